Context: an optimization exercise on an open-source flow, tuned for small area. The choices shown serve that exercise and are no tape-out recipe.
Only simulation tests tie the RTL to the original design; equivalence was not proved.
The runs stand in the order in which they began. Some may have run side by side, so a run need not build on the results above it, and the first need not be the original design.
Some runs may be left out. An edit can pass the tests and still lose a function that they never use.
Power figures rest on the tool's default switching activity, not on a simulated workload.

==> design.v <==
module fullAdder(Sum,Cout,Cin,In1,In2);
   input wire In1,In2,Cin;
   output wire Sum,Cout;
   assign Cout = (In1&In2)|(In1&Cin)|(In2&Cin);
   assign Sum = In1^In2^Cin;
endmodule
module j_mac #(
  parameter WEIGHT_RESET_VAL = 8'b00100011,
  parameter SHARED_W         = 0
) (
  input             clk               ,
  input             reset             ,
  input             accumulation      ,
  input             plus_one          ,
  input             clear_accu_control,
  input             dataflow_in       ,  
  input             control1          ,  
  input             update_w          ,
  input             mac_en            ,
  input       [7:0] shared_W          ,
  output reg        result            ,
  output wire       input_accu_adder
);
    wire       dd2        ;
    wire       dd1,dd3,dd4;
    wire [7:0] Sum        ;
    wire [7:0] B          ;
    wire [7:0] transferC  ;
    wire       Cout,cc_in;
    reg  [7:0] W          ;
    reg        p0         ;
    reg        p1         ;
    reg        p2         ;
    reg        p3         ;
    reg        p4         ;
    reg        p5         ;
    reg        p6         ;
    reg        p7         ;
    reg        f_in       ;
    reg        q2         ;
    reg        Sum0_reg   ;
    reg        result_d   ;
    reg        Cin_adder  ;
    reg        Cin_adder_d;
    wire       z0,z1,z2,z3,z4,z5,z6,z7;
    wire       Sum0_dummy ;
    generate if(SHARED_W == 0) begin: g_W
        always @(posedge clk) begin : proc_W
          if(reset) begin
            W <= WEIGHT_RESET_VAL;
          end else if(update_w) begin
            W <= {dataflow_in, W[7:1]};
          end
        end
      end
      else begin
        always @(*) begin : proc_W
          W = shared_W;
        end
      end 
    endgenerate
    assign cc_in      = f_in;
    assign Sum0_dummy = Sum0_reg;
    assign dd1        = ~dd2;
    assign dd2        = Sum[0];
    assign dd3        = dd2;
    wire Cin_adder_d_mask = Cin_adder_d & ~clear_accu_control;
    assign dd4 = mac_en ? (dd1 ^ plus_one ^ Cin_adder_d_mask) : 1'b0;
    assign z0 = W[0] & dataflow_in  ;
    assign z1 = W[1] & dataflow_in  ;
    assign z2 = W[2] & dataflow_in  ;
    assign z3 = W[3] & dataflow_in  ;
    assign z4 = W[4] & dataflow_in  ;
    assign z5 = W[5] & dataflow_in  ;
    assign z6 = W[6] & dataflow_in  ;
    assign z7 = W[7] & dataflow_in  ;
    assign B[0] = p0 & ~clear_accu_control;
    assign B[1] = p1 & ~clear_accu_control;
    assign B[2] = p2 & ~clear_accu_control;
    assign B[3] = p3 & ~clear_accu_control;
    assign B[4] = p4 & ~clear_accu_control;
    assign B[5] = p5 & ~clear_accu_control;
    assign B[6] = p6 & ~clear_accu_control;
    assign B[7] = p7 & ~clear_accu_control;
    assign input_accu_adder = (~control1&dd4)|(control1&dd3);
    fullAdder FA1 (
      .In1 (z0          ),
      .In2 (B[0]        ),
      .Cin (1'b0        ),
      .Sum (Sum[0]      ),
      .Cout(transferC[0])
    );
    fullAdder FA2 (
      .In1 (z1          ),
      .In2 (B[1]        ),
      .Cin (transferC[0]),
      .Sum (Sum[1]      ),
      .Cout(transferC[1])
    );
    fullAdder FA3 (
      .In1 (z2          ),
      .In2 (B[2]        ),
      .Cin (transferC[1]),
      .Sum (Sum[2]      ),
      .Cout(transferC[2])
    );
    fullAdder FA4 (
      .In1 (z3          ),
      .In2 (B[3]        ),
      .Cin (transferC[2]),
      .Sum (Sum[3]      ),
      .Cout(transferC[3])
    );
    fullAdder FA5 (
      .In1 (z4          ),
      .In2 (B[4]        ),
      .Cin (transferC[3]),
      .Sum (Sum[4]      ),
      .Cout(transferC[4])
    );
    fullAdder FA6 (
      .In1 (z5          ),
      .In2 (B[5]        ),
      .Cin (transferC[4]),
      .Sum (Sum[5]      ),
      .Cout(transferC[5])
    );
    fullAdder FA7 (
      .In1 (z6          ),
      .In2 (B[6]        ),
      .Cin (transferC[5]),
      .Sum (Sum[6]      ),
      .Cout(transferC[6])
    );
    fullAdder FA8 (
      .In1 (z7          ),
      .In2 (B[7]        ),
      .Cin (transferC[6]),
      .Sum (Sum[7]      ),
      .Cout(Cout        )
    );
    always@(posedge clk)
      if(reset) begin
        p0   <= 0;
        p1   <= 0;
        p2   <= 0;
        p3   <= 0;
        p4   <= 0;
        p5   <= 0;
        p6   <= 0;
        p7   <= 0;
        f_in <= 0;
      end
      else if(mac_en) begin
        p0   <= Sum[1];
        p1   <= Sum[2];
        p2   <= Sum[3];
        p3   <= Sum[4];
        p4   <= Sum[5];
        p5   <= Sum[6];
        p6   <= Sum[7];
        p7   <= Cout;
        f_in <= dataflow_in;
      end
    always@(posedge clk) begin
      if(reset) begin
        q2       <= 0;
        Sum0_reg <= 0;
      end
      else if(mac_en) begin
        q2       <= dd2;
        Sum0_reg <= Sum[0];
      end
    end
    wire Cin_adder_mask = Cin_adder & ~clear_accu_control;
    wire result_nxt     = input_accu_adder ^ accumulation ^ (Cin_adder_mask);   
    wire Cin_adder_nxt  = (input_accu_adder & Cin_adder_mask) | (accumulation & Cin_adder_mask) | (input_accu_adder & accumulation);
    always@(posedge clk)
      if(reset) begin
        Cin_adder <= 0;
      end
      else if(mac_en) begin
        Cin_adder <= Cin_adder_nxt;   
      end
    always@(posedge clk)
      if(reset) begin
        result    <= 0;
      end
      else if(mac_en) begin
        result    <= result_nxt;
      end
    wire Cin_adder_d_nxt = (dd1 & Cin_adder_d_mask) | (plus_one & Cin_adder_d_mask) | (dd1 & plus_one);
    always@(posedge clk)
      if(reset) begin
        result_d    <= 0;
        Cin_adder_d <= 0;
      end
      else if (mac_en) begin
        result_d    <=  dd1 ^ plus_one ^ Cin_adder_d_mask;   
        Cin_adder_d <= Cin_adder_d_nxt;   
      end
      reg  [5:0] timer;
      wire [5:0] timer_nxt;
      assign     timer_nxt = mac_en             ? timer + 1 :
                             0;
      always @(posedge clk) begin : proc_timer
        if(reset) begin
          timer <= 0;
        end else begin
          timer <= timer_nxt;
        end
      end
  endmodule
module j_MX_cell #(
  parameter DEFAULT_SHARED_WEIGHT = 8'h01            ,
  parameter DATA_WIDTH            = 2                ,
  parameter DATA_MUL_W            = clog2(DATA_WIDTH)
) (
  input                        clk               ,  
  input       [DATA_WIDTH-1:0] dataflow_in       ,  
  input       [DATA_MUL_W-1:0] dataflow_select   ,  
  input                        reset             ,
  input  wire                  control1          ,
  input  wire [           3:0] clr_and_plus_one_i,
  input  wire [           3:0] serial_end_i      ,
  input  wire                  update_w_i        ,
  input  wire [           3:0] mac_en_i          ,
  output wire [           3:0] result            ,  
  output wire [DATA_WIDTH-1:0] dataflow_out      ,  
  output reg  [           3:0] clr_and_plus_one_o,
  output wire [           3:0] serial_end_o      ,
  output reg                   update_w_o        ,
  output reg  [           3:0] mac_en_o          ,
  input  wire [           3:0] accumulation_in      
);
function [31:0] clog2 (input [31:0] x);
    reg [31:0] x_tmp;
    begin
            x_tmp = x-1;
            for(clog2=0; x_tmp>0; clog2=clog2+1) begin
                x_tmp = x_tmp >> 1;
            end
    end
endfunction
wire data_mux_in = dataflow_in[dataflow_select];
wire [3:0] data_in;
reg reg1, reg2;
always @(posedge clk) begin : proc_mac_en_o
  if(reset) begin
    mac_en_o <= 0;
  end else begin
    mac_en_o <= mac_en_i;
  end
end
assign data_in[0] = ((({reg2, reg1} == 2'b00) & ~clr_and_plus_one_i[1] & ~clr_and_plus_one_i[2] & ~clr_and_plus_one_i[3]) | clr_and_plus_one_i[0]) & data_mux_in;
assign data_in[1] = ((({reg2, reg1} == 2'b01) & ~clr_and_plus_one_i[2] & ~clr_and_plus_one_i[3] & ~clr_and_plus_one_i[0]) | clr_and_plus_one_i[1]) & data_mux_in;
assign data_in[2] = ((({reg2, reg1} == 2'b10) & ~clr_and_plus_one_i[3] & ~clr_and_plus_one_i[0] & ~clr_and_plus_one_i[1]) | clr_and_plus_one_i[2]) & data_mux_in;
assign data_in[3] = ((({reg2, reg1} == 2'b11) & ~clr_and_plus_one_i[0] & ~clr_and_plus_one_i[1] & ~clr_and_plus_one_i[2]) | clr_and_plus_one_i[3]) & data_mux_in;
wire [1:0] reg_cnt_nxt = {reg2, reg1} + 2'b01;
wire       reg_cnt_en  = (|clr_and_plus_one_i);
always @(posedge clk) begin : proc_reg
  if(reset) begin
    {reg2, reg1} <= 2'b11;
  end else if(reg_cnt_en) begin
    {reg2, reg1} <= reg_cnt_nxt;
  end
end
reg [7:0] shared_W;
generate
  if(DATA_WIDTH == 1) begin: g_shift_weight
    always @(posedge clk)
      if(reset) begin
        shared_W <= DEFAULT_SHARED_WEIGHT;
      end else if(update_w_i) begin
        shared_W <= {dataflow_in[0], shared_W[7:1]};
      end
  end 
  else if(DATA_WIDTH == 2) begin
    always @(posedge clk)
      if(reset) begin
        shared_W <= DEFAULT_SHARED_WEIGHT;
      end else if(update_w_i) begin
        shared_W <= {dataflow_in[1:0], shared_W[7:2]};
      end
  end
  else if(DATA_WIDTH == 4) begin
    always @(posedge clk)
      if(reset) begin
        shared_W <= DEFAULT_SHARED_WEIGHT;
      end else if(update_w_i) begin
        shared_W <= {dataflow_in[3:0], shared_W[7:4]};
      end
  end
  else if(DATA_WIDTH == 8) begin
    always @(posedge clk)
      if(reset) begin
        shared_W <= DEFAULT_SHARED_WEIGHT;
      end else if(update_w_i) begin
        shared_W <= {dataflow_in[7:0]};
      end
  end
endgenerate
j_mac #(.WEIGHT_RESET_VAL(DEFAULT_SHARED_WEIGHT), .SHARED_W(1)) mac1(.clk(clk), .shared_W(shared_W), .update_w(1'b0), .mac_en(mac_en_i[0]), .control1(control1),.reset(reset),.plus_one(clr_and_plus_one_i[0]),.clear_accu_control(clr_and_plus_one_i[0]),.accumulation(accumulation_in[0]),.dataflow_in(data_in[0]),.result(result[0]));
j_mac #(.WEIGHT_RESET_VAL(DEFAULT_SHARED_WEIGHT), .SHARED_W(1)) mac2(.clk(clk), .shared_W(shared_W), .update_w(1'b0), .mac_en(mac_en_i[1]), .control1(control1),.reset(reset),.plus_one(clr_and_plus_one_i[1]),.clear_accu_control(clr_and_plus_one_i[1]),.accumulation(accumulation_in[1]),.dataflow_in(data_in[1]),.result(result[1]));
j_mac #(.WEIGHT_RESET_VAL(DEFAULT_SHARED_WEIGHT), .SHARED_W(1)) mac3(.clk(clk), .shared_W(shared_W), .update_w(1'b0), .mac_en(mac_en_i[2]), .control1(control1),.reset(reset),.plus_one(clr_and_plus_one_i[2]),.clear_accu_control(clr_and_plus_one_i[2]),.accumulation(accumulation_in[2]),.dataflow_in(data_in[2]),.result(result[2]));
j_mac #(.WEIGHT_RESET_VAL(DEFAULT_SHARED_WEIGHT), .SHARED_W(1)) mac4(.clk(clk), .shared_W(shared_W), .update_w(1'b0), .mac_en(mac_en_i[3]), .control1(control1),.reset(reset),.plus_one(clr_and_plus_one_i[3]),.clear_accu_control(clr_and_plus_one_i[3]),.accumulation(accumulation_in[3]),.dataflow_in(data_in[3]),.result(result[3]));
reg  [DATA_WIDTH-1:0] dataflow_out_tmp;
always@(posedge clk) begin
  if(reset) begin
    dataflow_out_tmp       <= {(DATA_WIDTH){1'b0}};
    clr_and_plus_one_o     <= 4'b0;
    update_w_o             <= 1'b0;
  end else begin
    dataflow_out_tmp       <= dataflow_in;  
    clr_and_plus_one_o     <= clr_and_plus_one_i;
    update_w_o             <= update_w_i;
  end
end
assign serial_end_o = 4'b0;
assign dataflow_out = update_w_o ? shared_W : dataflow_out_tmp;
endmodule
module j_systolic_array #(
    parameter SUBARRAY_WIDTH      = 8                          ,  
    parameter SUBARRAY_HEIGHT     = 4                          ,  
    parameter NUM_DATAFLOW_PER_MX = 8                          ,
    parameter W_DATA_MUX          = clog2(NUM_DATAFLOW_PER_MX)
) (
    input                                                  clk             ,
    input                                                  reset           ,
    input  [                        4*SUBARRAY_HEIGHT-1:0] accumulation_in ,
    input  [                        4*SUBARRAY_HEIGHT-1:0] clr_and_plus_one,
    input  [                        4*SUBARRAY_HEIGHT-1:0] mac_en          ,
    input  [       NUM_DATAFLOW_PER_MX*SUBARRAY_WIDTH-1:0] dataflow_in     ,
    input  [SUBARRAY_WIDTH*SUBARRAY_HEIGHT*W_DATA_MUX-1:0] dataflow_select ,
    input  [                           SUBARRAY_WIDTH-1:0] update_w        ,
    input  [           SUBARRAY_WIDTH*SUBARRAY_HEIGHT-1:0] control1        ,
    output [                        4*SUBARRAY_HEIGHT-1:0] result          ,
    output [                        4*SUBARRAY_HEIGHT-1:0] result_en       ,
    output [                        4*SUBARRAY_HEIGHT-1:0] result_start
); 
function [31:0] clog2 (input [31:0] x);
    reg [31:0] x_tmp;
    begin
            x_tmp = x-1;
            for(clog2=0; x_tmp>0; clog2=clog2+1) begin
                x_tmp = x_tmp >> 1;
            end
    end
endfunction
wire [NUM_DATAFLOW_PER_MX-1:0] arr_dataflow_in       [SUBARRAY_WIDTH-1:0][SUBARRAY_HEIGHT-1:0];
wire [NUM_DATAFLOW_PER_MX-1:0] arr_dataflow_out      [SUBARRAY_WIDTH-1:0][SUBARRAY_HEIGHT-1:0];
wire [                    3:0] arr_clr_and_plus_one_i[SUBARRAY_WIDTH-1:0][SUBARRAY_HEIGHT-1:0];
wire [                    3:0] arr_clr_and_plus_one_o[SUBARRAY_WIDTH-1:0][SUBARRAY_HEIGHT-1:0];
wire [                    3:0] arr_serial_ende_i     [SUBARRAY_WIDTH-1:0][SUBARRAY_HEIGHT-1:0];
wire [                    3:0] arr_serial_ende_o     [SUBARRAY_WIDTH-1:0][SUBARRAY_HEIGHT-1:0];
wire                           arr_update_w_i        [SUBARRAY_WIDTH-1:0][SUBARRAY_HEIGHT-1:0];
wire                           arr_update_w_o        [SUBARRAY_WIDTH-1:0][SUBARRAY_HEIGHT-1:0];
wire [                    3:0] arr_mac_en_i          [SUBARRAY_WIDTH-1:0][SUBARRAY_HEIGHT-1:0];
wire [                    3:0] arr_mac_en_o          [SUBARRAY_WIDTH-1:0][SUBARRAY_HEIGHT-1:0];
wire [                    3:0] arr_accumulation_in   [SUBARRAY_WIDTH-1:0][SUBARRAY_HEIGHT-1:0];
wire [                    3:0] arr_result            [SUBARRAY_WIDTH-1:0][SUBARRAY_HEIGHT-1:0];
genvar i,j;
generate
    for (j=0; j<SUBARRAY_HEIGHT; j=j+1) begin: g_H
        for (i=0; i<SUBARRAY_WIDTH; i=i+1) begin: g_W
            assign arr_update_w_i[i][j] = update_w[i];
        if(j==0) begin: g_j_eq_0
            assign arr_dataflow_in       [i][0] = dataflow_in      [i*NUM_DATAFLOW_PER_MX +: NUM_DATAFLOW_PER_MX];
        end else begin: g_j_others
            assign arr_dataflow_in       [i][j] = arr_dataflow_out       [i][j-1];
        end
        if(i==0) begin: g_i_eq_0
            assign arr_accumulation_in   [0][j] = accumulation_in  [4*j +: 4];
            assign arr_mac_en_i          [0][j] = mac_en           [4*j +: 4];
            assign arr_clr_and_plus_one_i[0][j] = clr_and_plus_one [4*j +: 4];
        end else begin: g_i_others
            assign arr_accumulation_in   [i][j] = arr_result             [i-1][j];
            assign arr_mac_en_i          [i][j] = arr_mac_en_o           [i-1][j];
            assign arr_clr_and_plus_one_i[i][j] = arr_clr_and_plus_one_o [i-1][j];
        end
        if(i==(SUBARRAY_WIDTH-1)) begin: g_i_eq_W
            assign result                [4*j +: 4] = arr_result             [SUBARRAY_WIDTH-1][j];
            assign result_en             [4*j +: 4] = arr_mac_en_o           [SUBARRAY_WIDTH-1][j];
            assign result_start          [4*j +: 4] = arr_clr_and_plus_one_o [SUBARRAY_WIDTH-1][j];
        end
        j_MX_cell #(.DATA_WIDTH(NUM_DATAFLOW_PER_MX)) i_j_MX_cell (
            .clk               (clk                                                             ),
            .reset             (reset                                                           ),
            .dataflow_select   (dataflow_select[((SUBARRAY_WIDTH*j)+i)*W_DATA_MUX +: W_DATA_MUX]),
            .control1          (control1       [((SUBARRAY_WIDTH*j)+i)]                         ),
            .dataflow_in       (arr_dataflow_in       [i][j]                                    ),
            .dataflow_out      (arr_dataflow_out      [i][j]                                    ),
            .clr_and_plus_one_i(arr_clr_and_plus_one_i[i][j]                                    ),
            .clr_and_plus_one_o(arr_clr_and_plus_one_o[i][j]                                    ),
            .update_w_i        (arr_update_w_i        [i][j]                                    ),
            .update_w_o        (arr_update_w_o        [i][j]                                    ),
            .mac_en_i          (arr_mac_en_i          [i][j]                                    ),
            .mac_en_o          (arr_mac_en_o          [i][j]                                    ),
            .accumulation_in   (arr_accumulation_in   [i][j]                                    ),
            .result            (arr_result            [i][j]                                    )
        );
        end
    end
endgenerate
endmodule
==> run.sh <==
#!/bin/bash
# synth_recipe.tcl (not shown) runs the flow's synth.tcl, then flattens the netlist and writes it again
# the make line also repeats each setting of config.mk as NAME=value (left out here)
make -C /OpenROAD-flow-scripts/flow DESIGN_CONFIG=/design/flow/config.mk WORK_HOME=/design/flow/orfs CLKGATE_MAP_FILE= SYNTH_SCRIPT=/design/flow/synth_recipe.tcl finish
==> config.mk <==
export PLATFORM = sky130hd
export DESIGN_NAME = j_systolic_array
export DESIGN_NICKNAME = j_systolic_array
export VERILOG_FILES = /design/flow/design.v
export SDC_FILE = /design/flow/constraint.sdc
export NUM_CORES = 4
export LEC_CHECK = 0
export CAP_MARGIN = 20
export CORE_MARGIN = 2
export CORE_UTILIZATION = 35
export PLACE_DENSITY = 0.55
export SLEW_MARGIN = 20
==> constraint.sdc <==
create_clock -name core_clock -period 6.0 [get_ports {clk}]
set_input_delay 1.2000 -clock core_clock [delete_from_list [all_inputs] [get_ports {clk}]]
set_output_delay 1.2000 -clock core_clock [all_outputs]
set_load 0.01 [all_outputs]
==> results.toml, run 1 <==
[status]
status = "complete, no violations"

[finish]
drive_gt1_share_pct = 7.53
final_cell_mix = "2184 x dfxtp_1, 1984 x nor2_1, 1307 x nor2b_1, 1152 x fa_1, 1064 x a211oi_1"
area_growth_pct = 13.7
final_common_cell = "dfxtp_1"
utilization_pct = 39.9
fin_nets = 14300
finalInstanceArea_um2 = 139000

[setup_path]
crit_path_end_kind = "register"
path_class = "register to register"
crit_required_ps = 6800
cp_common_cell = "fa_1"
cp_data_arrival_time_ps = 6160
path_max_fanout = 16
r2r-start = "g_H[2].g_W[7].i_j_MX_cell.update_w_o"
worst_path_max_delay_cell = "dfxtp_1"
rrSetupSlack_ps = 640
critPathMaxStageDelay_ps = 660
crit_start = "g_H[2].g_W[7].i_j_MX_cell.update_w_o"
crit_chain = "buf_4 -> mux2i_1 -> a222oi_1 -> a32oi_2 -> nor2b_1 -> ha_1 -> inv_1 -> fa_1 -> fa_1 -> inv_1 -> fa_1 -> fa_1 -> fa_1 -> fa_1 -> inv_1 -> fa_1 -> a211oi_1"
cp-start-kind = "register"

[global_route]
grt_overflow = 0
track_usage_pct = 17.6
grt_max_degree = 203
grt_pass1_vias = 84300
grt_pass1_wl_um = 498000
antenna_found_initial = 45

[clocking]
cts-root-buf = "clkbuf_16"
cts_sinks = 2184
cts_buffers = 269
cts_setup_buffers = 0
cts_max_path_buffers = 4
htreeDepth = 5
cts-resized-gates = 0
cts_tree = "yes"
clkTransAtPathRegs_ps = 60
worstSkewPairLatency_ps = 900
hold_buffers = 0

[placed_design]
port_buffers = 297
gp_congestion = 0.803
dpl.hpwl_um = 226000
placedInstanceArea_um2 = 130000

[logic_synthesis]
ys_types = 39
synth_edf_count = 0
netlist_instances = 12500
synth_area_um2 = 122000
yosysSeqAreaShare_pct = 35.7
yosys_most_used_dff = "dfxtp_1"
yosysWarnings = 3
async_flop_share_pct = 0
yosysTopAreaCell = "dfxtp_1"
avgSynthCellArea_um2 = 9.82
ys_ff_latch = 2184
yosysTopAreaCellShare_pct = 35.7
synthTopCellsByArea = "dfxtp_1 36%, fa_1 19%, nor2b_1 6.7%"

[sta]
tightest_slew_ps = 1100
fmax_ghz = 0.187
drv_slew = 0
setup_tns_ps = 0
slew_headroom_pct = 26.4
period_share_pct = 89.3
rsz0062_at_grt = "no"
hold_violations = 0
fin_crit_ps = 5360
setup_viol = 0
fin_worst_skew_ps = 51.6

[route]
drtAntennaViolNets = 0
firstDrtPassIters = 12
drc_errors = 0
drtIter0Drc = 4902
via_per_inst = 4.84
routed_wl_um = 312000
wl_per_cell_um = 17.9
vias = 84300

[die]
design.core.area_um2 = 349000
die-area_um2 = 355000
die_w_um = 596
die_h_um = 596
io_pins = 298
start_util_pct = 35.1
row_count = 217

[pwr]
pwr_density_cell_nw_per_um2 = 256
leakage_uw = 0.0515
ir_drop_v = 0.000233

[min_path]
min_path_type = "register to register"
min_from = "g_H[0].g_W[7].i_j_MX_cell.mac1.p6"

[flow_run]
cap_violations = 0
stage by stage:
| step | instances | hold WS (ps) | power [µW] | setup slack [ps] |
|---|---|---|---|---|
| 5_1_grt | 17400 | 484 | 37100 | 320 |
| 2_1_floorplan | 12500 | 452 | 18000 | 939 |
| 3_5_place_dp | 16900 | 464 | 19300 | 37.2 |
| 6_report | 17400 | 470 | 35600 | 643 |
| 3_3_place_gp | 16900 | 460 | 19200 | 120 |
| 4_1_cts | 17400 | 471 | 36100 | 652 |
layout make-up:
| class | count | area (µm²) |
|---|---|---|
| diodes | 9 | 22.5 |
| well taps | 4599 | 5750 |
| clock inverters | 91 | 1150 |
| flip-flops and latches | 2184 | 43700 |
| inverters | 728 | 2730 |
| clock buffers | 386 | 7850 |
| repair buffers | 594 | 5320 |
| fillers | 34600 | 210000 |
| multi-input cells | 8816 | 72600 |
routing by layer:
metal	routed length (µm)	global-route usage, %
met1	143000	23.6
met2	148000	29.6
met3	13100	2.49
met4	8740	4.74
met5	195	0
worst paths after layout:
| check | to | cells after the start |
|---|---|---|
| min | g_H[0].g_W[7].i_j_MX_cell.mac1.p6 | 2 |
| max reg2reg | g_H[3].g_W[7].i_j_MX_cell.mac1.p6 | 17 |
| max | g_H[3].g_W[7].i_j_MX_cell.mac1.p6 | 17 |
| min reg2reg | g_H[0].g_W[7].i_j_MX_cell.mac1.p6 | 2 |
state kept, by name, indices dropped and copies added (netlist names), 128 cells and up:
signal,cells
g_H.g_W.i_j_MX_cell.clr_and_plus_one_o,128
g_H.g_W.i_j_MX_cell.mac_en_o,128
g_H.g_W.i_j_MX_cell.shared_W,256
g_H.g_W.i_j_MX_cell.dataflow_out_tmp,192
worst max-delay path: cells and delay by family, from the launching register on:
family | cells | cell delay (ps)
adders and majority gates | 8 | 2470
AOI/OAI and AO/OA | 3 | 880
DFF | 1 | 660
buffers and inverters | 4 | 590
muxes | 1 | 540
and+or+nand+nor | 1 | 100
where the power goes:
| group | total, µW | switching (µW) | internal (µW) |
|---|---|---|---|
| sequential | 15600 | 575 | 15000 |
| clock | 16700 | 6750 | 9940 |
| combinational | 3370 | 1960 | 1410 |
| total | 35600 | 9280 | 26300 |
cells by family after synthesis:
logic type / Yosys count / synth area share (%)
xor+xnor: 32 / 0.229
buf+inv: 1475 / 4.99
flops: 2184 / 35.7
simple gates: 5040 / 20.5
mux: 784 / 6.57
fa+ha+maj: 1408 / 21.4
compound gates: 1552 / 10.5
cell usage after synthesis, types with 39 or more instances:
cell type and n:
and2b_1 50, clkbuf_2 47, nand2b_1 352, nor3b_1 128, a222oi_1 96, ha_1 256, inv_1 600, nor2b_1 1307
and2_1 184, clkbuf_1 570, buf_4 44, buf_6 39, a211oi_1 1064, a32oi_2 95, mux2i_1 768, fa_1 1152
clkinv_1 128, nor2_1 1984, dfxtp_1 2184, or4b_1 72, nand2_1 864, a21oi_1 152
==> run 2, diff against run 1 <==
==> design.v (replaced) <==
module fullAdder(Sum,Cout,Cin,In1,In2);
   input wire In1,In2,Cin;
   output wire Sum,Cout;
   assign Cout = (In1&In2)|(In1&Cin)|(In2&Cin);
   assign Sum = In1^In2^Cin;
endmodule
module j_mac (
  input            clk     ,
  input            mac_en  ,
  input            take    ,  
  input            clr     ,  
  input            control1,
  input            acc_in  ,
  input      [8:0] t       ,  
  output reg [7:0] p       ,  
  output reg       result
);
wire s_hold  = ~mac_en;
wire s_shift = mac_en & ~take;
wire s_take  = mac_en & take;
wire [7:0] p_n = ({8{s_hold}}  & p)
               | ({8{s_shift}} & {1'b0, p[7:1]})
               | ({8{s_take}}  & t[8:1]);
wire d   = take ? t[0] : p[0];
reg  c;
wire dd  = d ^ ~control1;
wire ci  = clr ? ~control1 : c;
always @(posedge clk) begin
  p <= p_n;
  if (mac_en) c <= (acc_in & dd) | (acc_in & ci) | (dd & ci);
  result <= acc_in ^ dd ^ ci;
end
endmodule
module j_MX_cell (
  input            clk               ,
  input            reset             ,
  input      [7:0] dataflow_in       ,
  input      [2:0] dataflow_select   ,
  input            control1          ,
  input            update_w_i        ,
  input            w_default         ,
  input            ctl_valid         ,
  input      [3:0] clr_and_plus_one_i,
  input      [3:0] mac_en_i          ,
  input      [3:0] accumulation_in   ,
  output reg [7:0] dataflow_out      ,
  output reg [3:0] clr_and_plus_one_o,
  output reg [3:0] mac_en_o          ,
  output     [3:0] result
);
reg [7:0] shared_W;
reg [1:0] cnt;
always @(posedge clk) begin
  if (update_w_i) shared_W <= dataflow_in;
  clr_and_plus_one_o <= clr_and_plus_one_i;
  mac_en_o           <= mac_en_i;
end
always @(posedge clk) begin
  if (reset) begin
    cnt          <= 2'b11;
    dataflow_out <= 8'h00;
  end else begin
    if (ctl_valid & |clr_and_plus_one_i) cnt <= cnt + 2'b01;
    dataflow_out <= dataflow_in;
  end
end
wire       x    = dataflow_in[dataflow_select];
wire       nc   = ~|clr_and_plus_one_i;
wire [3:0] take = clr_and_plus_one_i | ({4{nc}} & (4'b0001 << cnt));
wire       xw = x & ~w_default;
wire [7:0] wx = {shared_W[7:1] & {7{xw}}, (shared_W[0] | w_default) & x};
wire [7:0] p0, p1, p2, p3;
reg  [7:0] pc;
always @(*) begin
  case (cnt)
    2'd0: pc = p0;
    2'd1: pc = p1;
    2'd2: pc = p2;
    default: pc = p3;
  endcase
end
wire [7:0] b = nc ? pc : 8'h00;
wire [8:0] t;
wire [7:0] cy;
assign t[0]  = wx[0] ^ b[0];
assign cy[0] = wx[0] & b[0];
genvar k;
generate
  for (k = 1; k < 8; k = k + 1) begin: g_fa
    fullAdder fa (.Sum(t[k]), .Cout(cy[k]), .Cin(cy[k-1]), .In1(wx[k]), .In2(b[k]));
  end
endgenerate
assign t[8] = cy[7];
j_mac mac0 (.clk(clk), .mac_en(mac_en_i[0]), .take(take[0]), .clr(clr_and_plus_one_i[0]), .control1(control1), .acc_in(accumulation_in[0]), .t(t), .p(p0), .result(result[0]));
j_mac mac1 (.clk(clk), .mac_en(mac_en_i[1]), .take(take[1]), .clr(clr_and_plus_one_i[1]), .control1(control1), .acc_in(accumulation_in[1]), .t(t), .p(p1), .result(result[1]));
j_mac mac2 (.clk(clk), .mac_en(mac_en_i[2]), .take(take[2]), .clr(clr_and_plus_one_i[2]), .control1(control1), .acc_in(accumulation_in[2]), .t(t), .p(p2), .result(result[2]));
j_mac mac3 (.clk(clk), .mac_en(mac_en_i[3]), .take(take[3]), .clr(clr_and_plus_one_i[3]), .control1(control1), .acc_in(accumulation_in[3]), .t(t), .p(p3), .result(result[3]));
endmodule
module j_systolic_array (
    input         clk             ,
    input         reset           ,
    input  [15:0] accumulation_in ,
    input  [15:0] clr_and_plus_one,
    input  [15:0] mac_en          ,
    input  [63:0] dataflow_in     ,
    input  [95:0] dataflow_select ,
    input  [ 7:0] update_w        ,
    input  [31:0] control1        ,
    output [15:0] result          ,
    output [15:0] result_en       ,
    output [15:0] result_start
);
localparam W = 8, H = 4;
reg [8:1] ctl_valid_q;
wire [8:0] ctl_valid = {ctl_valid_q, 1'b1};
always @(posedge clk) begin
  if (reset) ctl_valid_q <= 8'h00;
  else       ctl_valid_q <= ctl_valid[7:0];
end
reg [W-1:0] w_default;
always @(posedge clk) begin
  if (reset) w_default <= {W{1'b1}};
  else       w_default <= w_default & ~update_w;
end
wire [7:0] df_in  [W-1:0][H-1:0];
wire [7:0] df_out [W-1:0][H-1:0];
wire [3:0] clr_i  [W-1:0][H-1:0];
wire [3:0] clr_o  [W-1:0][H-1:0];
wire [3:0] en_i   [W-1:0][H-1:0];
wire [3:0] en_o   [W-1:0][H-1:0];
wire [3:0] acc_i  [W-1:0][H-1:0];
wire [3:0] res    [W-1:0][H-1:0];
genvar i, j;
generate
  for (j = 0; j < H; j = j + 1) begin: g_H
    for (i = 0; i < W; i = i + 1) begin: g_W
      if (j == 0) begin: g_j_eq_0
        assign df_in[i][0] = dataflow_in[8*i +: 8];
      end else begin: g_j_others
        assign df_in[i][j] = df_out[i][j-1];
      end
      if (i == 0) begin: g_i_eq_0
        assign acc_i[0][j] = accumulation_in [4*j +: 4];
        assign en_i [0][j] = mac_en          [4*j +: 4];
        assign clr_i[0][j] = clr_and_plus_one[4*j +: 4];
      end else begin: g_i_others
        assign acc_i[i][j] = res  [i-1][j];
        assign en_i [i][j] = en_o [i-1][j];
        assign clr_i[i][j] = clr_o[i-1][j];
      end
      if (i == W-1) begin: g_i_eq_W
        assign result      [4*j +: 4] = res  [i][j];
        assign result_en   [4*j +: 4] = en_o [i][j] & {4{ctl_valid[W]}};
        assign result_start[4*j +: 4] = clr_o[i][j] & {4{ctl_valid[W]}};
      end
      j_MX_cell i_j_MX_cell (
        .clk               (clk                                 ),
        .reset             (reset                               ),
        .dataflow_in       (df_in[i][j]                         ),
        .dataflow_select   (dataflow_select[3*(W*j+i) +: 3]     ),
        .control1          (control1[W*j+i]                     ),
        .update_w_i        (update_w[i]                         ),
        .w_default         (w_default[i]                        ),
        .ctl_valid         (ctl_valid[i]                        ),
        .clr_and_plus_one_i(clr_i[i][j]                         ),
        .mac_en_i          (en_i[i][j]                          ),
        .accumulation_in   (acc_i[i][j]                         ),
        .dataflow_out      (df_out[i][j]                        ),
        .clr_and_plus_one_o(clr_o[i][j]                         ),
        .mac_en_o          (en_o[i][j]                          ),
        .result            (res[i][j]                           )
      );
    end
  end
endgenerate
endmodule
--- a/config.mk
+++ b/config.mk
@@ -10,3 +10,4 @@
 export CORE_UTILIZATION = 35
 export PLACE_DENSITY = 0.55
 export SLEW_MARGIN = 20
+export SYNTH_HIERARCHICAL = 1
==> run 2 against run 1 <==
Effect of this change:
- still clean
- fmax decreased by 5.8%
- total power increased by 3.3%
- sequential share of layout area increased by 9.3 points
- sequential cell count decreased by 120
- combinational power increased by 42%
- critical path type is now input port to register
==> results.toml, run 2 <==
[clocking]
cts-root-buf = "clkbuf_16"
htreeDepth = 4
hold_buffers = 0
cts_setup_buffers = 0
worstSkewPairLatency_ps = 890
cts_sinks = 2064
cts_max_path_buffers = 4
cts_tree = "yes"
cts_buffers = 227
clkTransAtPathRegs_ps = 60
cts-resized-gates = 0

[route]
drtAntennaViolNets = 0
routed_wl_um = 250000
drtIter0Drc = 5566
firstDrtPassIters = 12
via_per_inst = 5.05
wl_per_cell_um = 18.6
drc_errors = 0
vias = 67900

[setup_path]
crit_path_end_kind = "register"
path_max_fanout = 4
cp-start-kind = "input port"
cp_data_arrival_time_ps = 6410
cp_common_cell = "fa_1"
crit_chain = "clkdlybuf4s50_1 -> mux2_2 -> o22ai_1 -> nor3_1 -> ha_1 -> fa_1 -> fa_1 -> fa_1 -> fa_1 -> fa_1 -> fa_1 -> fa_1 -> mux2i_1 -> a21oi_1"
critPathMaxStageDelay_ps = 560
crit_required_ps = 6720
path_class = "input port to register"
worst_path_max_delay_cell = "fa_1"
crit_buf_inv = 1
cpLargestDelayFamily = "adder cells"

[pwr]
power.share.switching_pct = 26.5
p_sw_uw = 9740
ir_drop_v = 0.000236
p_int_uw = 27000
p_total_uw = 36800
comb_power_share_pct = 13.0
clkPwrFrac_pct = 39.5
pwr-share-seq_pct = 47.5
pwr_density_cell_nw_per_um2 = 331
leakage_uw = 0.0474

[die]
die-area_um2 = 283000
design.core.area_um2 = 277000
die_h_um = 532
io_pins = 298
die_w_um = 532
row_count = 193
start_util_pct = 35.3

[sta]
rsz0062_at_grt = "no"
slew_headroom_pct = 28.4
fmax_ghz = 0.176
layout_setup_ws_ps = 313
tightest_slew_ps = 1070
setup_viol = 0
drv_slew = 0
whs_ps = 429
fin_worst_skew_ps = 40.5
hold_violations = 0
fin_crit_ps = 5690
period_share_pct = 94.8

[finish]
finalInstanceArea_um2 = 111000
final_cell_mix = "1676 x dfxtp_1, 1216 x nor2_1, 1216 x mux2i_1, 960 x a21oi_1, 553 x inv_1"
area_growth_pct = 13.7
drive_gt1_share_pct = 8.33
final_common_cell = "dfxtp_1"
stdcell_count = 13400
fin_nets = 10400

[placed_design]
port_buffers = 297
gp_congestion = 0.863
dp_slack_ps = -545
dp_cells = 13000
dpl.hpwl_um = 182000
placedInstanceArea_um2 = 103000

[min_path]
min_path_type = "register to register"

[flow_run]
cap_violations = 0

[logic_synthesis]
avgSynthCellArea_um2 = 10.5
yosysWarnings = 9
synth_area_um2 = 97700
netlist_instances = 9324

[global_route]
grt_pass1_wl_um = 390000
antenna_found_initial = 46
grt_max_degree = 133
track_usage_pct = 17.1
grt_overflow = 0
grt_pass1_vias = 67800

[status]
status = "complete, no violations"
[run 2: cell type report]
| type | count | area [µm²] |
|---|---|---|
| clock buffers | 330 | 6690 |
| clock inverters | 87 | 1100 |
| well taps | 3705 | 4640 |
| multi-input cells | 6143 | 46500 |
| inverters | 553 | 2080 |
| flip-flops and latches | 2064 | 45200 |
| fillers | 26700 | 166000 |
| diodes | 9 | 22.5 |
| repair buffers | 551 | 4880 |
[run 2: worst paths after layout]
path,startpoint,to,slack [ps],depth (start not counted)
max,dataflow_select[3],g_H[0].g_W[1].i_j_MX_cell.mac3.p[6],310,14
min,g_H[2].g_W[2].i_j_MX_cell.dataflow_out[5],g_H[3].g_W[2].i_j_MX_cell.shared_W[5],430,0
max reg2reg,g_H[1].g_W[1].i_j_MX_cell.cnt[0],g_H[1].g_W[1].i_j_MX_cell.mac0.p[6],350,15
min reg2reg,g_H[2].g_W[2].i_j_MX_cell.dataflow_out[5],g_H[3].g_W[2].i_j_MX_cell.shared_W[5],430,0
[run 2: through the flow]
| step | util (%) | TNS (ps) |
|---|---|---|
| CTS | 40.1 | 0 |
| detailed placement | 37.3 | -94450 |
| floorplan | - | 0 |
| global route | 40.1 | 0 |
| finish | 40.1 | 0 |
| global placement | 37.3 | -76220 |
[run 2: metal layers]
metal  wire length [µm]  global-route usage, %  vias up
li1                   -                      -    33100
met1             110000                   22.4    32600
met2             118000                   28.6     1642
met3              13500                   2.97      455
met4               7660                   5.39       44
met5                296                      0        -
[run 2: power groups by stage]
stage | combinational, µW | clock [µW] | sequential [µW]
after detailed placement | 4820 | 0 | 17800
final | 4790 | 14500 | 17500
after global routing | 5400 | 15500 | 17700
after CTS | 4840 | 15000 | 17500
after floorplan | 3360 | 0 | 17100
after global placement | 4670 | 0 | 17700
==> run 3, diff against run 2 <==
--- a/design.v
+++ b/design.v
@@ -3,6 +3,28 @@
    output wire Sum,Cout;
    assign Cout = (In1&In2)|(In1&Cin)|(In2&Cin);
    assign Sum = In1^In2^Cin;
+endmodule
+module j_pbit (
+  input      clk    ,
+  input      s_hold ,
+  input      s_shift,
+  input      s_take ,
+  input      shift_v,
+  input      take_v ,
+  output reg q
+);
+always @(posedge clk)
+  q <= (s_hold & q) | (s_shift & shift_v) | (s_take & take_v);
+endmodule
+module j_pbit_top (
+  input      clk    ,
+  input      s_hold ,
+  input      s_take ,
+  input      take_v ,
+  output reg q
+);
+always @(posedge clk)
+  q <= (s_hold & q) | (s_take & take_v);
 endmodule
 module j_mac (
   input            clk     ,
@@ -12,24 +34,54 @@
   input            control1,
   input            acc_in  ,
   input      [8:0] t       ,  
-  output reg [7:0] p       ,  
+  output     [7:0] p       ,  
   output reg       result
 );
 wire s_hold  = ~mac_en;
 wire s_shift = mac_en & ~take;
 wire s_take  = mac_en & take;
-wire [7:0] p_n = ({8{s_hold}}  & p)
-               | ({8{s_shift}} & {1'b0, p[7:1]})
-               | ({8{s_take}}  & t[8:1]);
+genvar b;
+generate
+  for (b = 0; b < 7; b = b + 1) begin: g_p
+    j_pbit pb (.clk(clk), .s_hold(s_hold), .s_shift(s_shift), .s_take(s_take),
+               .shift_v(p[b+1]), .take_v(t[b+1]), .q(p[b]));
+  end
+endgenerate
+j_pbit_top pb7 (.clk(clk), .s_hold(s_hold), .s_take(s_take), .take_v(t[8]), .q(p[7]));
 wire d   = take ? t[0] : p[0];
 reg  c;
 wire dd  = d ^ ~control1;
 wire ci  = clr ? ~control1 : c;
 always @(posedge clk) begin
-  p <= p_n;
   if (mac_en) c <= (acc_in & dd) | (acc_in & ci) | (dd & ci);
   result <= acc_in ^ dd ^ ci;
 end
+endmodule
+module j_tbit0 (
+  input  [3:0] act ,
+  input  [3:0] pv  ,
+  input        w   ,
+  input        x   ,
+  output       t   ,
+  output       cout
+);
+wire a = w & x;
+wire b = |(act & pv);
+assign t    = a ^ b;
+assign cout = a & b;
+endmodule
+module j_tbit (
+  input  [3:0] act ,
+  input  [3:0] pv  ,
+  input        w   ,
+  input        x   ,
+  input        cin ,
+  output       t   ,
+  output       cout
+);
+wire a = w & x;
+wire b = |(act & pv);
+fullAdder fa (.Sum(t), .Cout(cout), .Cin(cin), .In1(a), .In2(b));
 endmodule
 module j_MX_cell (
   input            clk               ,
@@ -57,37 +109,31 @@
 end
 always @(posedge clk) begin
   if (reset) begin
-    cnt          <= 2'b11;
+    cnt          <= 2'b10;
     dataflow_out <= 8'h00;
   end else begin
-    if (ctl_valid & |clr_and_plus_one_i) cnt <= cnt + 2'b01;
+    if (ctl_valid & |clr_and_plus_one_i) cnt <= {cnt[0], ~cnt[1]};
     dataflow_out <= dataflow_in;
   end
 end
 wire       x    = dataflow_in[dataflow_select];
 wire       nc   = ~|clr_and_plus_one_i;
-wire [3:0] take = clr_and_plus_one_i | ({4{nc}} & (4'b0001 << cnt));
+wire [3:0] act;   
+assign act[0] = nc & ~cnt[1] & ~cnt[0];
+assign act[1] = nc & ~cnt[1] &  cnt[0];
+assign act[2] = nc &  cnt[1] &  cnt[0];
+assign act[3] = nc &  cnt[1] & ~cnt[0];
+wire [3:0] take = clr_and_plus_one_i | act;
 wire       xw = x & ~w_default;
-wire [7:0] wx = {shared_W[7:1] & {7{xw}}, (shared_W[0] | w_default) & x};
+wire       w0 = shared_W[0] | w_default;
 wire [7:0] p0, p1, p2, p3;
-reg  [7:0] pc;
-always @(*) begin
-  case (cnt)
-    2'd0: pc = p0;
-    2'd1: pc = p1;
-    2'd2: pc = p2;
-    default: pc = p3;
-  endcase
-end
-wire [7:0] b = nc ? pc : 8'h00;
 wire [8:0] t;
 wire [7:0] cy;
-assign t[0]  = wx[0] ^ b[0];
-assign cy[0] = wx[0] & b[0];
+j_tbit0 tb0 (.act(act), .pv({p3[0], p2[0], p1[0], p0[0]}), .w(w0), .x(x), .t(t[0]), .cout(cy[0]));
 genvar k;
 generate
-  for (k = 1; k < 8; k = k + 1) begin: g_fa
-    fullAdder fa (.Sum(t[k]), .Cout(cy[k]), .Cin(cy[k-1]), .In1(wx[k]), .In2(b[k]));
+  for (k = 1; k < 8; k = k + 1) begin: g_t
+    j_tbit tb (.act(act), .pv({p3[k], p2[k], p1[k], p0[k]}), .w(shared_W[k]), .x(xw), .cin(cy[k-1]), .t(t[k]), .cout(cy[k]));
   end
 endgenerate
 assign t[8] = cy[7];
--- a/config.mk
+++ b/config.mk
@@ -8,6 +8,9 @@
 export CAP_MARGIN = 20
 export CORE_MARGIN = 2
 export CORE_UTILIZATION = 35
+export CTS_BUF_LIST = sky130_fd_sc_hd__clkbuf_16
+export CTS_CLUSTER_DIAMETER = 60
+export CTS_CLUSTER_SIZE = 20
 export PLACE_DENSITY = 0.55
 export SLEW_MARGIN = 20
 export SYNTH_HIERARCHICAL = 1
==> run 3 against run 2 <==
Effect of this change:
- first-iteration DRC count rose by 44%
- final cell count shrank 16%
- worst setup slack worse by 120 ps
- die area decreased by 12%
- utilization rose by 0.62 points
- largest cell class is now flip-flops and latches
- highest routed layer unchanged
==> results.toml, run 3 <==
[setup_path]
cp_data_arrival_time_ps = 6480
crit_path_end_kind = "register"
cp-start-kind = "input port"
r2r-start = "g_H[1].g_W[0].i_j_MX_cell.clr_and_plus_one_o[0]"
crit_required_ps = 6670
rrSetupSlack_ps = 430
path_class = "input port to register"
rr_worst_depth = 15
r2r-end = "g_H[1].g_W[1].i_j_MX_cell.mac2.g_p[6].pb.q"
path_max_fanout = 4

[min_path]
holdPathEnd = "g_H[2].g_W[3].i_j_MX_cell.mac_en_o[3]"
min_from = "g_H[2].g_W[2].i_j_MX_cell.mac_en_o[3]"
min_path_type = "register to register"
whs_path_depth = 0

[die]
die_h_um = 500
io_pins = 298
die_w_um = 500
row_count = 182
start_util_pct = 35.1
design.core.area_um2 = 245000
die-area_um2 = 250000

[placed_design]
gp_congestion = 0.874
port_buffers = 297
dpl.hpwl_um = 173000
placedInstanceArea_um2 = 94400
dp_slack_ps = -723

[clocking]
cts_sinks = 2064
cts_tree = "yes"
worstSkewPairLatency_ps = 820
cts_max_path_buffers = 3
cts_buffers = 161
clkTransAtPathRegs_ps = 80
cts-root-buf = "clkbuf_16"
htreeDepth = 4
hold_buffers = 0

[route]
vias = 61500
drtIter0Drc = 8020
via_per_inst = 5.42
routed_wl_um = 224000
drc_errors = 0
firstDrtPassIters = 13
drtAntennaViolNets = 0
wl_per_cell_um = 19.7

[logic_synthesis]
yosysWarnings = 11
netlist_instances = 7372
avgSynthCellArea_um2 = 11.7
synth_area_um2 = 86300

[global_route]
grt_max_degree = 66
grt_overflow = 0
track_usage_pct = 17.3
grt_pass1_wl_um = 350000
antenna_found_initial = 37
grt_pass1_vias = 60800

[sta]
rsz0062_at_grt = "no"
fin_crit_ps = 5800
drv_slew = 0
tightest_slew_ps = 922
hold_violations = 0
fmax_ghz = 0.172
period_share_pct = 96.7
fin_worst_skew_ps = 29.9
setup_tns_ps = 0
setup_viol = 0
slew_headroom_pct = 38.5
layout_setup_ws_ps = 195

[pwr]
ir_drop_v = 0.000331
pwr_density_cell_nw_per_um2 = 301
leakage_uw = 0.0458

[status]
status = "complete, no violations"

[finish]
area_growth_pct = 15.9
largest_register = "g_H.g_W.i_j_MX_cell.shared_W"
finalInstanceArea_um2 = 99900
final_cell_mix = "1679 x dfxtp_1, 1083 x inv_1, 896 x a222oi_1, 512 x a22oi_1, 384 x edfxtp_1"
utilization_pct = 40.7
fillCellCount = 23400
final_common_cell = "dfxtp_1"
largest_reg_flops = 256
fin_nets = 8613
drive_gt1_share_pct = 10.9

[flow_run]
cap_violations = 0
==> run 3: worst max-delay path by stage <==
stage                                                             to                start  depth (start not counted)  slack (ps)
after global placement    g_H[0].g_W[3].i_j_MX_cell.mac0.g_p[6].pb.q   dataflow_select[9]                         15        -660
after detailed placement  g_H[0].g_W[3].i_j_MX_cell.mac0.g_p[6].pb.q   dataflow_select[9]                         15        -720
after CTS                 g_H[0].g_W[6].i_j_MX_cell.mac0.g_p[6].pb.q  dataflow_select[18]                         15         160
final                     g_H[2].g_W[5].i_j_MX_cell.mac2.g_p[6].pb.q  dataflow_select[63]                         15         200
after global routing      g_H[1].g_W[5].i_j_MX_cell.mac2.g_p[6].pb.q  dataflow_select[39]                         16           1
after floorplan           g_H[0].g_W[0].i_j_MX_cell.mac0.g_p[6].pb.q   dataflow_select[0]                         15         180
==> run 3: layer usage <==
layer	vias to the layer above	part of all wire (%)	track usage [%]
met5	-	0.093	0
met3	336	6.6	3.09
met2	2026	46	28.5
met4	30	2.5	4.92
met1	30100	44	23.3
li1	28900	-	-
==> run 3: layout make-up <==
type                            count  area, µm²  area share [%]
Clock inverter                    130       1270            1.27
Inverter                         1065       4000            4.00
Sequential cell                  2064      45200            45.2
Multi-Input combinational cell   4211      36900            36.9
Antenna cell                       10       25.0          0.0250
Clock buffer                      167       4180            4.18
Tap cell                         3220       4030            4.03
Timing Repair Buffer              476       4400            4.40
==> run 3: repair_timing <==
item / 4_1_cts / 5_1_grt
setup buffers: 0 / 0
resized for setup: 0 / 18
endpoints found under the hold margin: 0 / 0
endpoints found under the setup margin: 0 / 42
==> run 3: critical path: stages <==
cell and delay [ps]:
clkdlybuf4s50_1 610, mux2i_1 220, mux4_2 260, inv_1 40, and2_1 140, ha_1 220
fa_1 450, fa_1 460, fa_1 460, fa_1 460, fa_1 460, fa_1 470
fa_1 570, a222oi_1 380, inv_1 70
==> run 3: power by group <==
group	total (µW)	switching (µW)	internal, µW
registers	16200	850	15300
logic	2790	1530	1260
clock network	11100	5590	5550
total	30100	7970	22100
==> run 3: stage by stage <==
step	power [µW]	hold WS (ps)	instances
after floorplan	17700	365	7375
final	30100	404	11300
after detailed placement	19300	397	11000
after global routing	31400	422	11300
after global placement	19200	392	11000
after CTS	30500	405	11300
==> run 4, diff against run 3 <==
--- a/config.mk
+++ b/config.mk
@@ -7,10 +7,10 @@
 export LEC_CHECK = 0
 export CAP_MARGIN = 20
 export CORE_MARGIN = 2
-export CORE_UTILIZATION = 35
+export CORE_UTILIZATION = 55
 export CTS_BUF_LIST = sky130_fd_sc_hd__clkbuf_16
 export CTS_CLUSTER_DIAMETER = 60
 export CTS_CLUSTER_SIZE = 20
-export PLACE_DENSITY = 0.55
+export PLACE_DENSITY = 0.7
 export SLEW_MARGIN = 20
 export SYNTH_HIERARCHICAL = 1
==> run 4 against run 3 <==
Effect of this change:
- final cell count is 10% lower
- sequential power hardly changed
- critical path type unchanged
- still clean
- clock skew hardly changed
- critical path depth unchanged
- clock power is 6% lower
- fmax hardly changed
- first-iteration DRC count grew 4.5%
- hold slack worse by 7.3 ps
- design area decreased by 1.8%
- total power is 2.7% lower
- critical endpoint is now g_H[2].g_W[7].i_j_MX_cell.mac1.g_p[6].pb.q
- highest routed layer unchanged
- worst setup slack gained 3.9 ps
- sequential cell count is the same
==> results.toml, run 4 <==
[status]
status = "complete, no violations"

[pwr]
ir_drop_v = 0.000321
leakage_uw = 0.0457
p_sw_uw = 7410
p_int_uw = 21900
pwr_density_cell_nw_per_um2 = 298
pwr-share-seq_pct = 55.2
clkPwrFrac_pct = 35.6
comb_power_share_pct = 9.2
power.share.switching_pct = 25.3

[route]
wl_met2_um = 100000
wl_met3_um = 12300
via_per_inst = 6.03
drtAntennaViolNets = 0
drt-met1-wl_um = 85200
topRoutingLayerUsed = "met5"
vias = 61300
wl_per_cell_um = 20.1
firstDrtPassIters = 13
routed_wl_um = 204000
drc_errors = 0
drtIter0Drc = 8380

[finish]
final_cell_mix = "1679 x dfxtp_1, 1097 x inv_1, 896 x a222oi_1, 512 x a22oi_1, 384 x edfxtp_1"
area_growth_pct = 13.7
finalInstanceArea_um2 = 98100
largest_register = "g_H.g_W.i_j_MX_cell.shared_W"
stdcell_count = 10200
largest_reg_flops = 256
fin_nets = 8611
drive_gt1_share_pct = 10.4
final_common_cell = "dfxtp_1"
fillCellCount = 12300

[die]
die_h_um = 400
start_util_pct = 55.3
row_count = 145
die_w_um = 400
io_pins = 298
design.core.area_um2 = 156000
die-area_um2 = 160000

[clocking]
cts_max_path_buffers = 3
htreeDepth = 4
cts_sinks = 2064
cts_buffers = 147
hold_buffers = 0
cts_tree = "yes"
clkTransAtPathRegs_ps = 80
worstSkewPairLatency_ps = 800
cts-root-buf = "clkbuf_16"

[sta]
layout_setup_ws_ps = 199
fin_crit_ps = 5800
setup_viol = 0
fmax_ghz = 0.172
drv_slew = 0
hold_violations = 0
slew_headroom_pct = 41.1
period_share_pct = 96.7
tightest_slew_ps = 883
fin_worst_skew_ps = 29.9
rsz0062_at_grt = "no"

[global_route]
grt_pass1_wl_um = 326000
track_usage_pct = 25.2
grt_overflow = 0
grt_max_degree = 98
antenna_found_initial = 19
grt_pass1_vias = 60400

[placed_design]
placedInstanceArea_um2 = 93100
gp_congestion = 0.931
dp_cells = 9886
dpl.hpwl_um = 157000
port_buffers = 297
dp_slack_ps = -679

[setup_path]
cp-start-kind = "input port"
path_max_fanout = 4
crit_path_end_kind = "register"
critPathMaxStageDelay_ps = 600
cp_common_cell = "fa_1"
crit_required_ps = 6670
worst_path_max_delay_cell = "clkdlybuf4s50_1"
cp_data_arrival_time_ps = 6470
crit_buf_inv = 3
crit_chain = "clkdlybuf4s50_1 -> mux2i_1 -> mux4_2 -> inv_1 -> and2_1 -> ha_1 -> fa_1 -> fa_1 -> fa_1 -> fa_1 -> fa_1 -> fa_1 -> fa_1 -> a222oi_1 -> inv_1"
path_class = "input port to register"
cpLargestDelayFamily = "adder cells"

[logic_synthesis]
synth_area_um2 = 86300
netlist_instances = 7372
avgSynthCellArea_um2 = 11.7
yosysWarnings = 11

[flow_run]
cap_violations = 0

[min_path]
min_path_type = "register to register"
## run 4: what timing repair did
item,in CTS,in global routing
gates resized for setup,0,16
buffers inserted,0,0
endpoints found under the setup margin,0,35
## run 4: metal layers
layer / up-vias / GRT usage (%)
li1: 28900 / -
met1: 30000 / 32.8
met2: 2080 / 43.3
met3: 359 / 3.68
met4: 20 / 8.31
met5: - / 0
## run 4: area by class of cell
class / instances / area, µm² / area share [%]
repair buffers: 488 / 4490 / 4.58
diodes: 7 / 17.5 / 0.0179
multi-input cells: 4211 / 36900 / 37.6
inverters: 1065 / 4000 / 4.07
clock buffers: 160 / 4000 / 4.08
flip-flops and latches: 2064 / 45200 / 46.0
clock inverters: 110 / 1000 / 1.02
well taps: 2058 / 2570 / 2.62
## run 4: through the flow
stage / setup TNS (ps) / utilization (%) / hold slack [ps] / power (µW)
6_report: 0 / 62.9 / 397 / 29300
3_3_place_gp: -102590 / 59.6 / 382 / 19000
2_1_floorplan: 0 / - / 365 / 17700
5_1_grt: 0 / 62.9 / 410 / 30500
4_1_cts: 0 / 62.9 / 402 / 29600
3_5_place_dp: -132340 / 59.6 / 393 / 19200
## run 4: path summary, 6_finish.rpt
| kind | cells past startpoint | startpoint | slack, ps | to |
|---|---|---|---|---|
| setup reg to reg | 15 | g_H[1].g_W[1].i_j_MX_cell.clr_and_plus_one_o[2] | 530 | g_H[1].g_W[2].i_j_MX_cell.mac2.g_p[6].pb.q |
| hold reg to reg | 0 | g_H[1].g_W[2].i_j_MX_cell.mac_en_o[0] | 400 | g_H[1].g_W[3].i_j_MX_cell.mac_en_o[0] |
| setup / recovery | 15 | dataflow_select[69] | 200 | g_H[2].g_W[7].i_j_MX_cell.mac1.g_p[6].pb.q |
| hold / removal | 0 | g_H[1].g_W[2].i_j_MX_cell.mac_en_o[0] | 400 | g_H[1].g_W[3].i_j_MX_cell.mac_en_o[0] |
## run 4: power groups by stage
stage	combinational [µW]	sequential, µW	clock, µW
2_1_floorplan	1500	16200	0
6_report	2690	16200	10400
4_1_cts	2710	16200	10700
3_3_place_gp	2580	16500	0
3_5_place_dp	2700	16500	0
5_1_grt	3020	16300	11200
## run 4: worst reg2reg max path, stage by stage, from the launching register on
cell      delay, ps
dfxtp_1         520
or4_4           230
nor2_1           50
and2_2          270
a22oi_1         170
nand2_1         100
ha_1            220
fa_1            450
fa_1            470
fa_1            460
fa_1            470
fa_1            470
fa_1            460
fa_1            550
a222oi_1        390
inv_1            80
==> run 5, diff against run 4 <==
==> flow/run.sh (new file) <==
#!/bin/bash
# The standard layout (standard.sh) with two changes:
#  - port buffers are buf_1 cells instead of the flow's default pick;
#  - CTS uses clkbuf_8 clusters of at most 16 sinks within 50 um, and no
#    dummy loads.
# make's full output goes to flow_make.log; each ORFS step also keeps its own
# log under orfs/logs/.
set -uo pipefail
bash standard.sh \
  BUFFER_PORTS_ARGS="-buffer_cell sky130_fd_sc_hd__buf_1" \
  CTS_ARGS="-sink_clustering_enable -repair_clock_nets -buf_list sky130_fd_sc_hd__clkbuf_8 -sink_clustering_size 16 -sink_clustering_max_diameter 50 -dont_use_dummy_load" \
  finish > flow_make.log 2>&1
==> standard.sh (new file) <==
#!/bin/bash
# synth_recipe.tcl (not shown) runs the flow's synth.tcl, then flattens the netlist and writes it again
# the make line also repeats each setting of config.mk as NAME=value (left out here)
make -C /OpenROAD-flow-scripts/flow DESIGN_CONFIG=/design/flow/config.mk WORK_HOME=/design/flow/orfs CLKGATE_MAP_FILE= SYNTH_SCRIPT=/design/flow/synth_recipe.tcl "${@:-finish}"
removed: run.sh
==> run 5 against run 4 <==
Effect of this change:
- final cell count shrank 1.0%
- register-to-register slack is essentially flat
- synthesized area is the same
- non-clock buffer count shrank 21
- sequential cell count is the same
- combinational power shrank 7%
- global-route usage grew 0.053 points
- via count shrank 0.20%
- largest cell class unchanged
- hold slack lost 30 ps
==> results.toml, run 5 <==
[placed_design]
port_buffers = 297
gp_congestion = 0.918
dpl.hpwl_um = 157000
dp_cells = 9865
placedInstanceArea_um2 = 91100
dp_slack_ps = -325

[finish]
largest_reg_flops = 256
largest_register = "g_H.g_W.i_j_MX_cell.shared_W"
fin_nets = 8626
finalInstanceArea_um2 = 93600
area_growth_pct = 8.50
drive_gt1_share_pct = 9.75
stdcell_count = 10100
final_cell_mix = "1679 x dfxtp_1, 1065 x inv_1, 896 x a222oi_1, 512 x a22oi_1, 384 x edfxtp_1"
final_common_cell = "dfxtp_1"

[clocking]
cts_buffers = 183
cts_tree = "yes"
cts_sinks = 2064
cts-resized-gates = 0
worstSkewPairLatency_ps = 930
cts-root-buf = "clkbuf_8"
cts_max_path_buffers = 3
htreeDepth = 4
clkTransAtPathRegs_ps = 100
cts_setup_buffers = 0
hold_buffers = 0

[die]
die_h_um = 400
design.core.area_um2 = 156000
start_util_pct = 55.3
die-area_um2 = 160000
io_pins = 298
row_count = 145
die_w_um = 400

[logic_synthesis]
avgSynthCellArea_um2 = 11.7
synth_area_um2 = 86300
yosysWarnings = 11
netlist_instances = 7372

[setup_path]
cp_common_cell = "fa_1"
rrSetupSlack_ps = 520
path_max_fanout = 8
crit_buf_inv = 1
rr_worst_depth = 15
r2r-end = "g_H[1].g_W[1].i_j_MX_cell.mac1.g_p[6].pb.q"
critPathMaxStageDelay_ps = 590
crit_chain = "or4_4 -> nor2_1 -> and2_2 -> a22oi_1 -> nand2_1 -> ha_1 -> fa_1 -> fa_1 -> fa_1 -> fa_1 -> fa_1 -> fa_1 -> fa_1 -> a222oi_1 -> inv_1"
worst_path_max_delay_cell = "fa_1"
cp_data_arrival_time_ps = 6290
r2r-start = "g_H[1].g_W[0].i_j_MX_cell.clr_and_plus_one_o[1]"
path_class = "register to register"
cp-start-kind = "register"
cpLargestDelayFamily = "adder cells"
crit_start = "g_H[1].g_W[0].i_j_MX_cell.clr_and_plus_one_o[1]"
crit_path_end_kind = "register"
crit_required_ps = 6810

[sta]
setup_viol = 0
fmax_ghz = 0.183
whs_ps = 367
tightest_slew_ps = 987
slew_headroom_pct = 34.2
fin_crit_ps = 5480
hold_violations = 0
setup_tns_ps = 0
fin_worst_skew_ps = 78.9
layout_setup_ws_ps = 524
drv_slew = 0
period_share_pct = 91.3
rsz0062_at_grt = "no"

[global_route]
grt_pass1_vias = 60300
antenna_found_initial = 24
grt_overflow = 0
track_usage_pct = 25.3
grt_pass1_wl_um = 326000
grt_max_degree = 111

[min_path]
holdPathEnd = "g_H[2].g_W[4].i_j_MX_cell.mac_en_o[0]"
whs_path_depth = 0
min_from = "g_H[2].g_W[3].i_j_MX_cell.mac_en_o[0]"
min_path_type = "register to register"

[status]
status = "complete, no violations"

[pwr]
ir_drop_v = 0.000247
leakage_uw = 0.0434
pwr_density_cell_nw_per_um2 = 274

[route]
drc_errors = 0
vias = 61200
via_per_inst = 6.09
firstDrtPassIters = 14
routed_wl_um = 204000
drtAntennaViolNets = 0
drtIter0Drc = 8618
wl_per_cell_um = 20.3

[flow_run]
cap_violations = 0
run 5: worst reg2reg max path: stages, from the launching register on:
cell	delay, ps
dfxtp_1	490
or4_4	210
nor2_1	50
and2_2	260
a22oi_1	200
nand2_1	110
ha_1	220
fa_1	460
fa_1	470
fa_1	460
fa_1	460
fa_1	460
fa_1	460
fa_1	590
a222oi_1	360
inv_1	80
run 5: how the worst max path moves through the flow:
stage | depth (start not counted) | slack, ps | to
final | 15 | 520 | g_H[1].g_W[1].i_j_MX_cell.mac1.g_p[6].pb.q
after global routing | 15 | 180 | g_H[2].g_W[3].i_j_MX_cell.mac0.g_p[6].pb.q
after CTS | 15 | 490 | g_H[1].g_W[1].i_j_MX_cell.mac1.g_p[6].pb.q
after detailed placement | 15 | -320 | g_H[0].g_W[5].i_j_MX_cell.mac0.g_p[6].pb.q
after global placement | 16 | -190 | g_H[3].g_W[6].i_j_MX_cell.mac0.g_p[6].pb.q
after floorplan | 15 | 180 | g_H[0].g_W[0].i_j_MX_cell.mac0.g_p[6].pb.q
run 5: through the flow:
step	total power [µW]	util, %
finish	25700	60.0
detailed placement	19000	58.4
global placement	18900	58.4
global route	26900	60.0
floorplan	17700	-
CTS	25900	60.0
run 5: final cells by class:
class	count	area [µm²]
Inverter	1065	4000
Clock buffer	183	2520
Fill cell	13000	62400
Timing Repair Buffer	467	2450
Sequential cell	2064	45200
Tap cell	2058	2570
Multi-Input combinational cell	4211	36900
Antenna cell	9	22.5
run 5: power by group:
group	internal, µW	switching [µW]
Clock	2710	4280
Combinational	1060	1450
Sequential	15300	850
run 5: routing by layer:
layer / wire length, µm / part of all wire, % / up-vias / GRT usage (%)
li1: - / - / 28800 / -
met1: 83900 / 41 / 29700 / 32.6
met2: 99500 / 49 / 2311 / 43.3
met3: 14500 / 7.1 / 368 / 4.25
met4: 6360 / 3.1 / 24 / 8.30
met5: 157 / 0.077 / - / 0
==> run 6, diff against run 5 <==
--- a/design.v
+++ b/design.v
@@ -83,7 +83,9 @@
 wire b = |(act & pv);
 fullAdder fa (.Sum(t), .Cout(cout), .Cin(cin), .In1(a), .In2(b));
 endmodule
-module j_MX_cell (
+module j_MX_cell #(
+  parameter FIRST = 0
+) (
   input            clk               ,
   input            reset             ,
   input      [7:0] dataflow_in       ,
@@ -91,31 +93,36 @@
   input            control1          ,
   input            update_w_i        ,
   input            w_default         ,
-  input            ctl_valid         ,
+  input      [1:0] cnt_i             ,  
   input      [3:0] clr_and_plus_one_i,
   input      [3:0] mac_en_i          ,
   input      [3:0] accumulation_in   ,
   output reg [7:0] dataflow_out      ,
   output reg [3:0] clr_and_plus_one_o,
   output reg [3:0] mac_en_o          ,
+  output reg [1:0] cnt               ,
   output     [3:0] result
 );
 reg [7:0] shared_W;
-reg [1:0] cnt;
 always @(posedge clk) begin
   if (update_w_i) shared_W <= dataflow_in;
   clr_and_plus_one_o <= clr_and_plus_one_i;
   mac_en_o           <= mac_en_i;
 end
 always @(posedge clk) begin
-  if (reset) begin
-    cnt          <= 2'b10;
-    dataflow_out <= 8'h00;
-  end else begin
-    if (ctl_valid & |clr_and_plus_one_i) cnt <= {cnt[0], ~cnt[1]};
-    dataflow_out <= dataflow_in;
-  end
-end
+  if (reset) dataflow_out <= 8'h00;
+  else       dataflow_out <= dataflow_in;
+end
+generate
+  if (FIRST) begin: g_count
+    always @(posedge clk) begin
+      if (reset) cnt <= 2'b10;
+      else if (|clr_and_plus_one_i) cnt <= {cnt[0], ~cnt[1]};
+    end
+  end else begin: g_copy
+    always @(posedge clk) cnt <= cnt_i;
+  end
+endgenerate
 wire       x    = dataflow_in[dataflow_select];
 wire       nc   = ~|clr_and_plus_one_i;
 wire [3:0] act;   
@@ -176,6 +183,7 @@
 wire [3:0] en_o   [W-1:0][H-1:0];
 wire [3:0] acc_i  [W-1:0][H-1:0];
 wire [3:0] res    [W-1:0][H-1:0];
+wire [1:0] cnt    [W-1:0][H-1:0];
 genvar i, j;
 generate
   for (j = 0; j < H; j = j + 1) begin: g_H
@@ -199,7 +207,7 @@
         assign result_en   [4*j +: 4] = en_o [i][j] & {4{ctl_valid[W]}};
         assign result_start[4*j +: 4] = clr_o[i][j] & {4{ctl_valid[W]}};
       end
-      j_MX_cell i_j_MX_cell (
+      j_MX_cell #(.FIRST(i == 0)) i_j_MX_cell (
         .clk               (clk                                 ),
         .reset             (reset                               ),
         .dataflow_in       (df_in[i][j]                         ),
@@ -207,13 +215,14 @@
         .control1          (control1[W*j+i]                     ),
         .update_w_i        (update_w[i]                         ),
         .w_default         (w_default[i]                        ),
-        .ctl_valid         (ctl_valid[i]                        ),
+        .cnt_i             (i == 0 ? 2'b00 : cnt[(i+W-1)%W][j]  ),
         .clr_and_plus_one_i(clr_i[i][j]                         ),
         .mac_en_i          (en_i[i][j]                          ),
         .accumulation_in   (acc_i[i][j]                         ),
         .dataflow_out      (df_out[i][j]                        ),
         .clr_and_plus_one_o(clr_o[i][j]                         ),
         .mac_en_o          (en_o[i][j]                          ),
+        .cnt               (cnt[i][j]                           ),
         .result            (res[i][j]                           )
       );
     end
--- a/config.mk
+++ b/config.mk
@@ -8,9 +8,6 @@
 export CAP_MARGIN = 20
 export CORE_MARGIN = 2
 export CORE_UTILIZATION = 55
-export CTS_BUF_LIST = sky130_fd_sc_hd__clkbuf_16
-export CTS_CLUSTER_DIAMETER = 60
-export CTS_CLUSTER_SIZE = 20
 export PLACE_DENSITY = 0.7
 export SLEW_MARGIN = 20
 export SYNTH_HIERARCHICAL = 1
==> run 6 against run 5 <==
Effect of this change:
- still clean
- clock power grew 0.9%
- sequential share of layout area grew 0.53 points
- utilization grew 0.17 points
- first-iteration DRC count shrank 18%
- synthesized cell count shrank 2.0%
- largest cell class unchanged
==> results.toml, run 6 <==
[sta]
tightest_slew_ps = 977
slew_headroom_pct = 34.8
period_share_pct = 92.1
fin_worst_skew_ps = 81.7
fin_crit_ps = 5530
hold_violations = 0
layout_setup_ws_ps = 474
setup_viol = 0
drv_slew = 0
fmax_ghz = 0.181
rsz0062_at_grt = "no"

[flow_run]
cap_violations = 0

[setup_path]
cp-start-kind = "register"
r2r-start = "g_H[2].g_W[4].i_j_MX_cell.clr_and_plus_one_o[1]"
cp_data_arrival_time_ps = 6280
path_max_fanout = 8
crit_required_ps = 6750
crit_path_end_kind = "register"
path_class = "register to register"
crit_end = "g_H[2].g_W[5].i_j_MX_cell.mac3.g_p[6].pb.q"
r2r-end = "g_H[2].g_W[5].i_j_MX_cell.mac3.g_p[6].pb.q"
rr_worst_depth = 15
rrSetupSlack_ps = 470
crit_start = "g_H[2].g_W[4].i_j_MX_cell.clr_and_plus_one_o[1]"

[route]
routed_wl_um = 199000
wl_per_cell_um = 20.1
drtIter0Drc = 7089
drc_errors = 0
vias = 59700
drtAntennaViolNets = 0
via_per_inst = 6.03
firstDrtPassIters = 11

[global_route]
track_usage_pct = 24.8
grt_pass1_vias = 59100
antenna_found_initial = 13
grt_pass1_wl_um = 318000
grt_max_degree = 79
grt_overflow = 0

[placed_design]
dp_slack_ps = -305
port_buffers = 297
dp_cells = 9710
gp_congestion = 0.917
dpl.hpwl_um = 154000

[logic_synthesis]
synth_area_um2 = 85200
yosysWarnings = 12
avgSynthCellArea_um2 = 11.8
netlist_instances = 7227

[clocking]
cts_setup_buffers = 0
cts-root-buf = "clkbuf_8"
cts_tree = "yes"
worstSkewPairLatency_ps = 910
cts-resized-gates = 0
clkTransAtPathRegs_ps = 100
cts_sinks = 2064
cts_max_path_buffers = 3
cts_buffers = 188
htreeDepth = 4
hold_buffers = 0

[finish]
area_growth_pct = 8.65
multi_input_area_um2 = 35700
largest_reg_flops = 256
fillCellCount = 12600
final_common_cell = "dfxtp_1"
largest_register = "g_H.g_W.i_j_MX_cell.shared_W"
drive_gt1_share_pct = 9.35
stdcell_count = 9905
seq_area_um2 = 45200
final_cell_mix = "1680 x dfxtp_1, 1065 x inv_1, 896 x a222oi_1, 512 x a22oi_1, 384 x edfxtp_1"
fin_nets = 8490

[die]
die-area_um2 = 158000
row_count = 144
die_w_um = 398
die_h_um = 398
start_util_pct = 55.4
design.core.area_um2 = 154000
io_pins = 298

[min_path]
min_path_type = "register to register"

[status]
status = "complete, no violations"

[pwr]
leakage_uw = 0.0434
pwr_density_cell_nw_per_um2 = 277
ir_drop_v = 0.000271
run 6: changes by cell type in the layout (fill, tap and decap cells not counted), moves of 28 or more:
cell      change
a211o_1      -32
a21o_2       -28
a211oi_1     -32
nor2b_1      -32
and2_2       -28
and2_1       +28
a21o_1       +28
o41a_1       -32
run 6: layout make-up:
type | instances | share of cell area, %
Sequential cell | 2064 | 48.8
Multi-Input combinational cell | 4063 | 38.5
Inverter | 1065 | 4.32
Clock buffer | 188 | 2.80
Timing Repair Buffer | 474 | 2.78
Tap cell | 2044 | 2.76
Antenna cell | 7 | 0.0189
run 6: power breakdown:
group	internal [µW]	total, µW	switching, µW
sequential	15300	16200	855
clock	2780	7050	4270
combinational	1030	2430	1410
total	19100	25700	6530
run 6: worst max-delay path, stage by stage, from the launching register on:
cell and delay (ps):
dfxtp_1 490, or4_4 210, nor2_1 50, and2_1 260, a22oi_1 250, nand2_1 140
ha_1 220, fa_1 450, fa_1 460, fa_1 460, fa_1 460, fa_1 470
fa_1 460, fa_1 580, a222oi_1 390, inv_1 80
run 6: how the worst min path moves through the flow:
stage               depth (start not counted)                                     to                                  start  slack [ps]
floorplan                                   0  g_H[0].g_W[1].i_j_MX_cell.mac_en_o[0]  g_H[0].g_W[0].i_j_MX_cell.mac_en_o[0]         360
global placement                            0  g_H[0].g_W[3].i_j_MX_cell.mac_en_o[1]  g_H[0].g_W[2].i_j_MX_cell.mac_en_o[1]         390
detailed placement                          0  g_H[1].g_W[1].i_j_MX_cell.mac_en_o[2]  g_H[1].g_W[0].i_j_MX_cell.mac_en_o[2]         390
CTS                                         1                         ctl_valid_q[2]                         ctl_valid_q[1]         380
global route                                0  g_H[3].g_W[6].i_j_MX_cell.mac_en_o[3]  g_H[3].g_W[5].i_j_MX_cell.mac_en_o[3]         390
finish                                      1                         ctl_valid_q[2]                         ctl_valid_q[1]         370
run 6: metrics by stage:
| step | total power [µW] | hold WS (ps) | util (%) | setup TNS, ps | cell area, µm² |
|---|---|---|---|---|---|
| after floorplan | 17700 | 365 | - | 0 | 85200 |
| after global placement | 18800 | 388 | 58.5 | -14140 | 90000 |
| after detailed placement | 19000 | 393 | 58.5 | -27810 | 90000 |
| after CTS | 26000 | 376 | 60.1 | 0 | 92600 |
| after global routing | 26900 | 387 | 60.2 | 0 | 92600 |
| final | 25700 | 375 | 60.2 | 0 | 92600 |
run 6: metal layers:
layer	track usage, %	up-vias	wire length, µm
met5	0	-	76
met4	9.15	12	7020
met3	3.74	390	12100
met2	42.9	2127	97600
met1	31.3	29000	81900
li1	-	28200	-
==> run 7, diff against run 6 <==
--- a/config.mk
+++ b/config.mk
@@ -8,6 +8,7 @@
 export CAP_MARGIN = 20
 export CORE_MARGIN = 2
 export CORE_UTILIZATION = 55
+export GPL_TIMING_DRIVEN = 0
 export PLACE_DENSITY = 0.7
 export SLEW_MARGIN = 20
 export SYNTH_HIERARCHICAL = 1
==> run 7 against run 6 <==
Effect of this change:
- die area stayed put
- utilization is 0.66 points lower
- via count is 3.2% lower
- critical path depth is 1 higher
- final cell count is 1.7% lower
- clock power is 0.7% lower
- count of clock-buffer cells in the layout is 4 lower
- total power is 0.61% lower
- synthesized area stayed put
- synthesized cell count stayed put
- routed wire length is 4.3% lower
- largest power group unchanged
==> results.toml, run 7 <==
[status]
status = "complete, no violations"

[sta]
hold_violations = 0
whs_ps = 395
period_share_pct = 94.0
tightest_slew_ps = 787
drv_slew = 0
fin_worst_skew_ps = 75.3
fin_crit_ps = 5640
slew_headroom_pct = 47.5
setup_viol = 0
fmax_ghz = 0.177
rsz0062_at_grt = "no"

[route]
drc_errors = 0
via_per_inst = 5.94
drtAntennaViolNets = 0
wl_per_cell_um = 19.5
drtIter0Drc = 6615
vias = 57800
routed_wl_um = 190000
firstDrtPassIters = 12

[die]
die-area_um2 = 158000
die_h_um = 398
start_util_pct = 55.4
die_w_um = 398
row_count = 144
io_pins = 298
design.core.area_um2 = 154000

[pwr]
ir_drop_v = 0.000251
pwr_density_cell_nw_per_um2 = 279
leakage_uw = 0.0428
p_total_uw = 25500

[setup_path]
cp_common_cell = "fa_1"
crit_required_ps = 6810
critPathMaxStageDelay_ps = 590
crit_buf_inv = 2
path_max_fanout = 8
crit_path_end_kind = "register"
path_class = "input port to register"
crit_chain = "buf_1 -> or4_4 -> nor2_1 -> and2_2 -> a22oi_1 -> nand2_1 -> ha_1 -> fa_1 -> fa_1 -> fa_1 -> fa_1 -> fa_1 -> fa_1 -> fa_1 -> a222oi_1 -> inv_1"
cp_data_arrival_time_ps = 6450
cp-start-kind = "input port"
worst_path_max_delay_cell = "fa_1"
cpLargestDelayFamily = "adder cells"

[global_route]
track_usage_pct = 23.9
antenna_found_initial = 17
grt_pass1_wl_um = 305000
grt_pass1_vias = 57100
grt_max_degree = 42
grt_overflow = 0

[finish]
final_common_cell = "dfxtp_1"
fin_nets = 8324
area_growth_pct = 7.45
drive_gt1_share_pct = 7.80
final_cell_mix = "1680 x dfxtp_1, 1065 x inv_1, 896 x a222oi_1, 512 x a22oi_1, 384 x edfxtp_1"
largest_register = "g_H.g_W.i_j_MX_cell.shared_W"
largest_reg_flops = 256

[flow_run]
cap_violations = 0

[placed_design]
dpl.hpwl_um = 149000
port_buffers = 265
gp_congestion = 0.893

[clocking]
cts_tree = "yes"
worstSkewPairLatency_ps = 960
hold_buffers = 0
cts_max_path_buffers = 3
cts-root-buf = "clkbuf_8"
htreeDepth = 4
clkTransAtPathRegs_ps = 90
cts_sinks = 2064
cts_setup_buffers = 0
cts_buffers = 184
cts-resized-gates = 0

[logic_synthesis]
synth_area_um2 = 85200
netlist_instances = 7227
yosysWarnings = 12
avgSynthCellArea_um2 = 11.8

[min_path]
min_path_type = "register to register"
[run 7: area by class of cell]
class                           instances  area [µm²]
Buffer                                 35         360
Antenna cell                            6        15.0
Timing Repair Buffer                  277        1250
Multi-Input combinational cell       4063       35700
Tap cell                             2044        2560
Sequential cell                      2064       45200
Inverter                             1065        4000
Fill cell                           12500       62300
Clock buffer                          184        2530
[run 7: final timing paths]
check                                                                      from                                         end  slack (ps)  depth (start not counted)
worst min-delay path                      g_H[1].g_W[4].i_j_MX_cell.mac_en_o[1]       g_H[1].g_W[5].i_j_MX_cell.mac_en_o[1]         390                          0
worst max-delay path                                        clr_and_plus_one[8]  g_H[2].g_W[0].i_j_MX_cell.mac3.g_p[6].pb.q         360                         16
worst min register to register            g_H[1].g_W[4].i_j_MX_cell.mac_en_o[1]       g_H[1].g_W[5].i_j_MX_cell.mac_en_o[1]         390                          0
worst max register to register  g_H[1].g_W[5].i_j_MX_cell.clr_and_plus_one_o[1]  g_H[1].g_W[6].i_j_MX_cell.mac1.g_p[6].pb.q         480                         15
[run 7: metrics by stage]
stage | worst slack [ps] | util, % | cells | TNS [ps] | area [µm²]
3_3_place_gp | -6440 | 57.7 | 9536 | -693410 | 88700
5_1_grt | 182 | 59.5 | 9737 | 0 | 91500
6_report | 360 | 59.5 | 9738 | 0 | 91500
3_5_place_dp | -561 | 57.8 | 9548 | -24090 | 89000
4_1_cts | 496 | 59.5 | 9732 | 0 | 91500
2_1_floorplan | 190 | - | 7227 | 0 | 85200
[run 7: power breakdown]
part	switching [µW]	leakage (µW)	internal (µW)	total, µW
Combinational	1360	0.0239	977	2340
Sequential	848	0.0176	15300	16200
Clock	4280	0.00132	2720	7000
Total	6490	0.0428	19000	25500
[run 7: layer usage]
layer | up-vias | track usage (%) | share of wire, %
li1 | 27800 | - | -
met1 | 27900 | 30.1 | 42
met2 | 1753 | 40.9 | 49
met3 | 360 | 4.17 | 5.7
met4 | 18 | 8.89 | 3.6
met5 | - | 0 | 0.060
[run 7: worst register-to-register path: stages (launching register included)]
cell	delay, ps
dfxtp_1	470
or4_4	200
nor2_1	50
and2_1	260
a22oi_1	250
nand2_1	80
ha_1	220
fa_1	460
fa_1	480
fa_1	470
fa_1	480
fa_1	470
fa_1	470
fa_1	590
a222oi_1	360
inv_1	70
==> run 8, diff against run 7 <==
==> flow/run.sh (replaced) <==
#!/bin/bash
# The standard layout (standard.sh) with two changes:
#  - port buffers are buf_1 cells instead of the flow's default pick;
#  - CTS uses clkbuf_8 clusters of at most 18 sinks within 60 um, and no
#    dummy loads.
# make's full output goes to flow_make.log; each ORFS step also keeps its own
# log under orfs/logs/.
set -uo pipefail
bash standard.sh \
  BUFFER_PORTS_ARGS="-buffer_cell sky130_fd_sc_hd__buf_1" \
  CTS_ARGS="-sink_clustering_enable -repair_clock_nets -buf_list sky130_fd_sc_hd__clkbuf_8 -sink_clustering_size 18 -sink_clustering_max_diameter 60 -dont_use_dummy_load" \
  finish > flow_make.log 2>&1
--- a/config.mk
+++ b/config.mk
@@ -7,8 +7,8 @@
 export LEC_CHECK = 0
 export CAP_MARGIN = 20
 export CORE_MARGIN = 2
-export CORE_UTILIZATION = 55
+export CORE_UTILIZATION = 70
 export GPL_TIMING_DRIVEN = 0
-export PLACE_DENSITY = 0.7
+export PLACE_DENSITY = 0.85
 export SLEW_MARGIN = 20
 export SYNTH_HIERARCHICAL = 1
==> run 8 against run 7 <==
Effect of this change:
- critical endpoint is now g_H[0].g_W[0].i_j_MX_cell.mac3.g_p[6].pb.q
- sequential share of layout area rose by 0.60 points
- critical path depth did not move
- fmax rose by 0.57%
- synthesized area did not move
- non-clock buffer count did not move
- die area fell by 21%
- synthesized cell count did not move
- first-iteration DRC count rose by 36%
- utilization rose by 16 points
- clock skew fell by 5.8 ps
- combinational power barely moved
==> results.toml, run 8 <==
[status]
status = "complete, no violations"

[die]
die-area_um2 = 125000
die_w_um = 353
row_count = 127
io_pins = 298
start_util_pct = 70.8
die_h_um = 353
design.core.area_um2 = 120000

[route]
wl_per_cell_um = 20.3
vias = 59200
drtIter0Drc = 8989
via_per_inst = 6.39
drc_errors = 0
drtAntennaViolNets = 0
firstDrtPassIters = 13
routed_wl_um = 188000

[sta]
fin_crit_ps = 5610
drv_slew = 0
tightest_slew_ps = 736
rsz0062_at_grt = "no"
slew_headroom_pct = 50.9
hold_violations = 0
period_share_pct = 93.5
whs_ps = 383
setup_viol = 0
fin_worst_skew_ps = 69.5
setup_tns_ps = 0
fmax_ghz = 0.178

[global_route]
grt_pass1_wl_um = 303000
grt_pass1_vias = 58200
grt_overflow = 0
grt_max_degree = 46
antenna_found_initial = 16
track_usage_pct = 29.8

[finish]
final_cell_mix = "1680 x dfxtp_1, 1065 x inv_1, 896 x a222oi_1, 512 x a22oi_1, 384 x edfxtp_1"
stdcell_count = 9269
largest_register = "g_H.g_W.i_j_MX_cell.shared_W"
fillCellCount = 8066
largest_reg_flops = 256
fin_nets = 8283
drive_gt1_share_pct = 7.31
final_common_cell = "dfxtp_1"
area_growth_pct = 6.17

[placed_design]
dpl.hpwl_um = 146000
gp_congestion = 0.915
port_buffers = 265
dp_cells = 9116

[clocking]
worstSkewPairLatency_ps = 910
hold_buffers = 0
cts_buffers = 143
cts_setup_buffers = 0
htreeDepth = 4
cts_max_path_buffers = 3
cts-resized-gates = 0
cts_sinks = 2064
cts-root-buf = "clkbuf_8"
cts_tree = "yes"
clkTransAtPathRegs_ps = 90

[logic_synthesis]
netlist_instances = 7227
yosysWarnings = 12
synth_area_um2 = 85200
avgSynthCellArea_um2 = 11.8

[setup_path]
cp_data_arrival_time_ps = 6400
crit_chain = "buf_1 -> or4_4 -> nor2_1 -> and2_2 -> a22oi_1 -> nand2_1 -> ha_1 -> fa_1 -> fa_1 -> fa_1 -> fa_1 -> fa_1 -> fa_1 -> fa_1 -> a222oi_1 -> inv_1"
crit_buf_inv = 2
cpLargestDelayFamily = "adder cells"
crit_required_ps = 6790
cp-start-kind = "input port"
path_max_fanout = 8
worst_path_max_delay_cell = "fa_1"
cp_common_cell = "fa_1"
crit_path_end_kind = "register"
critPathMaxStageDelay_ps = 570
path_class = "input port to register"

[pwr]
leakage_uw = 0.0425
p_int_uw = 18400
p_sw_uw = 6280
power.share.switching_pct = 25.4
clkPwrFrac_pct = 25.2
pwr-share-seq_pct = 65.4
comb_power_share_pct = 9.4
ir_drop_v = 0.000253
pwr_density_cell_nw_per_um2 = 273

[min_path]
min_path_type = "register to register"

[flow_run]
cap_violations = 0
[run 8: through the flow]
stage	area, µm²	total power [µW]	util [%]	setup slack [ps]
after CTS	90400	24900	75.2	484
after global placement	88200	18600	73.3	-5560
final	90500	24700	75.2	392
after global routing	90500	25800	75.2	211
after detailed placement	88500	18800	73.5	-528
after floorplan	85200	17700	-	190
[run 8: path summary, 6_finish.rpt]
path | startpoint | endpoint | slack (ps) | cells after the start
setup / recovery | clr_and_plus_one[0] | g_H[0].g_W[0].i_j_MX_cell.mac3.g_p[6].pb.q | 390 | 16
hold / removal | g_H[1].g_W[5].i_j_MX_cell.mac_en_o[2] | g_H[1].g_W[6].i_j_MX_cell.mac_en_o[2] | 380 | 0
setup reg to reg | g_H[3].g_W[3].i_j_MX_cell.clr_and_plus_one_o[1] | g_H[3].g_W[4].i_j_MX_cell.mac1.g_p[6].pb.q | 500 | 15
hold reg to reg | g_H[1].g_W[5].i_j_MX_cell.mac_en_o[2] | g_H[1].g_W[6].i_j_MX_cell.mac_en_o[2] | 380 | 0
[run 8: worst register-to-register path: cells and delay by family (launching register included)]
kind                     cells  cell delay (ps)
flip-flops                   1              470
adder cells (fa/ha/maj)      8             3590
AO/OA/AOI/OAI                2              670
AND/OR/NAND/NOR              4              590
buffers and inverters        1               80
[run 8: power by group through the flow]
stage	Combinational [µW]	Sequential (µW)	Clock, µW
CTS	2330	16200	6360
finish	2320	16200	6220
detailed placement	2320	16500	0
global route	2640	16300	6840
global placement	2140	16500	0
floorplan	1480	16200	0
[run 8: cell type report]
| cell class | instances | area [µm²] | share of cell area [%] |
|---|---|---|---|
| plain buffers | 35 | 360 | 0.398 |
| diodes | 10 | 25.0 | 0.0277 |
| clock buffers | 143 | 1970 | 2.18 |
| flip-flops and latches | 2064 | 45200 | 49.9 |
| inverters | 1065 | 4000 | 4.42 |
| repair buffers | 277 | 1250 | 1.38 |
| multi-input cells | 4063 | 35700 | 39.4 |
| well taps | 1612 | 2020 | 2.23 |
[run 8: routing by layer]
metal	routed length [µm]	track usage [%]	vias up	share of wire (%)
met5	48	0	-	0.026
met4	8340	13.7	8	4.4
met3	11300	4.35	418	6.0
met2	94300	52.2	2313	50
met1	74300	36.3	28700	39
li1	-	-	27800	-
==> run 9, diff against run 8 <==
--- a/design.v
+++ b/design.v
@@ -29,7 +29,7 @@
 module j_mac (
   input            clk     ,
   input            mac_en  ,
-  input            take    ,  
+  input            act     ,  
   input            clr     ,  
   input            control1,
   input            acc_in  ,
@@ -38,8 +38,8 @@
   output reg       result
 );
 wire s_hold  = ~mac_en;
-wire s_shift = mac_en & ~take;
-wire s_take  = mac_en & take;
+wire s_shift = mac_en & ~(clr | act);
+wire s_take  = mac_en &  (clr | act);
 genvar b;
 generate
   for (b = 0; b < 7; b = b + 1) begin: g_p
@@ -48,7 +48,7 @@
   end
 endgenerate
 j_pbit_top pb7 (.clk(clk), .s_hold(s_hold), .s_take(s_take), .take_v(t[8]), .q(p[7]));
-wire d   = take ? t[0] : p[0];
+wire d   = s_take ? t[0] : p[0];
 reg  c;
 wire dd  = d ^ ~control1;
 wire ci  = clr ? ~control1 : c;
@@ -84,7 +84,9 @@
 fullAdder fa (.Sum(t), .Cout(cout), .Cin(cin), .In1(a), .In2(b));
 endmodule
 module j_MX_cell #(
-  parameter FIRST = 0
+  parameter FIRST  = 0,  
+  parameter HAS_WZ = 0,  
+  parameter MASK_X = 0   
 ) (
   input            clk               ,
   input            reset             ,
@@ -93,6 +95,7 @@
   input            control1          ,
   input            update_w_i        ,
   input            w_default         ,
+  input            df_valid          ,
   input      [1:0] cnt_i             ,  
   input      [3:0] clr_and_plus_one_i,
   input      [3:0] mac_en_i          ,
@@ -109,10 +112,17 @@
   clr_and_plus_one_o <= clr_and_plus_one_i;
   mac_en_o           <= mac_en_i;
 end
-always @(posedge clk) begin
-  if (reset) dataflow_out <= 8'h00;
-  else       dataflow_out <= dataflow_in;
-end
+always @(posedge clk) dataflow_out <= dataflow_in;
+wire w_zero;
+generate
+  if (HAS_WZ) begin: g_wz
+    reg wz;
+    always @(posedge clk) if (update_w_i) wz <= ~df_valid;
+    assign w_zero = wz;
+  end else begin: g_no_wz
+    assign w_zero = 1'b0;
+  end
+endgenerate
 generate
   if (FIRST) begin: g_count
     always @(posedge clk) begin
@@ -123,16 +133,16 @@
     always @(posedge clk) cnt <= cnt_i;
   end
 endgenerate
-wire       x    = dataflow_in[dataflow_select];
+wire       x_df = dataflow_in[dataflow_select];
+wire       x    = MASK_X ? x_df & df_valid : x_df;
 wire       nc   = ~|clr_and_plus_one_i;
 wire [3:0] act;   
 assign act[0] = nc & ~cnt[1] & ~cnt[0];
 assign act[1] = nc & ~cnt[1] &  cnt[0];
 assign act[2] = nc &  cnt[1] &  cnt[0];
 assign act[3] = nc &  cnt[1] & ~cnt[0];
-wire [3:0] take = clr_and_plus_one_i | act;
-wire       xw = x & ~w_default;
-wire       w0 = shared_W[0] | w_default;
+wire       xw = x & ~w_default & ~w_zero;
+wire       w0 = (shared_W[0] & ~w_zero) | w_default;
 wire [7:0] p0, p1, p2, p3;
 wire [8:0] t;
 wire [7:0] cy;
@@ -144,10 +154,10 @@
   end
 endgenerate
 assign t[8] = cy[7];
-j_mac mac0 (.clk(clk), .mac_en(mac_en_i[0]), .take(take[0]), .clr(clr_and_plus_one_i[0]), .control1(control1), .acc_in(accumulation_in[0]), .t(t), .p(p0), .result(result[0]));
-j_mac mac1 (.clk(clk), .mac_en(mac_en_i[1]), .take(take[1]), .clr(clr_and_plus_one_i[1]), .control1(control1), .acc_in(accumulation_in[1]), .t(t), .p(p1), .result(result[1]));
-j_mac mac2 (.clk(clk), .mac_en(mac_en_i[2]), .take(take[2]), .clr(clr_and_plus_one_i[2]), .control1(control1), .acc_in(accumulation_in[2]), .t(t), .p(p2), .result(result[2]));
-j_mac mac3 (.clk(clk), .mac_en(mac_en_i[3]), .take(take[3]), .clr(clr_and_plus_one_i[3]), .control1(control1), .acc_in(accumulation_in[3]), .t(t), .p(p3), .result(result[3]));
+j_mac mac0 (.clk(clk), .mac_en(mac_en_i[0]), .act(act[0]), .clr(clr_and_plus_one_i[0]), .control1(control1), .acc_in(accumulation_in[0]), .t(t), .p(p0), .result(result[0]));
+j_mac mac1 (.clk(clk), .mac_en(mac_en_i[1]), .act(act[1]), .clr(clr_and_plus_one_i[1]), .control1(control1), .acc_in(accumulation_in[1]), .t(t), .p(p1), .result(result[1]));
+j_mac mac2 (.clk(clk), .mac_en(mac_en_i[2]), .act(act[2]), .clr(clr_and_plus_one_i[2]), .control1(control1), .acc_in(accumulation_in[2]), .t(t), .p(p2), .result(result[2]));
+j_mac mac3 (.clk(clk), .mac_en(mac_en_i[3]), .act(act[3]), .clr(clr_and_plus_one_i[3]), .control1(control1), .acc_in(accumulation_in[3]), .t(t), .p(p3), .result(result[3]));
 endmodule
 module j_systolic_array (
     input         clk             ,
@@ -207,7 +217,7 @@
         assign result_en   [4*j +: 4] = en_o [i][j] & {4{ctl_valid[W]}};
         assign result_start[4*j +: 4] = clr_o[i][j] & {4{ctl_valid[W]}};
       end
-      j_MX_cell #(.FIRST(i == 0)) i_j_MX_cell (
+      j_MX_cell #(.FIRST(i == 0), .HAS_WZ(j > 0), .MASK_X(i < j)) i_j_MX_cell (
         .clk               (clk                                 ),
         .reset             (reset                               ),
         .dataflow_in       (df_in[i][j]                         ),
@@ -215,6 +225,7 @@
         .control1          (control1[W*j+i]                     ),
         .update_w_i        (update_w[i]                         ),
         .w_default         (w_default[i]                        ),
+        .df_valid          (ctl_valid[j]                        ),
         .cnt_i             (i == 0 ? 2'b00 : cnt[(i+W-1)%W][j]  ),
         .clr_and_plus_one_i(clr_i[i][j]                         ),
         .mac_en_i          (en_i[i][j]                          ),
==> flow/run.sh (replaced) <==
#!/bin/bash
# The standard layout (standard.sh) with two changes:
#  - port buffers are buf_1 cells instead of the flow's default pick;
#  - CTS uses clkbuf_8 clusters of at most 16 sinks within 50 um, and no
#    dummy loads.
# make's full output goes to flow_make.log; each ORFS step also keeps its own
# log under orfs/logs/.
set -uo pipefail
bash standard.sh \
  BUFFER_PORTS_ARGS="-buffer_cell sky130_fd_sc_hd__buf_1" \
  CTS_ARGS="-sink_clustering_enable -repair_clock_nets -buf_list sky130_fd_sc_hd__clkbuf_8 -sink_clustering_size 16 -sink_clustering_max_diameter 50 -dont_use_dummy_load" \
  finish > flow_make.log 2>&1
--- a/config.mk
+++ b/config.mk
@@ -7,8 +7,8 @@
 export LEC_CHECK = 0
 export CAP_MARGIN = 20
 export CORE_MARGIN = 2
-export CORE_UTILIZATION = 70
+export CORE_UTILIZATION = 55
 export GPL_TIMING_DRIVEN = 0
-export PLACE_DENSITY = 0.85
+export PLACE_DENSITY = 0.7
 export SLEW_MARGIN = 20
 export SYNTH_HIERARCHICAL = 1
==> run 9 against run 8 <==
Effect of this change:
- worst setup slack got worse by 250 ps
- synthesized area decreased by 0.54%
- critical path depth decreased by 1
- sequential share of layout area increased by 0.30 points
- clock skew decreased by 2.8 ps
- synthesized cell count decreased by 2.5%
- design area increased by 0.99%
- final cell count increased by 3.5%
- total power increased by 5.2%
- combinational power increased by 7%
==> results.toml, run 9 <==
[setup_path]
path_max_fanout = 4
crit_chain = "buf_1 -> nor2b_1 -> a2111oi_4 -> nor3_1 -> and2_1 -> ha_1 -> fa_1 -> fa_1 -> fa_1 -> fa_1 -> fa_1 -> fa_1 -> fa_1 -> a222oi_1 -> inv_1"
cp_data_arrival_time_ps = 6630
crit_buf_inv = 2
cp_common_cell = "fa_1"
worst_path_max_delay_cell = "a2111oi_4"
crit_required_ps = 6770
critPathMaxStageDelay_ps = 590
cp-start-kind = "input port"
cpLargestDelayFamily = "adder cells"
path_class = "input port to register"
crit_path_end_kind = "register"

[sta]
rsz0062_at_grt = "no"
period_share_pct = 97.7
fin_crit_ps = 5860
setup_viol = 0
hold_violations = 0
drv_slew = 0
slew_headroom_pct = 20.8
whs_ps = 353
fmax_ghz = 0.171
fin_worst_skew_ps = 66.7
tightest_slew_ps = 1190

[die]
io_pins = 298
row_count = 144
die_h_um = 397
start_util_pct = 55.2
die-area_um2 = 157000
die_w_um = 397
design.core.area_um2 = 154000

[route]
drtIter0Drc = 8558
drc_errors = 0
drtAntennaViolNets = 0
routed_wl_um = 200000
topRoutingLayerUsed = "met5"
drt-met1-wl_um = 84400
firstDrtPassIters = 11
wl_per_cell_um = 20.8
vias = 58600
wl_met3_um = 13700
via_per_inst = 6.11
wl_met2_um = 95200

[finish]
final_common_cell = "dfxtp_1"
largest_reg_flops = 256
seq_area_um2 = 45900
fillCellCount = 12500
multi_input_area_um2 = 34500
final_cell_mix = "1680 x dfxtp_1, 1209 x inv_1, 896 x a222oi_1, 512 x a22oi_1, 408 x edfxtp_1"
largest_register = "g_H.g_W.i_j_MX_cell.shared_W"
drive_gt1_share_pct = 5.12
fin_nets = 8169
utilization_pct = 59.5
area_growth_pct = 7.80

[global_route]
grt_pass1_wl_um = 317000
antenna_found_initial = 44
grt_max_degree = 33
grt_overflow = 0
track_usage_pct = 25.0
grt_pass1_vias = 57200

[flow_run]
cap_violations = 0

[status]
status = "complete, no violations"

[clocking]
cts_tree = "yes"
cts_buffers = 182
cts_sinks = 2088
cts-root-buf = "clkbuf_8"
clkTransAtPathRegs_ps = 100
worstSkewPairLatency_ps = 910
cts_max_path_buffers = 3
htreeDepth = 4

[pwr]
pwr_density_cell_nw_per_um2 = 285
ir_drop_v = 0.000220
leakage_uw = 0.0423

[logic_synthesis]
yosysWarnings = 15
synth_area_um2 = 84700
avgSynthCellArea_um2 = 12.0
netlist_instances = 7043

[placed_design]
port_buffers = 297
dpl.hpwl_um = 154000
gp_congestion = 0.927

[min_path]
min_path_type = "register to register"
## run 9: cell types whose count changed in the layout (fill, tap and decap cells not counted), sizes merged, moves of 33 or more
cell,change
nand2,+33
clkbuf,+39
or2,-88
nor2b,-163
nor3,+126
nor2,-290
a21oi,-128
mux2,+90
o21a,+128
nand2b,+35
and2,-153
nor3b,+54
inv,+144
## run 9: metal layers
metal	vias up	track usage, %
li1	27600	-
met4	44	8.25
met1	28500	33.0
met2	2061	41.7
met3	382	4.50
met5	-	0
## run 9: area by class of cell
| class | count | share of cell area (%) |
|---|---|---|
| sequential | 2088 | 50.2 |
| clock buffer | 182 | 2.74 |
| tap | 2044 | 2.80 |
| inverter | 1209 | 4.97 |
| buffer | 3 | 0.0164 |
| antenna | 17 | 0.0466 |
| timing repair buffer | 308 | 1.46 |
| multi-input combinational | 3743 | 37.7 |
## run 9: what timing repair did
item | CTS | global route
hold buffers | 0 | 0
setup endpoints to repair | 0 | 4
setup buffers | 0 | 1
resized for setup | 0 | 3
## run 9: final timing paths
check | cells after the start | endpoint | slack [ps] | startpoint
min | 0 | g_H[2].g_W[4].i_j_MX_cell.dataflow_out[7] | 350 | g_H[1].g_W[4].i_j_MX_cell.dataflow_out[7]
max reg2reg | 14 | g_H[2].g_W[3].i_j_MX_cell.mac2.g_p[6].pb.q | 430 | g_H[1].g_W[3].i_j_MX_cell.dataflow_out[0]
max | 15 | g_H[0].g_W[4].i_j_MX_cell.mac3.g_p[6].pb.q | 140 | dataflow_in[32]
min reg2reg | 0 | g_H[2].g_W[4].i_j_MX_cell.dataflow_out[7] | 350 | g_H[1].g_W[4].i_j_MX_cell.dataflow_out[7]
## run 9: through the flow
stage	total power, µW	TNS (ps)	worst slack, ps	cell area [µm²]	cells
after global routing	27200	0	4.19	91300	9584
after detailed placement	19300	-87720	-924	88600	9393
after CTS	26200	0	61.6	91100	9575
after global placement	19100	-69420	-870	88400	9384
final	26000	0	139	91400	9594
after floorplan	18000	0	68.3	84700	7043
## run 9: report_power, final
group          leakage (µW)  internal (µW)  switching [µW]
registers            0.0178          15600             908
clock network       0.00131           2700            4310
logic                0.0232           1020            1470
total                0.0423          19300            6690
==> run 10, diff against run 9 <==
==> flow/run.sh (replaced) <==
#!/bin/bash
# The standard layout (standard.sh) with two changes:
#  - port buffers are buf_1 cells instead of the flow's default pick;
#  - CTS uses clkbuf_8 clusters of at most 18 sinks within 60 um, and no
#    dummy loads.
# make's full output goes to flow_make.log; each ORFS step also keeps its own
# log under orfs/logs/.
set -uo pipefail
bash standard.sh \
  BUFFER_PORTS_ARGS="-buffer_cell sky130_fd_sc_hd__buf_1" \
  CTS_ARGS="-sink_clustering_enable -repair_clock_nets -buf_list sky130_fd_sc_hd__clkbuf_8 -sink_clustering_size 18 -sink_clustering_max_diameter 60 -dont_use_dummy_load" \
  finish > flow_make.log 2>&1
--- a/config.mk
+++ b/config.mk
@@ -7,8 +7,8 @@
 export LEC_CHECK = 0
 export CAP_MARGIN = 20
 export CORE_MARGIN = 2
-export CORE_UTILIZATION = 55
+export CORE_UTILIZATION = 70
 export GPL_TIMING_DRIVEN = 0
-export PLACE_DENSITY = 0.7
+export PLACE_DENSITY = 0.85
 export SLEW_MARGIN = 20
 export SYNTH_HIERARCHICAL = 1
==> run 10 against run 9 <==
Effect of this change:
- largest cell class unchanged
- critical endpoint is now g_H[0].g_W[0].i_j_MX_cell.mac3.g_p[6].pb.q
- register-to-register slack improved by 30 ps
- non-clock buffer count decreased by 2
- critical path type unchanged
- total power is 2.9% lower
- die area is 21% lower
- first-iteration DRC count is 13% higher
==> results.toml, run 10 <==
[placed_design]
gp_congestion = 0.970
placedInstanceArea_um2 = 88000
dp_cells = 8960
port_buffers = 297
dpl.hpwl_um = 149000
dp_slack_ps = -709

[clocking]
cts_tree = "yes"
cts_setup_buffers = 0
cts-root-buf = "clkbuf_8"
worstSkewPairLatency_ps = 920
cts_sinks = 2088
cts_max_path_buffers = 3
htreeDepth = 4
hold_buffers = 0
clkTransAtPathRegs_ps = 110
cts_buffers = 145

[setup_path]
path_class = "input port to register"
r2r-end = "g_H[2].g_W[7].i_j_MX_cell.mac3.g_p[6].pb.q"
path_max_fanout = 5
cp-start-kind = "input port"
r2r-start = "g_H[1].g_W[7].i_j_MX_cell.dataflow_out[3]"
rr_worst_depth = 14
rrSetupSlack_ps = 460
crit_path_end_kind = "register"
crit_required_ps = 6780
cp_data_arrival_time_ps = 6560

[pwr]
power.share.switching_pct = 25.6
p_sw_uw = 6470
comb_power_share_pct = 9.9
pwr-share-seq_pct = 65.2
p_total_uw = 25200
ir_drop_v = 0.000275
pwr_density_cell_nw_per_um2 = 280
clkPwrFrac_pct = 24.9
p_int_uw = 18800
leakage_uw = 0.0420

[global_route]
track_usage_pct = 30.7
met2_usage_pct = 51.5
grt_busiest_layer = "met2"
grt_pass1_vias = 57800
antenna_found_initial = 36
grt_pass1_wl_um = 309000
grt_overflow = 0
grt_max_degree = 37
met1_usage_pct = 39.2
grt_use_met3_pct = 6.25

[route]
vias = 59400
wl_per_cell_um = 21.3
routed_wl_um = 194000
firstDrtPassIters = 13
drtIter0Drc = 9669
via_per_inst = 6.51
drtAntennaViolNets = 0
drc_errors = 0

[logic_synthesis]
netlist_instances = 7043
synth_area_um2 = 84700
avgSynthCellArea_um2 = 12.0
yosysWarnings = 15

[finish]
area_growth_pct = 6.45
fin_nets = 8130
final_cell_mix = "1680 x dfxtp_1, 1209 x inv_1, 896 x a222oi_1, 512 x a22oi_1, 408 x edfxtp_1"
fillCellCount = 7917
largest_reg_flops = 256
largest_register = "g_H.g_W.i_j_MX_cell.shared_W"
stdcell_count = 9117
finalInstanceArea_um2 = 90200
final_common_cell = "dfxtp_1"
drive_gt1_share_pct = 4.56

[sta]
tightest_slew_ps = 1150
period_share_pct = 96.5
fmax_ghz = 0.173
drv_slew = 0
hold_violations = 0
setup_tns_ps = 0
setup_viol = 0
slew_headroom_pct = 22.9
layout_setup_ws_ps = 213
rsz0062_at_grt = "no"
fin_crit_ps = 5790
fin_worst_skew_ps = 65.2

[min_path]
min_path_type = "register to register"
min_from = "g_H[0].g_W[7].i_j_MX_cell.dataflow_out[3]"
whs_path_depth = 0
holdPathEnd = "g_H[1].g_W[7].i_j_MX_cell.dataflow_out[3]"

[die]
die_h_um = 352
io_pins = 298
die_w_um = 352
row_count = 127
design.core.area_um2 = 120000
die-area_um2 = 124000
start_util_pct = 70.6

[status]
status = "complete, no violations"

[flow_run]
cap_violations = 0
run 10: metrics by stage:
stage | hold WS (ps) | utilization (%)
global placement | 357 | 73.2
finish | 371 | 75.2
CTS | 361 | 75.1
detailed placement | 357 | 73.4
floorplan | 340 | -
global route | 367 | 75.2
run 10: final cells by class:
type / count / area, µm² / area share (%)
sequential: 2088 / 45900 / 50.9
multi-input combinational: 3743 / 34400 / 38.2
inverter: 1209 / 4540 / 5.03
tap: 1612 / 2020 / 2.24
clock buffer: 145 / 2000 / 2.21
timing repair buffer: 306 / 1290 / 1.43
antenna: 11 / 27.5 / 0.0305
buffer: 3 / 15.0 / 0.0166
run 10: worst max-delay path by stage:
stage,start,to,slack [ps],cells past startpoint
final,dataflow_select[0],g_H[0].g_W[0].i_j_MX_cell.mac3.g_p[6].pb.q,210,15
after global routing,dataflow_select[0],g_H[0].g_W[0].i_j_MX_cell.mac3.g_p[6].pb.q,20,15
after CTS,dataflow_select[0],g_H[0].g_W[0].i_j_MX_cell.mac3.g_p[6].pb.q,190,15
after detailed placement,dataflow_select[0],g_H[0].g_W[0].i_j_MX_cell.mac3.g_p[6].pb.q,-710,15
after global placement,dataflow_select[6],g_H[0].g_W[2].i_j_MX_cell.mac1.g_p[6].pb.q,-500,15
after floorplan,dataflow_in[0],g_H[0].g_W[0].i_j_MX_cell.mac0.g_p[6].pb.q,70,14
run 10: routing by layer:
metal  share of wire (%)  wire length [µm]
met1                  40             77600
met4                 3.7              7140
met2                  48             93600
met3                 7.9             15400
met5                0.13               254
run 10: timing repair:
action                                 CTS  global route
setup endpoints to repair                0             2
endpoints found under the hold margin    0             0
gates resized for setup                  0             1
run 10: power by group through the flow:
stage | combinational [µW] | sequential, µW | clock (µW)
after global routing | 2810 | 16600 | 6910
after detailed placement | 2490 | 16800 | 0
after floorplan | 1540 | 16500 | 0
final | 2490 | 16500 | 6290
after CTS | 2500 | 16400 | 6420
after global placement | 2290 | 16700 | 0
run 10: critical path, stage by stage:
cell and delay (ps):
buf_1 200, mux2_2 370, nor3b_1 350, nor3_1 120, and2_1 240, ha_1 250, fa_1 460, fa_1 470
fa_1 470, fa_1 470, fa_1 460, fa_1 470, fa_1 580, a222oi_1 370, inv_1 80
==> run 11, diff against run 10 <==
--- a/design.v
+++ b/design.v
@@ -31,7 +31,7 @@
   input            mac_en  ,
   input            act     ,  
   input            clr     ,  
-  input            control1,
+  input            sub     ,  
   input            acc_in  ,
   input      [8:0] t       ,  
   output     [7:0] p       ,  
@@ -50,8 +50,8 @@
 j_pbit_top pb7 (.clk(clk), .s_hold(s_hold), .s_take(s_take), .take_v(t[8]), .q(p[7]));
 wire d   = s_take ? t[0] : p[0];
 reg  c;
-wire dd  = d ^ ~control1;
-wire ci  = clr ? ~control1 : c;
+wire dd  = d ^ sub;
+wire ci  = clr ? sub : c;
 always @(posedge clk) begin
   if (mac_en) c <= (acc_in & dd) | (acc_in & ci) | (dd & ci);
   result <= acc_in ^ dd ^ ci;
@@ -143,6 +143,7 @@
 assign act[3] = nc &  cnt[1] & ~cnt[0];
 wire       xw = x & ~w_default & ~w_zero;
 wire       w0 = (shared_W[0] & ~w_zero) | w_default;
+wire       sub = ~control1;
 wire [7:0] p0, p1, p2, p3;
 wire [8:0] t;
 wire [7:0] cy;
@@ -154,10 +155,10 @@
   end
 endgenerate
 assign t[8] = cy[7];
-j_mac mac0 (.clk(clk), .mac_en(mac_en_i[0]), .act(act[0]), .clr(clr_and_plus_one_i[0]), .control1(control1), .acc_in(accumulation_in[0]), .t(t), .p(p0), .result(result[0]));
-j_mac mac1 (.clk(clk), .mac_en(mac_en_i[1]), .act(act[1]), .clr(clr_and_plus_one_i[1]), .control1(control1), .acc_in(accumulation_in[1]), .t(t), .p(p1), .result(result[1]));
-j_mac mac2 (.clk(clk), .mac_en(mac_en_i[2]), .act(act[2]), .clr(clr_and_plus_one_i[2]), .control1(control1), .acc_in(accumulation_in[2]), .t(t), .p(p2), .result(result[2]));
-j_mac mac3 (.clk(clk), .mac_en(mac_en_i[3]), .act(act[3]), .clr(clr_and_plus_one_i[3]), .control1(control1), .acc_in(accumulation_in[3]), .t(t), .p(p3), .result(result[3]));
+j_mac mac0 (.clk(clk), .mac_en(mac_en_i[0]), .act(act[0]), .clr(clr_and_plus_one_i[0]), .sub(sub), .acc_in(accumulation_in[0]), .t(t), .p(p0), .result(result[0]));
+j_mac mac1 (.clk(clk), .mac_en(mac_en_i[1]), .act(act[1]), .clr(clr_and_plus_one_i[1]), .sub(sub), .acc_in(accumulation_in[1]), .t(t), .p(p1), .result(result[1]));
+j_mac mac2 (.clk(clk), .mac_en(mac_en_i[2]), .act(act[2]), .clr(clr_and_plus_one_i[2]), .sub(sub), .acc_in(accumulation_in[2]), .t(t), .p(p2), .result(result[2]));
+j_mac mac3 (.clk(clk), .mac_en(mac_en_i[3]), .act(act[3]), .clr(clr_and_plus_one_i[3]), .sub(sub), .acc_in(accumulation_in[3]), .t(t), .p(p3), .result(result[3]));
 endmodule
 module j_systolic_array (
     input         clk             ,
==> run 11 against run 10 <==
Effect of this change:
- via count increased by 0.13%
- sequential share of layout area increased by 0.089 points
- clock power about the same
- die area decreased by 0.23%
- synthesized area decreased by 0.24%
- sequential power about the same
- highest routed layer unchanged
- total power decreased by 0.26%
- count of clock-buffer cells in the layout unchanged
- critical path type unchanged
- routed wire length increased by 0.38%
- critical endpoint is now g_H[2].g_W[6].i_j_MX_cell.mac0.g_p[6].pb.q
==> results.toml, run 11 <==
[status]
status = "complete, no violations"

[global_route]
grt_max_degree = 34
grt_overflow = 0
grt_pass1_wl_um = 308000
track_usage_pct = 31.1
antenna_found_initial = 29
grt_pass1_vias = 57600

[sta]
setup_viol = 0
rsz0062_at_grt = "no"
slew_headroom_pct = 23.8
drv_slew = 0
fin_crit_ps = 5750
period_share_pct = 95.9
fin_worst_skew_ps = 46.4
fmax_ghz = 0.174
hold_violations = 0
tightest_slew_ps = 1140

[die]
die_w_um = 352
row_count = 127
io_pins = 298
die_h_um = 352
die-area_um2 = 124000
design.core.area_um2 = 120000
start_util_pct = 70.6

[route]
vias = 59500
drtIter0Drc = 9645
routed_wl_um = 195000
firstDrtPassIters = 13
drc_errors = 0
drtAntennaViolNets = 0
wl_per_cell_um = 21.6
via_per_inst = 6.59

[setup_path]
cp_data_arrival_time_ps = 6480
crit_required_ps = 6720
crit_buf_inv = 2
crit_chain = "buf_1 -> mux2_1 -> nor3b_1 -> nor3_1 -> and2_1 -> ha_1 -> fa_1 -> fa_1 -> fa_1 -> fa_1 -> fa_1 -> fa_1 -> fa_1 -> a222oi_1 -> inv_1"
critPathMaxStageDelay_ps = 590
cpLargestDelayFamily = "adder cells"
rr_worst_depth = 14
cp-start-kind = "input port"
path_max_fanout = 5
worst_path_max_delay_cell = "fa_1"
r2r-end = "g_H[2].g_W[5].i_j_MX_cell.mac1.g_p[6].pb.q"
r2r-start = "g_H[1].g_W[5].i_j_MX_cell.dataflow_out[0]"
path_class = "input port to register"
cp_common_cell = "fa_1"
rrSetupSlack_ps = 420
crit_path_end_kind = "register"

[clocking]
htreeDepth = 4
cts_tree = "yes"
cts_max_path_buffers = 3
cts_buffers = 145
cts-root-buf = "clkbuf_8"
clkTransAtPathRegs_ps = 110
worstSkewPairLatency_ps = 880
cts_sinks = 2088

[pwr]
leakage_uw = 0.0411
p_total_uw = 25200
pwr_density_cell_nw_per_um2 = 280
ir_drop_v = 0.000251

[finish]
fillCellCount = 7850
largest_register = "g_H.g_W.i_j_MX_cell.shared_W"
seq_area_um2 = 45900
area_growth_pct = 6.51
stdcell_count = 9030
final_cell_mix = "1680 x dfxtp_1, 1113 x inv_1, 896 x a222oi_1, 512 x a22oi_1, 408 x edfxtp_1"
largest_reg_flops = 256
multi_input_area_um2 = 34600
fin_nets = 8033
drive_gt1_share_pct = 6.37
final_common_cell = "dfxtp_1"

[logic_synthesis]
yosysWarnings = 15
netlist_instances = 6947
avgSynthCellArea_um2 = 12.2
synth_area_um2 = 84500

[min_path]
min_path_type = "register to register"
holdPathEnd = "g_H[1].g_W[1].i_j_MX_cell.dataflow_out[0]"
min_from = "g_H[0].g_W[1].i_j_MX_cell.dataflow_out[0]"
whs_path_depth = 0

[placed_design]
port_buffers = 297
dp_cells = 8864
dpl.hpwl_um = 148000
gp_congestion = 0.922

[flow_run]
cap_violations = 0
run 11: what timing repair did:
item,in CTS,in global routing
endpoints found under the setup margin,0,5
hold buffers,0,0
buffers inserted,0,0
gates resized for setup,0,4
run 11: how the worst max path moves through the flow:
stage / startpoint / endpoint / slack [ps] / cells past startpoint
global placement: dataflow_select[3] / g_H[0].g_W[1].i_j_MX_cell.mac0.g_p[6].pb.q / -450 / 15
finish: dataflow_select[66] / g_H[2].g_W[6].i_j_MX_cell.mac0.g_p[6].pb.q / 250 / 15
detailed placement: dataflow_select[63] / g_H[2].g_W[5].i_j_MX_cell.mac3.g_p[6].pb.q / -590 / 15
CTS: dataflow_select[63] / g_H[2].g_W[5].i_j_MX_cell.mac3.g_p[6].pb.q / 310 / 15
global route: dataflow_select[93] / g_H[3].g_W[7].i_j_MX_cell.mac1.g_p[6].pb.q / 50 / 15
floorplan: dataflow_in[0] / g_H[0].g_W[0].i_j_MX_cell.mac0.g_p[6].pb.q / 70 / 14
run 11: power breakdown:
group          switching (µW)  internal [µW]
Combinational            1430           1060
Sequential                840          15600
Clock                    4080           2180
Total                    6350          18800
run 11: through the flow:
stage | setup slack, ps | hold slack (ps) | cell area [µm²] | setup TNS, ps | utilization [%]
final | 248 | 365 | 90000 | 0 | 75.2
after CTS | 308 | 366 | 89900 | 0 | 75.0
after detailed placement | -588 | 352 | 87900 | -87190 | 73.3
after floorplan | 68.3 | 340 | 84500 | 0 | -
after global routing | 48.4 | 368 | 90000 | 0 | 75.1
after global placement | -446 | 351 | 87700 | -60340 | 73.2
run 11: area by class of cell:
type	count	share of cell area (%)
Tap cell	1612	2.24
Clock buffer	145	2.22
Antenna cell	21	0.0584
Inverter	1113	4.64
Sequential cell	2088	51.0
Buffer	3	0.0167
Timing Repair Buffer	305	1.45
Multi-Input combinational cell	3743	38.4
run 11: per-layer routing:
| layer | wire length (µm) | GRT usage [%] | vias up |
|---|---|---|---|
| met5 | 170 | 0 | - |
| met3 | 13900 | 4.89 | 437 |
| met1 | 76100 | 38.7 | 28900 |
| met4 | 8140 | 13.5 | 26 |
| li1 | - | - | 27300 |
| met2 | 96300 | 53.7 | 2787 |
run 11: worst register-to-register path, stage by stage, from the launching register on:
cell and delay, ps:
dfxtp_1 380, nor2b_1 160, a2111oi_1 530, nor3_1 120
and2_1 200, ha_1 230, fa_1 460, fa_1 460
fa_1 460, fa_1 460, fa_1 490, fa_1 480
fa_1 580, a222oi_1 370, inv_1 70

static timing again, ports no longer ideal:
In the flow no input, the clock included, has a driving cell. The finished layouts below were timed again as built, in two steps. Step 1, drivers: a clkbuf_16 drives clk and a buf_2 each remaining input, both assumed. Step 2 also shifts input and output timing later by t, the mid clock arrival at the registers, as if the neighbouring blocks saw the same clock. Slacks: ideal / step 1 / step 2; pairs: ideal / step 1.
run	t (ns)	setup WS [ns]	worst setup path at the end	latest minus earliest clock arrival (ns)
run 1	0.984	0.643 / 0.643 / 0.005	input to register	0.061 / 0.061
run 2	0.957	0.313 / 0.326 / -0.631	input to register	0.060 / 0.060
run 3	0.885	0.195 / 0.139 / -0.746	input to register	0.045 / 0.045
run 4	0.853	0.199 / 0.174 / -0.680	input to register	0.043 / 0.043
run 5	0.995	0.524 / 0.524 / -0.355	input to register	0.119 / 0.118
run 6	0.956	0.474 / 0.474 / -0.286	input to register	0.093 / 0.093
run 7	0.990	0.360 / 0.417 / -0.574	input to register	0.096 / 0.095
run 8	0.960	0.392 / 0.443 / -0.517	input to register	0.078 / 0.079
run 9	0.960	0.139 / 0.200 / -0.760	input to register	0.076 / 0.076
run 10	0.967	0.213 / 0.270 / -0.696	input to register	0.075 / 0.075
run 11	0.927	0.248 / 0.250 / -0.678	input to register	0.055 / 0.055
Met with ideal ports but missed after step 2: setup timing in 10 of these runs. The setup slack of run 2, which loses most, moves by +0.013 ns with the drivers and by -0.944 ns with both steps.
